What follows belongs to an exercise in optimizing a design on an open flow for small area; a production flow would make more cautious choices.
RTL that was checked went through simulation tests only; none was proved equivalent to the original.
The runs stand in the order in which they began. Some may have run side by side, so a run need not build on the results above it, and the first need not be the original design.
Some runs may be left out. An edit can pass the tests and still lose a function that they never use.
No functional check of the RTL was part of run 3.

### design.v
module dna_quant_processor #(
    parameter DNA_WIDTH = 32,       
    parameter QUANTUM_DEPTH = 4,    
    parameter AGING_FACTOR_WIDTH = 8
) (
    input wire clk,
    input wire rst_n,
    input wire start,
    input wire [DNA_WIDTH-1:0] dna_sequence,
    input wire [AGING_FACTOR_WIDTH-1:0] aging_factor,
    input wire [1:0] gate_select,   
    output reg [DNA_WIDTH-1:0] processed_dna,
    output reg [15:0] entropy_measure,
    output reg processing_done,
    output reg [7:0] mutation_count
);
    localparam BASE_A = 2'b00;
    localparam BASE_T = 2'b01;
    localparam BASE_G = 2'b10;
    localparam BASE_C = 2'b11;
    localparam GATE_HADAMARD = 2'b00;
    localparam GATE_CNOT = 2'b01;
    localparam GATE_TOFFOLI = 2'b10;
    localparam GATE_CUSTOM = 2'b11;
    reg [DNA_WIDTH-1:0] quantum_state;
    reg [DNA_WIDTH-1:0] working_dna;
    reg [3:0] process_counter;
    reg [15:0] entropy_accumulator;
    reg [7:0] mutation_counter;
    reg [15:0] pseudo_random;
    reg [15:0] lfsr;
    always @(posedge clk or negedge rst_n) begin
        if (!rst_n)
            lfsr <= 16'hACE1;
        else
            lfsr <= {lfsr[14:0], lfsr[15] ^ lfsr[13] ^ lfsr[12] ^ lfsr[10]};
    end
    reg [2:0] state;
    localparam IDLE = 3'b000;
    localparam INIT_QUANTUM = 3'b001;
    localparam APPLY_GATES = 3'b010;
    localparam AGING_MUTATION = 3'b011;
    localparam ENTROPY_CALC = 3'b100;
    localparam COLLAPSE = 3'b101;
    localparam DONE = 3'b110;
    always @(posedge clk or negedge rst_n) begin
        if (!rst_n) begin
            state <= IDLE;
            processed_dna <= 0;
            entropy_measure <= 0;
            processing_done <= 0;
            mutation_count <= 0;
            process_counter <= 0;
            entropy_accumulator <= 0;
            mutation_counter <= 0;
        end else begin
            case (state)
                IDLE: begin
                    processing_done <= 0;
                    mutation_counter <= 0;
                    entropy_accumulator <= 0;
                    if (start) begin
                        working_dna <= dna_sequence;
                        quantum_state <= dna_sequence;
                        process_counter <= 0;
                        state <= INIT_QUANTUM;
                    end
                end
                INIT_QUANTUM: begin
                    quantum_state <= working_dna ^ {{(DNA_WIDTH-16){1'b0}}, lfsr};
                    state <= APPLY_GATES;
                end
                APPLY_GATES: begin
                    case (gate_select)
                        GATE_HADAMARD: begin
                            quantum_state <= quantum_hadamard(quantum_state, process_counter);
                        end
                        GATE_CNOT: begin
                            quantum_state <= quantum_cnot(quantum_state, process_counter);
                        end
                        GATE_TOFFOLI: begin
                            quantum_state <= quantum_toffoli(quantum_state, process_counter);
                        end
                        GATE_CUSTOM: begin
                            quantum_state <= quantum_aging_gate(quantum_state, aging_factor, process_counter);
                        end
                    endcase
                    process_counter <= process_counter + 1;
                    if (process_counter >= QUANTUM_DEPTH - 1)
                        state <= AGING_MUTATION;
                end
                AGING_MUTATION: begin
                    {working_dna, mutation_counter} <= apply_aging_mutations(quantum_state, aging_factor, lfsr);
                    state <= ENTROPY_CALC;
                end
                ENTROPY_CALC: begin
                    entropy_accumulator <= calculate_dna_entropy(working_dna);
                    state <= COLLAPSE;
                end
                COLLAPSE: begin
                    processed_dna <= collapse_quantum_state(working_dna, lfsr);
                    entropy_measure <= entropy_accumulator;
                    mutation_count <= mutation_counter;
                    state <= DONE;
                end
                DONE: begin
                    processing_done <= 1;
                    if (!start)
                        state <= IDLE;
                end
            endcase
        end
    end
    function [DNA_WIDTH-1:0] quantum_hadamard;
        input [DNA_WIDTH-1:0] dna_in;
        input [3:0] position;
        integer i;
        begin
            quantum_hadamard = dna_in;
            for (i = 0; i < DNA_WIDTH; i = i + 2) begin
                if ((i >> 1) % 4 == position % 4) begin
                    quantum_hadamard[i +: 2] = dna_in[i +: 2] ^ lfsr[1:0];
                end
            end
        end
    endfunction
    function [DNA_WIDTH-1:0] quantum_cnot;
        input [DNA_WIDTH-1:0] dna_in;
        input [3:0] position;
        integer i;
        begin
            quantum_cnot = dna_in;
            for (i = 0; i < DNA_WIDTH-2; i = i + 2) begin
                if ((i >> 1) % 4 == position % 4) begin
                    if (dna_in[i +: 2] == BASE_A || dna_in[i +: 2] == BASE_G)
                        quantum_cnot[i+2 +: 2] = dna_in[i+2 +: 2] ^ 2'b01;
                end
            end
        end
    endfunction
    function [DNA_WIDTH-1:0] quantum_toffoli;
        input [DNA_WIDTH-1:0] dna_in;
        input [3:0] position;
        integer i;
        begin
            quantum_toffoli = dna_in;
            for (i = 0; i < DNA_WIDTH-4; i = i + 2) begin
                if ((i >> 1) % 4 == position % 4) begin
                    if ((dna_in[i +: 2] == BASE_G) && (dna_in[i+2 +: 2] == BASE_C))
                        quantum_toffoli[i+4 +: 2] = dna_in[i+4 +: 2] ^ 2'b11;
                end
            end
        end
    endfunction
    function [DNA_WIDTH-1:0] quantum_aging_gate;
        input [DNA_WIDTH-1:0] dna_in;
        input [AGING_FACTOR_WIDTH-1:0] aging;
        input [3:0] position;
        integer i;
        begin
            quantum_aging_gate = dna_in;
            for (i = 0; i < DNA_WIDTH; i = i + 2) begin
                if ((lfsr[7:0] < aging) && ((i >> 1) % 8 == position % 8)) begin
                    quantum_aging_gate[i +: 2] = dna_in[i +: 2] ^ lfsr[9:8];
                end
            end
        end
    endfunction
    function [DNA_WIDTH:0] apply_aging_mutations;
        input [DNA_WIDTH-1:0] dna_in;
        input [AGING_FACTOR_WIDTH-1:0] aging;
        input [15:0] random;
        integer i;
        reg [7:0] mutations;
        reg [DNA_WIDTH-1:0] mutated_dna;
        begin
            mutated_dna = dna_in;
            mutations = 0;
            for (i = 0; i < DNA_WIDTH; i = i + 2) begin
                if (random[i%16] && (random[7:0] < aging)) begin
                    case (dna_in[i +: 2])
                        BASE_A: mutated_dna[i +: 2] = BASE_G;   
                        BASE_T: mutated_dna[i +: 2] = BASE_C;   
                        BASE_G: mutated_dna[i +: 2] = BASE_A;   
                        BASE_C: mutated_dna[i +: 2] = BASE_T;   
                    endcase
                    mutations = mutations + 1;
                end
            end
            apply_aging_mutations = {mutated_dna, mutations};
        end
    endfunction
    function [15:0] calculate_dna_entropy;
        input [DNA_WIDTH-1:0] dna_in;
        integer i;
        reg [7:0] base_count [0:3];
        reg [15:0] entropy;
        begin
            base_count[0] = 0; base_count[1] = 0; base_count[2] = 0; base_count[3] = 0;
            for (i = 0; i < DNA_WIDTH; i = i + 2) begin
                base_count[dna_in[i +: 2]] = base_count[dna_in[i +: 2]] + 1;
            end
            entropy = (base_count[0] * base_count[0]) + 
                     (base_count[1] * base_count[1]) + 
                     (base_count[2] * base_count[2]) + 
                     (base_count[3] * base_count[3]);
            calculate_dna_entropy = 16'hFFFF - entropy;   
        end
    endfunction
    function [DNA_WIDTH-1:0] collapse_quantum_state;
        input [DNA_WIDTH-1:0] quantum_dna;
        input [15:0] random;
        integer i;
        begin
            collapse_quantum_state = quantum_dna;
            for (i = 0; i < DNA_WIDTH; i = i + 2) begin
                if (random[i%16]) begin
                    case (quantum_dna[i +: 2])
                        2'b00: collapse_quantum_state[i +: 2] = BASE_A;
                        2'b01: collapse_quantum_state[i +: 2] = BASE_T;
                        2'b10: collapse_quantum_state[i +: 2] = BASE_G;
                        2'b11: collapse_quantum_state[i +: 2] = BASE_C;
                    endcase
                end
            end
        end
    endfunction
endmodule
module quant_interface #(
    parameter DNA_WIDTH = 32,
    parameter BATCH_SIZE = 16,
    parameter RESULT_BUFFER_DEPTH = 64,
    parameter AGING_FACTOR_WIDTH = 8
) (
    input wire clk,
    input wire rst_n,
    input wire host_req,
    input wire [7:0] host_cmd,
    input wire [DNA_WIDTH-1:0] host_dna_data,
    input wire [AGING_FACTOR_WIDTH-1:0] host_aging_factor,
    output reg host_ack,
    output reg [DNA_WIDTH-1:0] host_result_data,
    output reg [15:0] host_entropy_data,
    output reg [7:0] host_mutation_count,
    output reg host_data_valid,
    output reg proc_start,
    output reg [DNA_WIDTH-1:0] proc_dna_sequence,
    output reg [AGING_FACTOR_WIDTH-1:0] proc_aging_factor,
    output reg [1:0] proc_gate_select,
    input wire [DNA_WIDTH-1:0] proc_processed_dna,
    input wire [15:0] proc_entropy_measure,
    input wire proc_processing_done,
    input wire [7:0] proc_mutation_count,
    output reg [7:0] batch_progress,
    output reg batch_complete,
    output reg error_flag,
    output reg [15:0] total_sequences_processed
);
    localparam CMD_SINGLE_PROCESS = 8'h01;
    localparam CMD_BATCH_PROCESS = 8'h02;
    localparam CMD_SET_GATE = 8'h03;
    localparam CMD_GET_STATUS = 8'h04;
    localparam CMD_RESET_COUNTERS = 8'h05;
    localparam CMD_CONFIGURE_AGING = 8'h06;
    localparam CMD_GET_BATCH_RESULTS = 8'h07;
    localparam CMD_CONTINUOUS_MODE = 8'h08;
    reg [3:0] interface_state;
    localparam IF_IDLE = 4'h0;
    localparam IF_DECODE_CMD = 4'h1;
    localparam IF_SETUP_PROC = 4'h2;
    localparam IF_WAIT_PROC = 4'h3;
    localparam IF_COLLECT_RESULT = 4'h4;
    localparam IF_SEND_RESPONSE = 4'h5;
    localparam IF_BATCH_PROCESS = 4'h6;
    localparam IF_ERROR = 4'hF;
    reg [7:0] current_cmd;
    reg [1:0] current_gate_select;
    reg [AGING_FACTOR_WIDTH-1:0] configured_aging_factor;
    reg [DNA_WIDTH-1:0] batch_dna_buffer [0:BATCH_SIZE-1];
    reg [4:0] batch_counter;
    reg [4:0] batch_size_reg;
    reg continuous_mode;
    reg [15:0] sequence_counter;
    reg [DNA_WIDTH-1:0] result_buffer [0:RESULT_BUFFER_DEPTH-1];
    reg [15:0] entropy_buffer [0:RESULT_BUFFER_DEPTH-1];
    reg [7:0] mutation_buffer [0:RESULT_BUFFER_DEPTH-1];
    reg [5:0] result_write_ptr;
    reg [5:0] result_read_ptr;
    reg result_buffer_full;
    reg [15:0] timeout_counter;
    localparam TIMEOUT_LIMIT = 16'hFFFF;
    always @(posedge clk or negedge rst_n) begin
        if (!rst_n) begin
            interface_state <= IF_IDLE;
            host_ack <= 0;
            host_data_valid <= 0;
            host_result_data <= 0;
            host_entropy_data <= 0;
            host_mutation_count <= 0;
            proc_start <= 0;
            batch_progress <= 0;
            batch_complete <= 0;
            error_flag <= 0;
            current_gate_select <= 2'b00;
            configured_aging_factor <= 8'h10;
            batch_counter <= 0;
            sequence_counter <= 0;
            total_sequences_processed <= 0;
            result_write_ptr <= 0;
            result_read_ptr <= 0;
            result_buffer_full <= 0;
            continuous_mode <= 0;
            timeout_counter <= 0;
        end else begin
            if (proc_processing_done) begin
                sequence_counter <= sequence_counter + 1;
            end
            if (interface_state != IF_IDLE && interface_state != IF_SEND_RESPONSE) begin
                timeout_counter <= timeout_counter + 1;
                if (timeout_counter >= TIMEOUT_LIMIT) begin
                    interface_state <= IF_ERROR;
                    error_flag <= 1;
                end
            end else begin
                timeout_counter <= 0;
            end
            case (interface_state)
                IF_IDLE: begin
                    host_ack <= 0;
                    host_data_valid <= 0;
                    proc_start <= 0;
                    error_flag <= 0;
                    if (host_req) begin
                        current_cmd <= host_cmd;
                        interface_state <= IF_DECODE_CMD;
                    end
                end
                IF_DECODE_CMD: begin
                    case (current_cmd)
                        CMD_SINGLE_PROCESS: begin
                            proc_dna_sequence <= host_dna_data;
                            proc_aging_factor <= host_aging_factor;
                            proc_gate_select <= current_gate_select;
                            interface_state <= IF_SETUP_PROC;
                        end
                        CMD_BATCH_PROCESS: begin
                            batch_counter <= 0;
                            batch_size_reg <= host_dna_data[4:0];   
                            batch_complete <= 0;
                            interface_state <= IF_BATCH_PROCESS;
                        end
                        CMD_SET_GATE: begin
                            current_gate_select <= host_dna_data[1:0];
                            interface_state <= IF_SEND_RESPONSE;
                        end
                        CMD_CONFIGURE_AGING: begin
                            configured_aging_factor <= host_aging_factor;
                            interface_state <= IF_SEND_RESPONSE;
                        end
                        CMD_GET_STATUS: begin
                            host_result_data <= {16'h0, batch_progress, 8'h0};
                            host_entropy_data <= total_sequences_processed;
                            host_mutation_count <= {7'h0, batch_complete};
                            interface_state <= IF_SEND_RESPONSE;
                        end
                        CMD_RESET_COUNTERS: begin
                            total_sequences_processed <= 0;
                            sequence_counter <= 0;
                            result_write_ptr <= 0;
                            result_read_ptr <= 0;
                            result_buffer_full <= 0;
                            interface_state <= IF_SEND_RESPONSE;
                        end
                        CMD_GET_BATCH_RESULTS: begin
                            if (result_read_ptr != result_write_ptr || result_buffer_full) begin
                                host_result_data <= result_buffer[result_read_ptr];
                                host_entropy_data <= entropy_buffer[result_read_ptr];
                                host_mutation_count <= mutation_buffer[result_read_ptr];
                                result_read_ptr <= (result_read_ptr + 1) % RESULT_BUFFER_DEPTH;
                                result_buffer_full <= 0;
                            end
                            interface_state <= IF_SEND_RESPONSE;
                        end
                        CMD_CONTINUOUS_MODE: begin
                            continuous_mode <= host_dna_data[0];
                            interface_state <= IF_SEND_RESPONSE;
                        end
                        default: begin
                            interface_state <= IF_ERROR;
                        end
                    endcase
                end
                IF_SETUP_PROC: begin
                    proc_start <= 1;
                    interface_state <= IF_WAIT_PROC;
                end
                IF_WAIT_PROC: begin
                    if (proc_processing_done) begin
                        proc_start <= 0;
                        interface_state <= IF_COLLECT_RESULT;
                    end
                end
                IF_COLLECT_RESULT: begin
                    host_result_data <= proc_processed_dna;
                    host_entropy_data <= proc_entropy_measure;
                    host_mutation_count <= proc_mutation_count;
                    if (!result_buffer_full) begin
                        result_buffer[result_write_ptr] <= proc_processed_dna;
                        entropy_buffer[result_write_ptr] <= proc_entropy_measure;
                        mutation_buffer[result_write_ptr] <= proc_mutation_count;
                        result_write_ptr <= (result_write_ptr + 1) % RESULT_BUFFER_DEPTH;
                        if (((result_write_ptr + 1) % RESULT_BUFFER_DEPTH) == result_read_ptr)
                            result_buffer_full <= 1;
                    end
                    total_sequences_processed <= total_sequences_processed + 1;
                    if (current_cmd == CMD_BATCH_PROCESS)
                        interface_state <= IF_BATCH_PROCESS;
                    else
                        interface_state <= IF_SEND_RESPONSE;
                end
                IF_SEND_RESPONSE: begin
                    host_ack <= 1;
                    host_data_valid <= 1;
                    if (continuous_mode && current_cmd == CMD_SINGLE_PROCESS) begin
                        interface_state <= IF_IDLE;
                    end else if (!host_req) begin
                        interface_state <= IF_IDLE;
                    end
                end
                IF_BATCH_PROCESS: begin
                    if (batch_counter < batch_size_reg) begin
                        proc_dna_sequence <= generate_synthetic_dna(batch_counter, configured_aging_factor);
                        proc_aging_factor <= configured_aging_factor;
                        proc_gate_select <= current_gate_select;
                        proc_start <= 1;
                        batch_counter <= batch_counter + 1;
                        interface_state <= IF_WAIT_PROC;
                        batch_progress <= (batch_counter * 100) / batch_size_reg;
                    end else begin
                        batch_complete <= 1;
                        batch_progress <= 100;
                        interface_state <= IF_SEND_RESPONSE;
                    end
                end
                IF_ERROR: begin
                    error_flag <= 1;
                    host_ack <= 1;
                    host_result_data <= 32'hDEADBEEF;   
                    host_entropy_data <= 16'hFFFF;
                    host_mutation_count <= 8'hFF;
                    if (!host_req) begin
                        interface_state <= IF_IDLE;
                    end
                end
            endcase
        end
    end
    function [DNA_WIDTH-1:0] generate_synthetic_dna;
        input [4:0] sequence_id;
        input [AGING_FACTOR_WIDTH-1:0] aging;
        integer i;
        reg [DNA_WIDTH-1:0] synthetic_dna;
        reg [15:0] seed;
        begin
            seed = {sequence_id, aging, 3'b101};
            synthetic_dna = 0;
            for (i = 0; i < DNA_WIDTH; i = i + 2) begin
                seed = seed * 1664525 + 1013904223;   
                case (seed[1:0])
                    2'b00: synthetic_dna[i +: 2] = 2'b00;   
                    2'b01: synthetic_dna[i +: 2] = 2'b01;   
                    2'b10: synthetic_dna[i +: 2] = 2'b10;   
                    2'b11: synthetic_dna[i +: 2] = 2'b11;   
                endcase
                if ((seed[7:0] < aging) && (aging > 8'h20)) begin
                    synthetic_dna[i +: 2] = synthetic_dna[i +: 2] ^ 2'b01;
                end
            end
            generate_synthetic_dna = synthetic_dna;
        end
    endfunction
endmodule
module qga_top (
    input wire clk,
    input wire rst_n,
    input wire host_req,
    input wire [7:0] host_cmd,
    input wire [31:0] host_dna_data,
    input wire [7:0] host_aging_factor,
    output wire host_ack,
    output wire [31:0] host_result_data,
    output wire [15:0] host_entropy_data,
    output wire [7:0] host_mutation_count,
    output wire host_data_valid,
    output wire [7:0] batch_progress,
    output wire batch_complete,
    output wire error_flag,
    output wire [15:0] total_sequences_processed
);
    wire proc_start;
    wire [31:0] proc_dna_sequence;
    wire [7:0] proc_aging_factor;
    wire [1:0] proc_gate_select;
    wire [31:0] proc_processed_dna;
    wire [15:0] proc_entropy_measure;
    wire proc_processing_done;
    wire [7:0] proc_mutation_count;
    quant_interface #(
        .DNA_WIDTH(32),
        .BATCH_SIZE(16),
        .RESULT_BUFFER_DEPTH(64),
        .AGING_FACTOR_WIDTH(8)
    ) u_if (
        .clk(clk),
        .rst_n(rst_n),
        .host_req(host_req),
        .host_cmd(host_cmd),
        .host_dna_data(host_dna_data),
        .host_aging_factor(host_aging_factor),
        .host_ack(host_ack),
        .host_result_data(host_result_data),
        .host_entropy_data(host_entropy_data),
        .host_mutation_count(host_mutation_count),
        .host_data_valid(host_data_valid),
        .proc_start(proc_start),
        .proc_dna_sequence(proc_dna_sequence),
        .proc_aging_factor(proc_aging_factor),
        .proc_gate_select(proc_gate_select),
        .proc_processed_dna(proc_processed_dna),
        .proc_entropy_measure(proc_entropy_measure),
        .proc_processing_done(proc_processing_done),
        .proc_mutation_count(proc_mutation_count),
        .batch_progress(batch_progress),
        .batch_complete(batch_complete),
        .error_flag(error_flag),
        .total_sequences_processed(total_sequences_processed)
    );
    dna_quant_processor #(
        .DNA_WIDTH(32),
        .QUANTUM_DEPTH(4),
        .AGING_FACTOR_WIDTH(8)
    ) u_p (
        .clk(clk),
        .rst_n(rst_n),
        .start(proc_start),
        .dna_sequence(proc_dna_sequence),
        .aging_factor(proc_aging_factor),
        .gate_select(proc_gate_select),
        .processed_dna(proc_processed_dna),
        .entropy_measure(proc_entropy_measure),
        .processing_done(proc_processing_done),
        .mutation_count(proc_mutation_count)
    );
endmodule
### run.sh
#!/bin/bash
# synth_recipe.tcl (not shown) runs the flow's synth.tcl, then flattens the netlist and writes it again
# the make line also repeats each setting of config.mk as NAME=value (left out here)
make -C /OpenROAD-flow-scripts/flow DESIGN_CONFIG=/design/flow/config.mk WORK_HOME=/design/flow/orfs CLKGATE_MAP_FILE= SYNTH_SCRIPT=/design/flow/synth_recipe.tcl finish
### config.mk
export PLATFORM = sky130hd
export DESIGN_NAME = qga_top
export DESIGN_NICKNAME = qga_top
export VERILOG_FILES = /design/flow/design.v
export SDC_FILE = /design/flow/constraint.sdc
export NUM_CORES = 8
export LEC_CHECK = 0
export CAP_MARGIN = 20
export CORE_MARGIN = 2
export CORE_UTILIZATION = 40
export SLEW_MARGIN = 20
### constraint.sdc
create_clock -name core_clock -period 100.0 [get_ports {clk}]
set_input_delay 20.0000 -clock core_clock [delete_from_list [all_inputs] [get_ports {clk}]]
set_output_delay 20.0000 -clock core_clock [all_outputs]
set_load 0.01 [all_outputs]
==> results of run 1 <==
==> worst max-delay path, delay by kind of cell (launching register included) <==
kind,cells,cell delay [ns]
adder cells (fa/ha/maj),36,11.38
XOR/XNOR,4,0.95
buffers and inverters,20,2.92
multiplexers,8,2.45
flip-flops,1,0.75
AO/OA/AOI/OAI,152,35.14
AND/OR/NAND/NOR,127,34.40
==> per-stage QoR <==
stage / instance area, µm² / setup WS, ns / util (%)
floorplan: 196000 / 25.36 / -
global placement: 207000 / 14.49 / 42.4
detailed placement: 207000 / 12.73 / 42.4
CTS: 219000 / 12.33 / 44.8
global route: 219000 / 3.88 / 44.8
finish: 219000 / 11.54 / 44.8
==> area by class of cell <==
type	instances	area share (%)
clock buffers	507	4.62
repair buffers	616	2.46
diodes	37	0.0422
clock inverters	187	0.703
inverters	533	0.913
flip-flops and latches	3934	53.4
well taps	6475	3.70
multi-input cells	9719	34.2
==> cells in the final DEF (no fill, tap or decap), types with 119 or more instances in the layout <==
cell,count
sky130_fd_sc_hd__a221oi_1,397
sky130_fd_sc_hd__xnor2_1,612
sky130_fd_sc_hd__edfxtp_1,3696
sky130_fd_sc_hd__nand2b_1,122
sky130_fd_sc_hd__nand4_1,386
sky130_fd_sc_hd__clkbuf_16,381
sky130_fd_sc_hd__nand3_1,325
sky130_fd_sc_hd__ha_1,532
sky130_fd_sc_hd__fa_1,200
sky130_fd_sc_hd__inv_1,517
sky130_fd_sc_hd__clkdlybuf4s50_1,133
sky130_fd_sc_hd__nor2_1,838
sky130_fd_sc_hd__o21ai_0,366
sky130_fd_sc_hd__a22o_1,380
sky130_fd_sc_hd__nor2_4,136
sky130_fd_sc_hd__a211oi_1,129
sky130_fd_sc_hd__nand2_1,693
sky130_fd_sc_hd__nor3_1,260
sky130_fd_sc_hd__buf_4,447
sky130_fd_sc_hd__a21oi_1,503
sky130_fd_sc_hd__xor2_1,285
sky130_fd_sc_hd__mux2_2,119
sky130_fd_sc_hd__dfrtp_1,177
sky130_fd_sc_hd__a22oi_1,999
==> metal layers <==
| metal | share of wire [%] | routed length, µm |
|---|---|---|
| met5 | 0.068 | 559 |
| met4 | 6.6 | 53900 |
| met3 | 15 | 120000 |
| met2 | 43 | 348000 |
| met1 | 36 | 296000 |
==> kinds of logic after synthesis <==
| group | after synthesis |
|---|---|
| buffers and inverters | 1289 |
| adders and majority gates | 732 |
| other | 2 |
| muxes | 292 |
| xor gates and xnor gates | 938 |
| and+or+nand+nor | 3785 |
| AOI/OAI and AO/OA | 3946 |
| DFF | 3934 |
==> worst max-delay path by stage <==
stage,start,endpoint,cells after the start
final,u_if.batch_counter[2],u_if.batch_progress[0],347
after global routing,u_if.batch_counter[2],u_if.batch_progress[0],356
after CTS,u_if.batch_counter[2],u_if.batch_progress[0],345
after detailed placement,u_if.batch_counter[2],u_if.batch_progress[0],344
after global placement,u_if.batch_counter[2],u_if.batch_progress[0],354
after floorplan,u_if.batch_counter[0],u_if.batch_progress[0],389
==> results.sh, run 1 <==
export IMPL_drt_pass1_iterations=9
export IMPL_fp_row_count=257
export IMPL_ys_top_cells_by_area="sky130_fd_sc_hd__edfxtp_1 57%, sky130_fd_sc_hd__a22oi_1 3.8%, sky130_fd_sc_hd__ha_1 3.4%, sky130_fd_sc_hd__dfrtp_1 2.9%, sky130_fd_sc_hd__xnor2_1 2.7%"
export IMPL_synth_seq_cells=3934
export IMPL_clk_insertion_delay_late_ns=1.06
export IMPL_post_cts_setup_buffers=0
export IMPL_biggestRegsByFlops="u_if.result_buffer (2048), u_if.entropy_buffer (1024), u_if.mutation_buffer (512)"
export IMPL_drc=0
export IMPL_cts_root_buffer_cell="sky130_fd_sc_hd__clkbuf_16"
export IMPL_coreArea_um2=489000
export IMPL_whs_ns=0.396
export IMPL_starting_density_of_the_core_pct=40.1
export IMPL_post_synth_top_area_share_pct=56.6
export IMPL_synthesis_area_um2=196000
export IMPL_max_flop_register="u_if.result_buffer"
export IMPL_area_growth_pct=11.7
export IMPL_main_flop_type_after_synthesis="sky130_fd_sc_hd__edfxtp_1"
export IMPL_ff2ff_path_depth=347
export IMPL_synth_mux_area_share_pct=1.83
export IMPL_synth_area_leader_cell="sky130_fd_sc_hd__edfxtp_1"
export IMPL_maximum_number_of_pins_on_one_net_before_global_route_repair=96
export IMPL_die_width_um=704
export IMPL_setup_total_negative_slack_ns=0
export IMPL_synth_sequential_area_ratio_pct=59.6
export IMPL_ctsHoldBuffers=0
export IMPL_multi_input_area_um2=74900
export IMPL_drt_vias_per_instance=6.72
export IMPL_asyncSetResetFlopFracSynth_pct=6.05
export IMPL_synth_compound_area_share_pct=15.5
export IMPL_dp_hpwl_um=483000
export IMPL_synth_top_family_by_area="compound AO/OA/AOI/OAI gates"
export IMPL_place_inst=21271
export IMPL_numClockSinks=3934
export IMPL_detailroute_via_count=147833
export IMPL_die_y_um=704
export IMPL_clock_path_buffers=4
export IMPL_grt_first_pass_wirelength_um=1110000
export IMPL_post_route_period_util_pct=88.5
export IMPL_number_of_nets_in_the_layout=15966
export IMPL_synth_xor_area_share_pct=4.37
export IMPL_max_slew_margin_rel_pct=8.77
export IMPL_finalWeightedCongestion=0.890
export IMPL_post_synth_and_or_nand_nor_area_fraction_pct=10.4
export IMPL_post_synth_inst_count=14918
export IMPL_ys_top_cells_by_count="3,696 x sky130_fd_sc_hd__edfxtp_1, 999 x sky130_fd_sc_hd__a22oi_1, 966 x sky130_fd_sc_hd__nor2_1, 694 x sky130_fd_sc_hd__nand2_1, 612 x sky130_fd_sc_hd__xnor2_1"
export IMPL_postRouteWirelength_um=818000
export IMPL_min_path_type="reg2reg"
export IMPL_worst_setup_hold_path_clk_slew_ns=0.06
export IMPL_drt_first_iter_violations=28106
export IMPL_fmax_mhz=11.3
export IMPL_reg2reg_slack_ns=11.54
export IMPL_finalMaxSlewViolations=0
export IMPL_slowest_stage_delay_cp_ns=0.86
export IMPL_ant_nets=0
export IMPL_yosysWarningCount=6
export IMPL_crit_reg2reg_capture="u_if.batch_progress[0]"
export IMPL_cpMostUsedCell="sky130_fd_sc_hd__a21oi_1"
export IMPL_grt_antenna_before_repair=37
export IMPL_cpMaxStageDelayCell="sky130_fd_sc_hd__and3_1"
export IMPL_cts_tree="yes"
export IMPL_post_synth_top_count_cell="sky130_fd_sc_hd__edfxtp_1"
export IMPL_grt_usage_pct=31.6
export IMPL_worstHoldPathCells=0
export IMPL_run_status="no timing/DRC/antenna violations"
export IMPL_sequential_cell_area_um2=117000
export IMPL_max_ffs_per_register=2048
export IMPL_fin_crit_ns=88.46
export IMPL_drt_wirelength_per_cell_um=37.2
export IMPL_n_fill_cell=43647
export IMPL_timing_final_hold_violations=0
export IMPL_critPathCaptureType="flip-flop"
export IMPL_fin_skew_ns=0.146
export IMPL_yosys_area_share_adder_pct=5.43
export IMPL_busiest_layer="met2"
export IMPL_finalSetupViolations=0
export IMPL_worstMarginPinSlew_ns=1.37
export IMPL_syn_mean_instance_area_um2=13.2
export IMPL_number_of_synthesized_flops_with_an_enable_pin=3696
export IMPL_r2r_start="u_if.batch_counter[2]"
export IMPL_global_route_usage_met1_pct=41.5
export IMPL_cts_buffers=379
export IMPL_die_footprint_um2=496000
export IMPL_first_global_vias=135023
export IMPL_arrival_ns=89.25
export IMPL_io_buffers=134
export IMPL_met3_usage_pct=9.97
export IMPL_start_kind="flip-flop"
export IMPL_cp_max_fo=32
export IMPL_final_instance_count_excl_fill=22008
export IMPL_global_route_usage_met2_pct=46.7
export IMPL_hold_worst_path_end="u_p.lfsr[11]"
export IMPL_hold_start="u_p.lfsr[10]"
export IMPL_design_portCount=135
export IMPL_netlist_cell_type_count=211
export IMPL_critical_path_required_ns=100.80
export IMPL_rsz0062_at_grt="false"
export IMPL_timing_setup_critical_path_class="reg2reg"
export IMPL_ctsHtreeMaxLevel=5
export IMPL_postCtsResizedCells=0
export IMPL_cap_violations=0
export IMPL_gr_total_overflow=0
export IMPL_share_of_cells_above_drive_strength_1_pct=13.2
Power of run 1 is not shown: default switching activity piles up to over one toggle a cycle in this logic, so the estimate is an artifact.
==> run 2, diff against run 1 <==
==> design.v (replaced) <==
module qga_top (
    input wire clk,
    input wire rst_n,
    input wire host_req,
    input wire [7:0] host_cmd,
    input wire [31:0] host_dna_data,
    input wire [7:0] host_aging_factor,
    output wire host_ack,
    output wire [31:0] host_result_data,
    output wire [15:0] host_entropy_data,
    output wire [7:0] host_mutation_count,
    output wire host_data_valid,
    output reg [7:0] batch_progress,
    output reg batch_complete,
    output reg error_flag,
    output reg [15:0] total_sequences_processed
);
    localparam S_IDLE = 3'd0, S_DEC = 3'd1, S_SETUP = 3'd2, S_WAIT = 3'd3,
               S_COLL = 3'd4, S_SEND = 3'd5, S_BATCH = 3'd6, S_ERR = 3'd7;
    reg [2:0] st;
    reg [3:0] cnt;           
    reg [3:0] cc;            
    reg ack;
    reg [1:0] gate_sel;
    reg [7:0] cfg_aging;
    reg [7:0] aging;         
    reg [4:0] bcnt;
    reg [4:0] bsize;
    reg cont;
    reg [15:0] lfsr;
    reg [31:0] q;            
    reg [3:0] mp;            
    reg [31:0] r;            
    reg [4:0] m;             
    reg m_stat, m_err;       
    reg [5:0] wptr, rptr;
    reg full, pend;
    reg [2:0] phi;           
    wire lt = lfsr[7:0] < aging;
    function [31:0] synth;
        input [7:0] ag;
        integer k;
        reg [7:0] s;
        begin
            s = {ag[4:0], 3'b101};
            synth = 0;
            for (k = 0; k < 16; k = k + 1) begin
                s = s * 8'd13 + 8'd95;
                synth[2*k +: 2] = s[1:0] ^ {1'b0, (s < ag) && (ag > 8'h20)};
            end
        end
    endfunction
    function [31:0] gate_step;
        input [31:0] d;
        input [1:0] p;
        input [1:0] g;
        input [15:0] rnd;
        input ltc;
        integer b;
        begin
            gate_step = d;
            for (b = 0; b < 16; b = b + 1) begin
                case (g)
                    2'b00: if (b % 4 == p) gate_step[2*b +: 2] = d[2*b +: 2] ^ rnd[1:0];
                    2'b01: if (b < 15 && b % 4 == p && !d[2*b])
                               gate_step[2*b+2 +: 2] = d[2*b+2 +: 2] ^ 2'b01;
                    2'b10: if (b < 14 && b % 4 == p && d[2*b +: 2] == 2'b10 && d[2*b+2 +: 2] == 2'b11)
                               gate_step[2*b+4 +: 2] = d[2*b+4 +: 2] ^ 2'b11;
                    2'b11: if (ltc && b % 8 == {1'b0, p}) gate_step[2*b +: 2] = d[2*b +: 2] ^ rnd[9:8];
                endcase
            end
        end
    endfunction
    wire [31:0] mut_mask;
    genvar gb;
    generate
        for (gb = 0; gb < 16; gb = gb + 1) begin : g_mut
            assign mut_mask[2*gb] = 1'b0;
            assign mut_mask[2*gb+1] = lfsr[2*(gb%8)] & lt;
        end
    endgenerate
    wire [3:0] pc8 = lfsr[0] + lfsr[2] + lfsr[4] + lfsr[6] + lfsr[8] + lfsr[10] + lfsr[12] + lfsr[14];
    reg [29*64-1:0] ring;
    wire [28:0] wdata = {q[24:0], mp};
    wire wr = pend && (phi == ~wptr[2:0]);
    integer bi, pi;
    always @(posedge clk) begin
        for (bi = 0; bi < 8; bi = bi + 1) begin
            for (pi = 1; pi < 8; pi = pi + 1)
                ring[29*(bi*8+pi) +: 29] <= ring[29*(bi*8+pi-1) +: 29];
            ring[29*(bi*8) +: 29] <= (wr && wptr[5:3] == bi) ? wdata : ring[29*(bi*8+7) +: 29];
        end
    end
    wire [2:0] rpos = rptr[2:0] + phi;
    wire [5:0] raddr = {rptr[5:3], rpos};
    reg [28:0] rdata;
    integer ri;
    always @(*) begin
        rdata = 29'd0;
        for (ri = 0; ri < 64; ri = ri + 1)
            rdata = rdata | ({29{raddr == ri}} & ring[29*ri +: 29]);
    end
    reg [4:0] c0, c1, c2, c3;
    reg [8:0] sq;
    integer ei;
    always @(*) begin
        c0 = 0; c1 = 0; c2 = 0; c3 = 0;
        for (ei = 0; ei < 16; ei = ei + 1) begin
            c0 = c0 + (r[2*ei +: 2] == 2'd0);
            c1 = c1 + (r[2*ei +: 2] == 2'd1);
            c2 = c2 + (r[2*ei +: 2] == 2'd2);
            c3 = c3 + (r[2*ei +: 2] == 2'd3);
        end
        sq = c0 * c0 + c1 * c1 + c2 * c2 + c3 * c3;
    end
    assign host_ack = ack;
    assign host_data_valid = ack & ~error_flag;
    assign host_result_data = {r[31:16] & {16{~m_stat}}, r[15:0]};
    assign host_entropy_data = m_err ? 16'hFFFF : m_stat ? r[31:16] : {7'h7F, ~sq};
    assign host_mutation_count = {{3{m_err}}, m};
    wire pop_ok = (rptr != wptr) || full || pend;
    wire byp = pend && (rptr == wptr);
    wire [11:0] pnum = bcnt * 7'd100;
    wire [11:0] prog = pnum / bsize;
    always @(posedge clk or negedge rst_n) begin
        if (!rst_n)
            lfsr <= 16'hACE1;
        else
            lfsr <= {lfsr[14:0], lfsr[15] ^ lfsr[13] ^ lfsr[12] ^ lfsr[10]};
    end
    always @(posedge clk or negedge rst_n) begin
        if (!rst_n)
            phi <= 3'd0;
        else
            phi <= phi + 3'd1;
    end
    always @(posedge clk) begin
        if (st == S_IDLE && host_req)
            cc <= (host_cmd[7:4] == 4'd0 && host_cmd[3:0] >= 4'd1 && host_cmd[3:0] <= 4'd8) ? host_cmd[3:0] : 4'd0;
        if (st == S_DEC && cc == 4'd1) begin
            q <= host_dna_data;
            aging <= host_aging_factor;
        end
        if (st == S_DEC && cc == 4'd2)
            bsize <= host_dna_data[4:0];
        if (st == S_BATCH)
            aging <= cfg_aging;
        if (st == S_SETUP || st == S_BATCH)
            cnt <= 4'd0;
        else
            cnt <= cnt + 4'd1;
        if (st == S_WAIT) begin
            if (cnt == 4'd1)
                q <= (cc == 4'd2 ? synth(cfg_aging) : q) ^ {16'h0, lfsr};
            else if (cnt >= 4'd2 && cnt <= 4'd5)
                q <= gate_step(q, cnt[1:0] - 2'd2, gate_sel, lfsr, lt);
            else if (cnt == 4'd6) begin
                q <= q ^ mut_mask;
                mp <= lt ? pc8 : 4'd0;
            end
        end
    end
    always @(posedge clk or negedge rst_n) begin
        if (!rst_n) begin
            st <= S_IDLE;
            ack <= 1'b0;
            error_flag <= 1'b0;
            batch_progress <= 8'd0;
            batch_complete <= 1'b0;
            total_sequences_processed <= 16'd0;
            gate_sel <= 2'b00;
            cfg_aging <= 8'h10;
            bcnt <= 5'd0;
            cont <= 1'b0;
            r <= 32'd0;
            m <= 5'd0;
            m_stat <= 1'b1;
            m_err <= 1'b0;
            wptr <= 6'd0;
            rptr <= 6'd0;
            full <= 1'b0;
            pend <= 1'b0;
        end else begin
            if (st == S_WAIT && cnt == 4'd6 && !full)
                pend <= 1'b1;
            if (wr) begin
                pend <= 1'b0;
                wptr <= wptr + 6'd1;
                if (wptr + 6'd1 == rptr)
                    full <= 1'b1;
            end
            case (st)
                S_IDLE: begin
                    ack <= 1'b0;
                    error_flag <= 1'b0;
                    if (host_req)
                        st <= S_DEC;
                end
                S_DEC: begin
                    case (cc)
                        4'd1: st <= S_SETUP;
                        4'd2: begin
                            bcnt <= 5'd0;
                            batch_complete <= 1'b0;
                            st <= S_BATCH;
                        end
                        4'd3: begin
                            gate_sel <= host_dna_data[1:0];
                            st <= S_SEND;
                        end
                        4'd6: begin
                            cfg_aging <= host_aging_factor;
                            st <= S_SEND;
                        end
                        4'd4: begin
                            r <= {total_sequences_processed, batch_progress, 8'h0};
                            m <= {4'h0, batch_complete};
                            m_stat <= 1'b1;
                            m_err <= 1'b0;
                            st <= S_SEND;
                        end
                        4'd5: begin
                            total_sequences_processed <= 16'd0;
                            wptr <= 6'd0;
                            rptr <= 6'd0;
                            full <= 1'b0;
                            pend <= 1'b0;
                            st <= S_SEND;
                        end
                        4'd7: begin
                            if (pop_ok) begin
                                r <= {7'h0, byp ? q[24:0] : rdata[28:4]};
                                m <= {byp ? mp : rdata[3:0], 1'b0};
                                m_stat <= 1'b0;
                                m_err <= 1'b0;
                                rptr <= rptr + 6'd1;
                                full <= 1'b0;
                            end
                            st <= S_SEND;
                        end
                        4'd8: begin
                            cont <= host_dna_data[0];
                            st <= S_SEND;
                        end
                        default: st <= S_ERR;
                    endcase
                end
                S_SETUP: st <= S_WAIT;
                S_WAIT: if (cnt == 4'd10) st <= S_COLL;
                S_COLL: begin
                    r <= {7'h0, q[24:0]};
                    m <= {mp, 1'b0};
                    m_stat <= 1'b0;
                    m_err <= 1'b0;
                    total_sequences_processed <= total_sequences_processed + 16'd1;
                    st <= (cc == 4'd2) ? S_BATCH : S_SEND;
                end
                S_SEND: begin
                    ack <= 1'b1;
                    if ((cont && cc == 4'd1) || !host_req)
                        st <= S_IDLE;
                end
                S_BATCH: begin
                    if (bcnt < bsize) begin
                        bcnt <= bcnt + 5'd1;
                        batch_progress <= prog[7:0];
                        st <= S_WAIT;
                    end else begin
                        batch_complete <= 1'b1;
                        batch_progress <= 8'd100;
                        st <= S_SEND;
                    end
                end
                S_ERR: begin
                    error_flag <= 1'b1;
                    ack <= 1'b1;
                    r <= 32'hDEADBEEF;
                    m <= 5'h1F;
                    m_stat <= 1'b0;
                    m_err <= 1'b1;
                    if (!host_req)
                        st <= S_IDLE;
                end
            endcase
        end
    end
endmodule
==> run 2 against run 1 <==
Net effect:
- still clean on timing, DRC and antenna
- final area down 62%
- via count down 63%
- worst hold slack worse by 0.088 ns
- critical endpoint is now host_entropy_data[8]
==> results.sh, run 2 <==
export IMPL_finalSetupViolations=0
export IMPL_top_metal_layer_carrying_routed_signals="met5"
export IMPL_biggestRegsByFlops="ring (1856), r (32), q (25)"
export IMPL_layout_cell_area_non_filler_um2=83600
export IMPL_n_fill_cell=16313
export IMPL_die_footprint_um2=185000
export IMPL_worstMarginPinSlew_ns=1.32
export IMPL_drc=0
export IMPL_grt_first_pass_wirelength_um=389000
export IMPL_ys_top_cells_by_count="1,866 x sky130_fd_sc_hd__dfxtp_1, 392 x sky130_fd_sc_hd__a22oi_1, 314 x sky130_fd_sc_hd__nor2_1, 287 x sky130_fd_sc_hd__clkbuf_1, 272 x sky130_fd_sc_hd__a221oi_1"
export IMPL_most_common_layout_cells="1,866 x sky130_fd_sc_hd__dfxtp_1, 392 x sky130_fd_sc_hd__a22oi_1, 272 x sky130_fd_sc_hd__a221oi_1"
export IMPL_critical_path_required_ns=80.00
export IMPL_clk_insertion_delay_late_ns=0.87
export IMPL_die_width_um=430
export IMPL_slowest_stage_delay_cp_ns=0.60
export IMPL_number_of_nets_in_the_layout=6829
export IMPL_clock_path_buffers=3
export IMPL_grt_usage_pct=29.0
export IMPL_synth_sequential_area_ratio_pct=57.1
export IMPL_first_global_vias=53924
export IMPL_detailroute_via_count=55322
export IMPL_fp_row_count=156
export IMPL_route_layer_met1_wl_um=112000
export IMPL_synth_area_leader_cell="sky130_fd_sc_hd__dfxtp_1"
export IMPL_drt_vias_per_instance=6.18
export IMPL_post_synth_inst_count=6344
export IMPL_arrival_ns=10.58
export IMPL_cpMaxStageDelayCell="sky130_fd_sc_hd__fa_1"
export IMPL_main_flop_type_after_synthesis="sky130_fd_sc_hd__dfxtp_1"
export IMPL_ys_top_cells_by_area="sky130_fd_sc_hd__dfxtp_1 51%, sky130_fd_sc_hd__ha_1 4.4%, sky130_fd_sc_hd__a22oi_1 4.0%, sky130_fd_sc_hd__mux2_2 3.9%, sky130_fd_sc_hd__dfrtp_1 3.7%"
export IMPL_postCtsResizedCells=0
export IMPL_finalMaxSlewViolations=0
export IMPL_cp_max_fo=6
export IMPL_number_of_synthesized_flops_with_an_enable_pin=40
export IMPL_placed_area_um2=77000
export IMPL_fmax_mhz=32.7
export IMPL_max_flop_register="ring"
export IMPL_post_synth_top_count_cell="sky130_fd_sc_hd__dfxtp_1"
export IMPL_finalWeightedCongestion=0.929
export IMPL_io_buffers=127
export IMPL_dp_hpwl_um=175000
export IMPL_drt_first_iter_violations=8119
export IMPL_postRouteWirelength_um=277000
export IMPL_fin_skew_ns=0.0624
export IMPL_maximum_number_of_pins_on_one_net_before_global_route_repair=70
export IMPL_most_common_cell_after_layout_fill_and_taps_aside="sky130_fd_sc_hd__dfxtp_1"
export IMPL_routed_met2_length_um=119000
export IMPL_cpMostUsedCell="sky130_fd_sc_hd__fa_1"
export IMPL_max_ffs_per_register=1856
export IMPL_worst_setup_hold_path_clk_slew_ns=0.07
export IMPL_starting_density_of_the_core_pct=40.2
export IMPL_ant_nets=0
export IMPL_rsz0062_at_grt="false"
export IMPL_critPathCaptureType="output pin"
export IMPL_share_of_cells_above_drive_strength_1_pct=12.6
export IMPL_cts_tree="yes"
export IMPL_netlist_cell_type_count=106
export IMPL_whs_ns=0.308
export IMPL_cts_root_buffer_cell="sky130_fd_sc_hd__clkbuf_16"
export IMPL_setup_total_negative_slack_ns=0
export IMPL_run_status="no timing/DRC/antenna violations"
export IMPL_cts_buffers=190
export IMPL_area_growth_pct=15.0
export IMPL_synth_seq_cells=2024
export IMPL_synthesis_area_um2=72700
export IMPL_yosysWarningCount=26
export IMPL_min_path_type="reg2reg"
export IMPL_timing_final_hold_violations=0
export IMPL_design_portCount=135
export IMPL_post_route_period_util_pct=30.6
export IMPL_coreArea_um2=181000
export IMPL_grt_antenna_before_repair=11
export IMPL_asyncSetResetFlopFracSynth_pct=5.83
export IMPL_ctsHtreeMaxLevel=4
export IMPL_layout_core_utilization_pct=46.3
export IMPL_post_synth_top_area_share_pct=51.4
export IMPL_gr_total_overflow=0
export IMPL_max_slew_margin_rel_pct=11.3
export IMPL_timing_setup_critical_path_class="reg2out"
export IMPL_syn_mean_instance_area_um2=11.5
export IMPL_detailroute_wirelength_met3_um=30900
export IMPL_die_y_um=430
export IMPL_ctsHoldBuffers=0
export IMPL_fin_crit_ns=30.58
export IMPL_post_cts_setup_buffers=0
export IMPL_drt_wirelength_per_cell_um=30.9
export IMPL_cap_violations=0
export IMPL_drt_pass1_iterations=9
export IMPL_numClockSinks=2024
export IMPL_start_kind="flip-flop"
## run 2: cell types whose count changed after synthesis, moves of 298 or more
cell,delta
sky130_fd_sc_hd__a21oi_1,-298
sky130_fd_sc_hd__inv_1,-328
sky130_fd_sc_hd__nand2_1,-429
sky130_fd_sc_hd__a22oi_1,-607
sky130_fd_sc_hd__xnor2_1,-448
sky130_fd_sc_hd__dfxtp_1,+1866
sky130_fd_sc_hd__edfxtp_1,-3656
sky130_fd_sc_hd__nor2_1,-652
## run 2: path summary, 6_finish.rpt
| path | start | end | slack [ns] | cells past startpoint |
|---|---|---|---|---|
| min in group asynchronous | rst_n | cfg_aging[5] | 19.10 | 1 |
| worst max-delay path | r[2] | host_entropy_data[8] | 69.42 | 32 |
| worst max register to register | bcnt[2] | batch_progress[0] | 73.08 | 117 |
| worst min register to register | ring[1824] | ring[1853] | 0.31 | 0 |
| worst min-delay path | ring[1824] | ring[1853] | 0.31 | 0 |
| max in group asynchronous | rst_n | total_sequences_processed[7] | 79.55 | 2 |
## run 2: cell families (layout without fill, tap and decap cells)
family / after synthesis / count (layout) / share of synthesized area [%]
multiplexers: 294 / 294 / 4.52
other: 0 / 7 / 0
flip-flops: 2024 / 2024 / 57.1
buffers and inverters: 570 / 805 / 3.07
AND/OR/NAND/NOR: 1252 / 1252 / 8.67
XOR/XNOR: 240 / 240 / 2.94
AO/OA/AOI/OAI: 1606 / 1606 / 16.5
adder cells (fa/ha/maj): 358 / 358 / 7.21
## run 2: metrics by stage
step	instances	setup WS, ns
finish	8956	69.42
global route	8950	68.95
CTS	8949	69.30
detailed placement	8598	70.20
global placement	8598	70.17
floorplan	6344	71.29
## run 2: critical path: cells and delay by family (launching register included)
family          cells  cell delay [ns]
buf+inv             7             0.85
fa+ha+maj          14             6.68
compound gates      5             0.83
mux                 1             0.11
simple gates        4             0.62
xor+xnor            1             0.18
flops               1             0.49
## run 2: per-layer routing
metal	vias up	track usage (%)
met2	3610	43.7
met3	851	7.02
met5	-	0.0781
li1	23360	-
met4	6	14.0
met1	27495	38.9
## run 2: cell type report
| cell class | instances | area [µm²] | area share [%] |
|---|---|---|---|
| sequential | 2024 | 41500 | 49.7 |
| multi-input combinational | 3750 | 29500 | 35.3 |
| clock buffer | 277 | 5590 | 6.68 |
| tap | 2370 | 2970 | 3.55 |
| timing repair buffer | 258 | 2270 | 2.71 |
| clock inverter | 74 | 1020 | 1.22 |
| inverter | 196 | 736 | 0.880 |
| antenna | 7 | 17.5 | 0.0209 |
Power of run 2 is left out for the same reason.
==> run 3, diff against run 2 <==
--- a/design.v
+++ b/design.v
@@ -39,15 +39,18 @@
     wire lt = lfsr[7:0] < aging;
-    function [31:0] synth;
-        input [7:0] ag;
-        integer k;
-        reg [7:0] s;
-        begin
-            s = {ag[4:0], 3'b101};
-            synth = 0;
-            for (k = 0; k < 16; k = k + 1) begin
-                s = s * 8'd13 + 8'd95;
-                synth[2*k +: 2] = s[1:0] ^ {1'b0, (s < ag) && (ag > 8'h20)};
+    localparam [13*5-1:0] SMK = {5'd29, 5'd17, 5'd21, 5'd9, 5'd13, 5'd1, 5'd5, 5'd25, 5'd29, 5'd17, 5'd21, 5'd9, 5'd13};
+    localparam [13*5-1:0] SDK = {5'd31, 5'd26, 5'd23, 5'd0, 5'd9, 5'd9, 5'd4, 5'd4, 5'd26, 5'd1, 5'd26, 5'd15, 5'd20};
+    localparam [13*3-1:0] SEK = {3'd4, 3'd1, 3'd2, 3'd7, 3'd0, 3'd5, 3'd6, 3'd3, 3'd4, 3'd1, 3'd2, 3'd7, 3'd0};
+    wire [24:0] syn;
+    wire ag_big = cfg_aging > 8'h20;
+    genvar gk;
+    generate
+        for (gk = 0; gk < 13; gk = gk + 1) begin : g_syn
+            wire [4:0] uk = SMK[5*gk +: 5] * cfg_aging[4:0] + SDK[5*gk +: 5];
+            wire ltk = (uk < cfg_aging[7:3]) || (uk == cfg_aging[7:3] && SEK[3*gk +: 3] < cfg_aging[2:0]);
+            assign syn[2*gk] = SEK[3*gk] ^ (ag_big & ltk);
+            if (gk < 12) begin : g_hi
+                assign syn[2*gk+1] = SEK[3*gk+1];
             end
         end
-    endfunction
+    endgenerate
     function [31:0] gate_step;
@@ -93,10 +96,21 @@
     end
-    wire [2:0] rpos = rptr[2:0] + phi;
-    wire [5:0] raddr = {rptr[5:3], rpos};
-    reg [28:0] rdata;
+    reg [28:0] hd;
+    wire [5:0] rptr_n;
+    wire [2:0] tpos = rptr_n[2:0] + phi;
+    wire tap = (tpos == 3'd0) || (tpos == 3'd3) || (tpos == 3'd6);
+    reg [28:0] tdata;
     integer ri;
     always @(*) begin
-        rdata = 29'd0;
-        for (ri = 0; ri < 64; ri = ri + 1)
-            rdata = rdata | ({29{raddr == ri}} & ring[29*ri +: 29]);
+        tdata = 29'd0;
+        for (ri = 0; ri < 8; ri = ri + 1) begin
+            tdata = tdata | ({29{rptr_n[5:3] == ri && tpos == 3'd0}} & ring[29*(ri*8+0) +: 29])
+                          | ({29{rptr_n[5:3] == ri && tpos == 3'd3}} & ring[29*(ri*8+3) +: 29])
+                          | ({29{rptr_n[5:3] == ri && tpos == 3'd6}} & ring[29*(ri*8+6) +: 29]);
+        end
+    end
+    always @(posedge clk) begin
+        if (pend && rptr_n == wptr)
+            hd <= wdata;
+        else if (tap)
+            hd <= tdata;
     end
@@ -121,5 +135,16 @@
     wire pop_ok = (rptr != wptr) || full || pend;
-    wire byp = pend && (rptr == wptr);
+    wire do_pop = st == S_DEC && cc == 4'd7 && pop_ok;
+    wire do_clr = st == S_DEC && cc == 4'd5;
+    assign rptr_n = do_clr ? 6'd0 : do_pop ? rptr + 6'd1 : rptr;
+    reg [11:0] dv;
     wire [11:0] pnum = bcnt * 7'd100;
-    wire [11:0] prog = pnum / bsize;
+    wire [5:0] dvt = dv[11:6];
+    wire dvge = dvt >= {1'b0, bsize};
+    wire [5:0] dvs = dvt - {1'b0, bsize};
+    always @(posedge clk) begin
+        if (st == S_WAIT && cnt == 4'd4)
+            dv <= pnum;
+        else
+            dv <= {dvge ? dvs[4:0] : dvt[4:0], dv[5:0], dvge};
+    end
     always @(posedge clk or negedge rst_n) begin
@@ -153,3 +178,3 @@
             if (cnt == 4'd1)
-                q <= (cc == 4'd2 ? synth(cfg_aging) : q) ^ {16'h0, lfsr};
+                q <= (cc == 4'd2 ? {7'h0, syn} : q) ^ {16'h0, lfsr};
             else if (cnt >= 4'd2 && cnt <= 4'd5)
@@ -231,4 +256,4 @@
                             if (pop_ok) begin
-                                r <= {7'h0, byp ? q[24:0] : rdata[28:4]};
-                                m <= {byp ? mp : rdata[3:0], 1'b0};
+                                r <= {7'h0, hd[28:4]};
+                                m <= {hd[3:0], 1'b0};
                                 m_stat <= 1'b0;
@@ -265,3 +290,3 @@
                         bcnt <= bcnt + 5'd1;
-                        batch_progress <= prog[7:0];
+                        batch_progress <= (bcnt == 5'd0) ? 8'd0 : {1'b0, dv[6:0]};
                         st <= S_WAIT;
--- a/config.mk
+++ b/config.mk
@@ -9,3 +9,4 @@
 export CORE_MARGIN = 2
-export CORE_UTILIZATION = 40
+export CORE_UTILIZATION = 60
+export CTS_BUF_LIST = sky130_fd_sc_hd__clkbuf_4
 export SLEW_MARGIN = 20
==> run 3 against run 2 <==
Net effect:
- still clean on timing, DRC and antenna
- flip-flop and latch count increased by 40
- sequential share of layout area is 8.8 points higher
- count of clock-buffer cells in the layout grew 459
- worst hold slack lost 0.061 ns
- via count down 27%
- setup slack got worse by 0.63 ns
- final cell count is 20% lower
==> results.sh, run 3 <==
export IMPL_grt_first_pass_wirelength_um=257000
export IMPL_gr_total_overflow=0
export IMPL_cpMostUsedCell="sky130_fd_sc_hd__fa_1"
export IMPL_synthesis_area_um2=64200
export IMPL_ys_top_cells_by_count="1,878 x sky130_fd_sc_hd__dfxtp_1, 255 x sky130_fd_sc_hd__nand2_1, 252 x sky130_fd_sc_hd__mux2_2, 195 x sky130_fd_sc_hd__inv_1"
export IMPL_cpMaxStageDelayCell="sky130_fd_sc_hd__fa_1"
export IMPL_fp_row_count=119
export IMPL_drt_pass1_iterations=7
export IMPL_setup_total_negative_slack_ns=0
export IMPL_slowest_stage_delay_cp_ns=0.56
export IMPL_critPathCaptureType="output pin"
export IMPL_critical_path_required_ns=80.00
export IMPL_share_of_cells_above_drive_strength_1_pct=20.3
export IMPL_yosysWarningCount=26
export IMPL_max_slew_margin_rel_pct=20.6
export IMPL_fin_crit_ns=31.21
export IMPL_run_status="no timing/DRC/antenna violations"
export IMPL_ctsHtreeMaxLevel=5
export IMPL_finalWeightedCongestion=0.901
export IMPL_clock_path_buffers=4
export IMPL_worst_setup_hold_path_clk_slew_ns=0.07
export IMPL_cap_violations=0
export IMPL_cts_tree="yes"
export IMPL_post_route_period_util_pct=31.2
export IMPL_clk_insertion_delay_late_ns=1.30
export IMPL_cts_root_buffer_cell="sky130_fd_sc_hd__clkbuf_4"
export IMPL_maximum_number_of_pins_on_one_net_before_global_route_repair=75
export IMPL_grt_antenna_before_repair=8
export IMPL_drt_vias_per_instance=5.64
export IMPL_die_width_um=331
export IMPL_worstMarginPinSlew_ns=1.19
export IMPL_ant_nets=0
export IMPL_post_synth_top_count_cell="sky130_fd_sc_hd__dfxtp_1"
export IMPL_timing_setup_critical_path_class="reg2out"
export IMPL_max_ffs_per_register=1856
export IMPL_die_footprint_um2=110000
export IMPL_coreArea_um2=106000
export IMPL_min_path_type="reg2reg"
export IMPL_fmax_mhz=32.0
export IMPL_syn_mean_instance_area_um2=12.9
export IMPL_final_instance_count_excl_fill=7183
export IMPL_ctsHoldBuffers=0
export IMPL_rsz0062_at_grt="false"
export IMPL_finalSetupViolations=0
export IMPL_layout_core_utilization_pct=69.0
export IMPL_synth_seq_cells=2064
export IMPL_postCtsResizedCells=0
export IMPL_start_kind="flip-flop"
export IMPL_fin_skew_ns=0.167
export IMPL_cts_buffers=477
export IMPL_synth_area_leader_cell="sky130_fd_sc_hd__dfxtp_1"
export IMPL_postRouteWirelength_um=175000
export IMPL_detailroute_via_count=40496
export IMPL_arrival_ns=11.21
export IMPL_drt_wirelength_per_cell_um=24.3
export IMPL_main_flop_type_after_synthesis="sky130_fd_sc_hd__dfxtp_1"
export IMPL_asyncSetResetFlopFracSynth_pct=5.67
export IMPL_cp_max_fo=7
export IMPL_design_portCount=135
export IMPL_synth_sequential_area_ratio_pct=66.4
export IMPL_place_inst=6333
export IMPL_number_of_synthesized_flops_with_an_enable_pin=69
export IMPL_dp_hpwl_um=110000
export IMPL_finalMaxSlewViolations=0
export IMPL_numClockSinks=2064
export IMPL_biggestRegsByFlops="ring (1856), r (32), hd (29)"
export IMPL_n_fill_cell=7896
export IMPL_timing_final_hold_violations=0
export IMPL_grt_usage_pct=32.0
export IMPL_drt_first_iter_violations=3482
export IMPL_io_buffers=126
export IMPL_netlist_cell_type_count=97
export IMPL_ys_top_cells_by_area="sky130_fd_sc_hd__dfxtp_1 59%, sky130_fd_sc_hd__mux2_2 4.4%, sky130_fd_sc_hd__dfrtp_1 4.2%, sky130_fd_sc_hd__ha_1 3.5%, sky130_fd_sc_hd__edfxtp_1 3.2%"
export IMPL_starting_density_of_the_core_pct=60.7
export IMPL_most_common_cell_after_layout_fill_and_taps_aside="sky130_fd_sc_hd__dfxtp_1"
export IMPL_die_y_um=331
export IMPL_most_common_layout_cells="1,878 x sky130_fd_sc_hd__dfxtp_1, 736 x sky130_fd_sc_hd__clkbuf_4, 254 x sky130_fd_sc_hd__nand2_1"
export IMPL_post_synth_inst_count=4991
export IMPL_drc=0
export IMPL_area_growth_pct=13.7
export IMPL_number_of_nets_in_the_layout=5751
export IMPL_max_flop_register="ring"
export IMPL_post_synth_top_area_share_pct=58.6
export IMPL_first_global_vias=40311
export IMPL_post_cts_setup_buffers=0
## run 3: final timing paths
check                            from                    to  slack, ns  cells after the start
max                              r[2]  host_entropy_data[8]      68.79                     31
min                        ring[1761]            ring[1790]       0.25                      0
max reg2reg                     st[0]                hd[13]      92.25                     18
min reg2reg                ring[1761]            ring[1790]       0.25                      0
max in group asynchronous       rst_n                 r[15]      79.95                      2
min in group asynchronous       rst_n          cfg_aging[5]      18.82                      1
## run 3: cell families after synthesis
kind of cell | synth area share (%)
AO/OA/AOI/OAI | 9.70
XOR/XNOR | 2.21
adder cells (fa/ha/maj) | 6.57
buffers and inverters | 2.93
flip-flops | 66.4
multiplexers | 5.19
other | 0.00585
AND/OR/NAND/NOR | 6.98
## run 3: metal layers
metal  vias to the layer above  part of all wire (%)  global-route usage [%]
met3                       310                   7.5                    6.13
met2                      1618                    44                    48.6
met4                         2                   3.3                    13.1
met1                     20021                    45                    45.3
met5                         -                0.0052                       0
li1                      18545                     -                       -
## run 3: final cells by class
class / count / area, µm² / area share, %
Inverter: 195 / 732 / 1.00
Timing Repair Buffer: 218 / 1970 / 2.71
Clock inverter: 101 / 508 / 0.697
Tap cell: 1391 / 1740 / 2.39
Sequential cell: 2064 / 42600 / 58.4
Multi-Input combinational cell: 2466 / 19800 / 27.2
Antenna cell: 12 / 30.0 / 0.0412
Clock buffer: 736 / 5530 / 7.58
## run 3: critical path, delay by kind of cell, from the launching register on
| kind | cells | cell delay (ns) |
|---|---|---|
| xor+xnor | 2 | 0.71 |
| simple gates | 2 | 0.25 |
| buf+inv | 8 | 0.90 |
| flops | 1 | 0.47 |
| compound gates | 5 | 0.91 |
| fa+ha+maj | 14 | 6.74 |
## run 3: through the flow
step,cell area (µm²),hold slack (ns),setup WS (ns)
floorplan,64200,0.310,71.19
global placement,66800,0.310,69.99
detailed placement,66800,0.312,70.01
CTS,72900,0.238,68.63
global route,72900,0.230,68.31
finish,72900,0.247,68.79
Power of run 3 is left out for the same reason.
==> run 4, diff against run 3 <==
--- a/design.v
+++ b/design.v
@@ -30,3 +30,3 @@
     reg [15:0] lfsr;
-    reg [31:0] q;            
+    reg [24:0] q;            
     reg [3:0] mp;            
@@ -55,29 +55,31 @@
     endgenerate
-    function [31:0] gate_step;
-        input [31:0] d;
-        input [1:0] p;
-        input [1:0] g;
-        input [15:0] rnd;
-        input ltc;
-        integer b;
-        begin
-            gate_step = d;
-            for (b = 0; b < 16; b = b + 1) begin
-                case (g)
-                    2'b00: if (b % 4 == p) gate_step[2*b +: 2] = d[2*b +: 2] ^ rnd[1:0];
-                    2'b01: if (b < 15 && b % 4 == p && !d[2*b])
-                               gate_step[2*b+2 +: 2] = d[2*b+2 +: 2] ^ 2'b01;
-                    2'b10: if (b < 14 && b % 4 == p && d[2*b +: 2] == 2'b10 && d[2*b+2 +: 2] == 2'b11)
-                               gate_step[2*b+4 +: 2] = d[2*b+4 +: 2] ^ 2'b11;
-                    2'b11: if (ltc && b % 8 == {1'b0, p}) gate_step[2*b +: 2] = d[2*b +: 2] ^ rnd[9:8];
-                endcase
-            end
-        end
-    endfunction
-    wire [31:0] mut_mask;
+    wire w_init = st == S_WAIT && cnt == 4'd1;
+    wire w_gate = st == S_WAIT && cnt >= 4'd2 && cnt <= 4'd5;
+    wire w_mut = st == S_WAIT && cnt == 4'd6;
+    wire [1:0] gp = cnt[1:0] - 2'd2;
+    wire [3:0] ph = {gp == 2'd3, gp == 2'd2, gp == 2'd1, gp == 2'd0};
+    wire gh = w_gate && gate_sel == 2'd0;    
+    wire gn = w_gate && gate_sel == 2'd1;    
+    wire gt = w_gate && gate_sel == 2'd2;    
+    wire gc = w_gate && gate_sel == 2'd3 && lt;   
+    wire [24:0] dq;
     genvar gb;
     generate
-        for (gb = 0; gb < 16; gb = gb + 1) begin : g_mut
-            assign mut_mask[2*gb] = 1'b0;
-            assign mut_mask[2*gb+1] = lfsr[2*(gb%8)] & lt;
+        for (gb = 0; gb < 13; gb = gb + 1) begin : g_dq
+            wire r0 = ph[gb % 4];
+            wire rn = (gb >= 1) ? ph[(gb + 3) % 4] & ~q[2*gb-2 + (gb == 0 ? 2 : 0)] : 1'b0;
+            wire rt = (gb >= 2) ? ph[(gb + 2) % 4] & (q[2*gb-4 + (gb < 2 ? 4 : 0) +: 4] == 4'b1110) : 1'b0;
+            wire cu = (gb % 8) < 4;
+            wire d0 = (r0 & gh & lfsr[0]) | (r0 & cu & gc & lfsr[8]) | (gn & rn) | (gt & rt);
+            wire d1 = (r0 & gh & lfsr[1]) | (r0 & cu & gc & lfsr[9]) | (gt & rt)
+                      | (w_mut & lt & lfsr[2*(gb%8)]);
+            if (gb < 8) begin : g_lo
+                assign dq[2*gb] = d0 | (w_init & lfsr[2*gb]);
+                assign dq[2*gb+1] = d1 | (w_init & lfsr[2*gb+1]);
+            end else if (gb < 12) begin : g_hi
+                assign dq[2*gb] = d0;
+                assign dq[2*gb+1] = d1;
+            end else begin : g_top
+                assign dq[2*gb] = d0;
+            end
         end
@@ -86,3 +88,3 @@
     reg [29*64-1:0] ring;
-    wire [28:0] wdata = {q[24:0], mp};
+    wire [28:0] wdata = {q, mp};
     wire wr = pend && (phi == ~wptr[2:0]);
@@ -116,15 +118,47 @@
     end
-    reg [4:0] c0, c1, c2, c3;
-    reg [8:0] sq;
-    integer ei;
-    always @(*) begin
-        c0 = 0; c1 = 0; c2 = 0; c3 = 0;
-        for (ei = 0; ei < 16; ei = ei + 1) begin
-            c0 = c0 + (r[2*ei +: 2] == 2'd0);
-            c1 = c1 + (r[2*ei +: 2] == 2'd1);
-            c2 = c2 + (r[2*ei +: 2] == 2'd2);
-            c3 = c3 + (r[2*ei +: 2] == 2'd3);
+    wire [11:0] ba, bt, bg, bc;
+    genvar ge;
+    generate
+        for (ge = 0; ge < 12; ge = ge + 1) begin : g_ent
+            assign ba[ge] = ~r[2*ge+1] & ~r[2*ge];
+            assign bt[ge] = ~r[2*ge+1] &  r[2*ge];
+            assign bg[ge] =  r[2*ge+1] & ~r[2*ge];
+            assign bc[ge] =  r[2*ge+1] &  r[2*ge];
         end
-        sq = c0 * c0 + c1 * c1 + c2 * c2 + c3 * c3;
-    end
+    endgenerate
+    function [3:0] pop12;
+        input [11:0] v;
+        reg [1:0] p0, p1, p2, p3;
+        reg [2:0] h0, h1;
+        begin
+            p0 = v[0] + v[1] + v[2];
+            p1 = v[3] + v[4] + v[5];
+            p2 = v[6] + v[7] + v[8];
+            p3 = v[9] + v[10] + v[11];
+            h0 = p0 + p1;
+            h1 = p2 + p3;
+            pop12 = h0 + h1;
+        end
+    endfunction
+    function [8:0] sqa;
+        input [4:0] v;
+        case (v)
+            5'd3: sqa = 9'd9;     5'd4: sqa = 9'd16;    5'd5: sqa = 9'd25;    5'd6: sqa = 9'd36;
+            5'd7: sqa = 9'd49;    5'd8: sqa = 9'd64;    5'd9: sqa = 9'd81;    5'd10: sqa = 9'd100;
+            5'd11: sqa = 9'd121;  5'd12: sqa = 9'd144;  5'd13: sqa = 9'd169;  5'd14: sqa = 9'd196;
+            5'd15: sqa = 9'd225;  5'd16: sqa = 9'd256;  default: sqa = 9'bx;
+        endcase
+    endfunction
+    function [7:0] sqb;
+        input [3:0] v;
+        case (v)
+            4'd0: sqb = 8'd0;     4'd1: sqb = 8'd1;     4'd2: sqb = 8'd4;     4'd3: sqb = 8'd9;
+            4'd4: sqb = 8'd16;    4'd5: sqb = 8'd25;    4'd6: sqb = 8'd36;    4'd7: sqb = 8'd49;
+            4'd8: sqb = 8'd64;    4'd9: sqb = 8'd81;    4'd10: sqb = 8'd100;  4'd11: sqb = 8'd121;
+            4'd12: sqb = 8'd144;  4'd13: sqb = 8'd169;  default: sqb = 8'bx;
+        endcase
+    endfunction
+    wire [4:0] cnt_a = pop12(ba) + 5'd3 + {4'd0, ~r[24]};
+    wire [3:0] cnt_t = pop12(bt) + {3'd0, r[24]};
+    wire [8:0] sq = sqa(cnt_a) + sqb(cnt_t) + sqb(pop12(bg)) + sqb(pop12(bc));
     assign host_ack = ack;
@@ -165,3 +199,3 @@
         if (st == S_DEC && cc == 4'd1) begin
-            q <= host_dna_data;
+            q <= host_dna_data[24:0];
             aging <= host_aging_factor;
@@ -176,12 +210,6 @@
             cnt <= cnt + 4'd1;
-        if (st == S_WAIT) begin
-            if (cnt == 4'd1)
-                q <= (cc == 4'd2 ? {7'h0, syn} : q) ^ {16'h0, lfsr};
-            else if (cnt >= 4'd2 && cnt <= 4'd5)
-                q <= gate_step(q, cnt[1:0] - 2'd2, gate_sel, lfsr, lt);
-            else if (cnt == 4'd6) begin
-                q <= q ^ mut_mask;
-                mp <= lt ? pc8 : 4'd0;
-            end
-        end
+        if (w_init || w_gate || w_mut)
+            q <= ((w_init && cc == 4'd2) ? syn : q) ^ dq;
+        if (w_mut)
+            mp <= lt ? pc8 : 4'd0;
     end
@@ -275,3 +303,3 @@
                 S_COLL: begin
-                    r <= {7'h0, q[24:0]};
+                    r <= {7'h0, q};
                     m <= {mp, 1'b0};
--- a/config.mk
+++ b/config.mk
@@ -10,3 +10,5 @@
 export CORE_UTILIZATION = 60
-export CTS_BUF_LIST = sky130_fd_sc_hd__clkbuf_4
+export CTS_BUF_LIST = sky130_fd_sc_hd__clkbuf_16
+export CTS_CLUSTER_DIAMETER = 60
+export CTS_CLUSTER_SIZE = 40
 export SLEW_MARGIN = 20
==> run 4 against run 3 <==
Net effect:
- area after synthesis shrank 4.1%
- global-route usage barely moved
- flip-flop and latch count did not move
- core utilization decreased by 1.4 points
- setup slack improved by 2.9 ns
- final cell count shrank 13%
- highest routed layer unchanged
- critical path depth down 4
- worst hold slack gained 0.053 ns
==> results.sh, run 4 <==
export IMPL_grt_first_pass_wirelength_um=242000
export IMPL_first_global_vias=35341
export IMPL_io_buffers=126
export IMPL_start_kind="flip-flop"
export IMPL_number_of_synthesized_flops_with_an_enable_pin=75
export IMPL_run_status="no timing/DRC/antenna violations"
export IMPL_drc=0
export IMPL_arrival_ns=8.34
export IMPL_postRouteWirelength_um=169000
export IMPL_synthesis_area_um2=61500
export IMPL_setup_total_negative_slack_ns=0
export IMPL_critPathCaptureType="output pin"
export IMPL_max_flop_register="ring"
export IMPL_dp_hpwl_um=109000
export IMPL_cap_violations=0
export IMPL_clock_path_buffers=3
export IMPL_post_cts_setup_buffers=0
export IMPL_slowest_stage_delay_cp_ns=0.57
export IMPL_clk_insertion_delay_late_ns=0.75
export IMPL_most_common_cell_after_layout_fill_and_taps_aside="sky130_fd_sc_hd__dfxtp_1"
export IMPL_area_growth_pct=11.7
export IMPL_worst_setup_hold_path_clk_slew_ns=0.10
export IMPL_cpMostUsedCell="sky130_fd_sc_hd__fa_1"
export IMPL_maximum_number_of_pins_on_one_net_before_global_route_repair=72
export IMPL_coreArea_um2=102000
export IMPL_cts_root_buffer_cell="sky130_fd_sc_hd__clkbuf_16"
export IMPL_main_flop_type_after_synthesis="sky130_fd_sc_hd__dfxtp_1"
export IMPL_yosys_area_share_adder_pct=4.48
export IMPL_detailroute_via_count=36828
export IMPL_grt_antenna_before_repair=10
export IMPL_cts_buffers=115
export IMPL_fin_crit_ns=28.34
export IMPL_design_portCount=135
export IMPL_most_common_layout_cells="1,872 x sky130_fd_sc_hd__dfxtp_1, 275 x sky130_fd_sc_hd__nand2_1, 246 x sky130_fd_sc_hd__mux2_2"
export IMPL_ctsHoldBuffers=0
export IMPL_fin_skew_ns=0.0542
export IMPL_synth_compound_area_share_pct=10.1
export IMPL_die_y_um=324
export IMPL_yosysWarningCount=1
export IMPL_max_ffs_per_register=1856
export IMPL_ant_nets=0
export IMPL_finalMaxSlewViolations=0
export IMPL_timing_final_hold_violations=0
export IMPL_timing_setup_critical_path_class="reg2out"
export IMPL_synth_seq_cells=2064
export IMPL_worstMarginPinSlew_ns=1.19
export IMPL_synth_top_family_by_area="compound AO/OA/AOI/OAI gates"
export IMPL_cp_num_buf_inv=4
export IMPL_place_inst=6065
export IMPL_synth_sequential_area_ratio_pct=69.4
export IMPL_die_width_um=324
export IMPL_synth_mux_area_share_pct=4.89
export IMPL_grt_usage_pct=32.0
export IMPL_synth_xor_area_share_pct=1.77
export IMPL_max_slew_margin_rel_pct=20.5
export IMPL_ys_top_cells_by_count="1,872 x sky130_fd_sc_hd__dfxtp_1, 277 x sky130_fd_sc_hd__nand2_1, 246 x sky130_fd_sc_hd__mux2_2, 192 x sky130_fd_sc_hd__nor2_1, 174 x sky130_fd_sc_hd__a22oi_1"
export IMPL_share_of_cells_above_drive_strength_1_pct=12.8
export IMPL_busiest_layer="met2"
export IMPL_biggestRegsByFlops="ring (1856), r (32), hd (29)"
export IMPL_synth_area_leader_cell="sky130_fd_sc_hd__dfxtp_1"
export IMPL_met3_usage_pct=5.20
export IMPL_finalSetupViolations=0
export IMPL_fmax_mhz=35.3
export IMPL_final_instance_count_excl_fill=6284
export IMPL_cts_tree="yes"
export IMPL_rsz0062_at_grt="false"
export IMPL_drt_first_iter_violations=3477
export IMPL_post_synth_and_or_nand_nor_area_fraction_pct=7.00
export IMPL_cp_max_fo=6
export IMPL_postCtsResizedCells=0
export IMPL_drt_vias_per_instance=5.86
export IMPL_worstHoldPathCells=0
export IMPL_post_synth_top_area_share_pct=60.9
export IMPL_critPathTopFamily="adder cells"
export IMPL_min_path_type="reg2reg"
export IMPL_critical_path_required_ns=80.00
export IMPL_number_of_nets_in_the_layout=5057
export IMPL_ctsHtreeMaxLevel=3
export IMPL_syn_mean_instance_area_um2=13.0
export IMPL_global_route_usage_met1_pct=44.8
export IMPL_finalWeightedCongestion=0.929
export IMPL_asyncSetResetFlopFracSynth_pct=5.67
export IMPL_drt_wirelength_per_cell_um=26.8
export IMPL_die_footprint_um2=105000
export IMPL_ys_top_cells_by_area="sky130_fd_sc_hd__dfxtp_1 61%, sky130_fd_sc_hd__mux2_2 4.5%, sky130_fd_sc_hd__dfrtp_1 4.4%, sky130_fd_sc_hd__edfxtp_1 3.7%, sky130_fd_sc_hd__ha_1 2.9%"
export IMPL_numClockSinks=2064
export IMPL_global_route_usage_met2_pct=49.0
export IMPL_crit_cells=27
export IMPL_drt_pass1_iterations=8
export IMPL_post_synth_inst_count=4724
export IMPL_post_route_period_util_pct=28.3
export IMPL_gr_total_overflow=0
export IMPL_ff2ff_path_depth=17
export IMPL_starting_density_of_the_core_pct=60.5
export IMPL_fp_row_count=117
export IMPL_cpMaxStageDelayCell="sky130_fd_sc_hd__fa_1"
export IMPL_post_synth_top_count_cell="sky130_fd_sc_hd__dfxtp_1"
export IMPL_netlist_cell_type_count=96
-- run 4: cell types whose count changed after synthesis, sizes merged, moves of 17 or more --
cell | before | now
a211oi | 31 | 14
a22oi | 124 | 175
and2 | 53 | 21
clkbuf | 182 | 163
fa | 98 | 49
ha | 180 | 142
inv | 195 | 118
mux2i | 49 | 24
nand2 | 256 | 278
nand3 | 79 | 99
nor2b | 67 | 37
nor3 | 26 | 44
xor2 | 64 | 41
-- run 4: worst register-to-register path, delay by kind of cell, from the launching register on --
family	cells	cell delay (ns)
DFF	1	0.69
adders and majority gates	2	0.73
AOI/OAI and AO/OA	4	1.56
buffers and inverters	5	1.57
and+or+nand+nor	6	2.88
-- run 4: area by class of cell --
class | count | area (µm²)
Inverter | 120 | 450
Sequential cell | 2064 | 42700
Timing Repair Buffer | 216 | 1950
Antenna cell | 1 | 2.50
Clock inverter | 100 | 1400
Multi-Input combinational cell | 2298 | 17600
Fill cell | 7571 | 33000
Tap cell | 1368 | 1710
Clock buffer | 117 | 2930
-- run 4: logic make-up after synthesis --
logic type | Yosys count
AO/OA/AOI/OAI | 840
XOR/XNOR | 124
adder cells (fa/ha/maj) | 191
buffers and inverters | 362
flip-flops | 2064
multiplexers | 270
other | 1
AND/OR/NAND/NOR | 872
-- run 4: worst paths after layout --
| path | endpoint | start | slack [ns] |
|---|---|---|---|
| worst max-delay path | host_entropy_data[8] | r[13] | 71.66 |
| worst min-delay path | ring[319] | ring[290] | 0.30 |
| worst max register to register | hd[20] | st[0] | 92.22 |
| worst min register to register | ring[319] | ring[290] | 0.30 |
| max in group asynchronous | r[4] | rst_n | 79.22 |
| min in group asynchronous | cfg_aging[0] | rst_n | 19.30 |
-- run 4: layer usage --
| metal | part of all wire, % | up-vias |
|---|---|---|
| li1 | - | 16744 |
| met2 | 44 | 1432 |
| met5 | 0.018 | - |
| met4 | 4.9 | 4 |
| met3 | 7.4 | 357 |
| met1 | 44 | 18291 |
-- run 4: through the flow --
stage / instance area, µm² / setup WS (ns) / hold slack (ns) / utilization (%)
final: 68700 / 71.66 / 0.300 / 67.5
after global routing: 68700 / 71.23 / 0.312 / 67.5
after CTS: 68700 / 71.55 / 0.299 / 67.5
after detailed placement: 64400 / 72.38 / 0.312 / 63.3
after global placement: 64300 / 72.45 / 0.309 / 63.2
after floorplan: 61500 / 73.42 / 0.310 / -
Power of run 4 is not shown: the default activity estimate is doubtful for this run.
==> run 5, diff against run 4 <==
--- a/config.mk
+++ b/config.mk
@@ -10,5 +10,5 @@
 export CORE_UTILIZATION = 60
-export CTS_BUF_LIST = sky130_fd_sc_hd__clkbuf_16
-export CTS_CLUSTER_DIAMETER = 60
-export CTS_CLUSTER_SIZE = 40
+export CTS_BUF_LIST = sky130_fd_sc_hd__clkbuf_4
+export CTS_CLUSTER_DIAMETER = 40
+export CTS_CLUSTER_SIZE = 10
 export SLEW_MARGIN = 20
==> run 5 against run 4 <==
Net effect:
- first-iteration DRC count is 4.4% lower
- critical endpoint unchanged
- synthesized cell count unchanged
- worst hold slack got worse by 0.026 ns
- flip-flop and latch count is the same
- global-route usage increased by 0.37 points
- sequential share of layout area increased by 1.9 points
- via count rose by 1.3%
==> results.sh, run 5 <==
export IMPL_run_status="no timing/DRC/antenna violations"
export IMPL_dp_hpwl_um=109000
export IMPL_post_place_ws_ns=72.38
export IMPL_ys_top_cells_by_count="1,872 x sky130_fd_sc_hd__dfxtp_1, 277 x sky130_fd_sc_hd__nand2_1, 246 x sky130_fd_sc_hd__mux2_2, 192 x sky130_fd_sc_hd__nor2_1, 174 x sky130_fd_sc_hd__a22oi_1"
export IMPL_start_kind="flip-flop"
export IMPL_synth_sequential_area_ratio_pct=69.4
export IMPL_area_growth_pct=8.46
export IMPL_finalWeightedCongestion=0.929
export IMPL_asyncSetResetFlopFracSynth_pct=5.67
export IMPL_syn_mean_instance_area_um2=13.0
export IMPL_ctsHtreeMaxLevel=4
export IMPL_ys_top_cells_by_area="sky130_fd_sc_hd__dfxtp_1 61%, sky130_fd_sc_hd__mux2_2 4.5%, sky130_fd_sc_hd__dfrtp_1 4.4%, sky130_fd_sc_hd__edfxtp_1 3.7%, sky130_fd_sc_hd__ha_1 2.9%"
export IMPL_numClockSinks=2064
export IMPL_die_y_um=324
export IMPL_drt_first_iter_violations=3323
export IMPL_number_of_nets_in_the_layout=5177
export IMPL_share_of_cells_above_drive_strength_1_pct=14.4
export IMPL_synth_seq_cells=2064
export IMPL_grt_usage_pct=32.4
export IMPL_post_synth_top_count_cell="sky130_fd_sc_hd__dfxtp_1"
export IMPL_die_width_um=324
export IMPL_post_synth_inst_count=4724
export IMPL_fmax_mhz=34.7
export IMPL_die_footprint_um2=105000
export IMPL_worst_setup_hold_path_clk_slew_ns=0.12
export IMPL_starting_density_of_the_core_pct=60.5
export IMPL_most_common_layout_cells="1,872 x sky130_fd_sc_hd__dfxtp_1, 275 x sky130_fd_sc_hd__nand2_1, 267 x sky130_fd_sc_hd__clkbuf_4"
export IMPL_timing_final_hold_violations=0
export IMPL_post_route_period_util_pct=28.8
export IMPL_main_flop_type_after_synthesis="sky130_fd_sc_hd__dfxtp_1"
export IMPL_final_critical_path_setup_slack_ns=71.20
export IMPL_drt_pass1_iterations=7
export IMPL_synth_area_leader_cell="sky130_fd_sc_hd__dfxtp_1"
export IMPL_detailroute_via_count=37296
export IMPL_post_cts_setup_buffers=0
export IMPL_finalMaxSlewViolations=0
export IMPL_biggestRegsByFlops="ring (1856), r (32), hd (29)"
export IMPL_fp_row_count=117
export IMPL_postCtsResizedCells=0
export IMPL_drt_wirelength_per_cell_um=26.6
export IMPL_cts_buffers=236
export IMPL_critPathTopFamily="adder cells"
export IMPL_gr_total_overflow=0
export IMPL_finalSetupViolations=0
export IMPL_timing_setup_critical_path_class="reg2out"
export IMPL_clock_path_buffers=3
export IMPL_number_of_synthesized_flops_with_an_enable_pin=75
export IMPL_n_fill_cell=7911
export IMPL_cpMostUsedCell="sky130_fd_sc_hd__fa_1"
export IMPL_cts_root_buffer_cell="sky130_fd_sc_hd__clkbuf_4"
export IMPL_min_path_type="reg2reg"
export IMPL_clk_insertion_delay_late_ns=1.20
export IMPL_cp_max_fo=6
export IMPL_io_buffers=126
export IMPL_postRouteWirelength_um=170000
export IMPL_critical_path_required_ns=80.00
export IMPL_arrival_ns=8.80
export IMPL_setup_total_negative_slack_ns=0
export IMPL_cp_num_buf_inv=4
export IMPL_maximum_number_of_pins_on_one_net_before_global_route_repair=72
export IMPL_slowest_stage_delay_cp_ns=0.57
export IMPL_drc=0
export IMPL_ant_nets=0
export IMPL_rsz0062_at_grt="false"
export IMPL_drt_vias_per_instance=5.85
export IMPL_critPathCaptureType="output pin"
export IMPL_synthesis_area_um2=61500
export IMPL_first_global_vias=36235
export IMPL_cpMaxStageDelayCell="sky130_fd_sc_hd__fa_1"
export IMPL_grt_antenna_before_repair=13
export IMPL_design_portCount=135
export IMPL_fin_skew_ns=0.0996
export IMPL_cap_violations=0
export IMPL_cts_tree="yes"
export IMPL_fin_crit_ns=28.80
export IMPL_grt_first_pass_wirelength_um=244000
export IMPL_most_common_cell_after_layout_fill_and_taps_aside="sky130_fd_sc_hd__dfxtp_1"
export IMPL_max_ffs_per_register=1856
export IMPL_netlist_cell_type_count=96
export IMPL_max_flop_register="ring"
export IMPL_yosysWarningCount=1
export IMPL_max_slew_margin_rel_pct=25.2
export IMPL_ctsHoldBuffers=0
export IMPL_coreArea_um2=102000
export IMPL_post_synth_top_area_share_pct=60.9
export IMPL_worstMarginPinSlew_ns=1.12
-- run 5: cell counts after synthesis --
Identical to the previous run, type by type.
-- run 5: metrics by stage --
| step | cell area [µm²] | utilization (%) | std cells | hold WS (ns) |
|---|---|---|---|---|
| after detailed placement | 64400 | 63.3 | 6065 | 0.312 |
| after floorplan | 61500 | - | 4724 | 0.310 |
| after CTS | 66700 | 65.6 | 6367 | 0.265 |
| after global placement | 64300 | 63.2 | 6064 | 0.309 |
| after global routing | 66700 | 65.6 | 6374 | 0.275 |
| final | 66700 | 65.6 | 6374 | 0.274 |
-- run 5: worst paths after layout --
| kind | slack [ns] | cells past startpoint | startpoint | endpoint |
|---|---|---|---|---|
| worst min-delay path | 0.27 | 0 | ring[1685] | ring[1714] |
| worst max register to register | 92.38 | 17 | st[0] | hd[20] |
| worst min register to register | 0.27 | 0 | ring[1685] | ring[1714] |
| min in group asynchronous | 18.85 | 1 | rst_n | cfg_aging[6] |
| worst max-delay path | 71.20 | 27 | r[9] | host_entropy_data[8] |
| max in group asynchronous | 79.66 | 2 | rst_n | r[1] |
-- run 5: cells by family after synthesis --
family          count (synthesis)  synth area share, %
xor+xnor                      124                 1.77
flops                        2064                 69.4
other cells                     1              0.00610
compound gates                840                 10.1
fa+ha+maj                     191                 4.48
mux                           270                 4.89
simple gates                  872                 7.00
buf+inv                       362                 2.43
-- run 5: routing by layer --
layer  share of wire (%)  GRT usage, %  up-vias  wire length (µm)
met4                 4.6          14.9        4              7770
met5               0.016             0        -                27
met2                  44          49.5     1453             74600
li1                    -             -    17006                 -
met3                 7.4          6.57      384             12600
met1                  44          44.5    18449             74500
-- run 5: area by class of cell --
| type | instances | area [µm²] | share of cell area (%) |
|---|---|---|---|
| clock inverter | 35 | 337 | 0.504 |
| tap | 1368 | 1710 | 2.57 |
| antenna | 7 | 17.5 | 0.0263 |
| sequential | 2064 | 42700 | 63.9 |
| timing repair buffer | 215 | 1930 | 2.90 |
| multi-input combinational | 2298 | 17600 | 26.4 |
| clock buffer | 267 | 2000 | 3.00 |
| inverter | 120 | 450 | 0.675 |
Power of run 5 is not shown: the default activity estimate is doubtful for this run.
==> run 6, diff against run 5 <==
--- a/config.mk
+++ b/config.mk
@@ -10,5 +10,5 @@
 export CORE_UTILIZATION = 60
-export CTS_BUF_LIST = sky130_fd_sc_hd__clkbuf_4
-export CTS_CLUSTER_DIAMETER = 40
-export CTS_CLUSTER_SIZE = 10
+export CTS_BUF_LIST = sky130_fd_sc_hd__clkbuf_8
+export CTS_CLUSTER_DIAMETER = 50
+export CTS_CLUSTER_SIZE = 20
 export SLEW_MARGIN = 20
==> run 6 against run 5 <==
Net effect:
- clock skew decreased by 0.048 ns
- global-route usage down 0.29 points
- register-to-register slack got worse by 0.11 ns
- flip-flop and latch count stayed put
- final area is 0.71% higher
- die area did not move
- wire length decreased by 0.50%
- synthesized cell count did not move
- sequential share of layout area down 0.45 points
- via count decreased by 1.6%
==> results.sh, run 6 <==
export IMPL_drt_vias_per_instance=5.84
export IMPL_n_fill_cell=7789
export IMPL_gr_total_overflow=0
export IMPL_cp_max_fo=6
export IMPL_clock_path_buffers=3
export IMPL_area_growth_pct=9.24
export IMPL_max_slew_margin_rel_pct=21.5
export IMPL_crit_reg2reg_capture="hd[4]"
export IMPL_max_ffs_per_register=1856
export IMPL_cpMostUsedCell="sky130_fd_sc_hd__fa_1"
export IMPL_max_flop_register="ring"
export IMPL_biggestRegsByFlops="ring (1856), r (32), hd (29)"
export IMPL_ant_nets=0
export IMPL_cts_root_buffer_cell="sky130_fd_sc_hd__clkbuf_8"
export IMPL_worstHoldPathCells=0
export IMPL_ys_top_cells_by_area="sky130_fd_sc_hd__dfxtp_1 61%, sky130_fd_sc_hd__mux2_2 4.5%, sky130_fd_sc_hd__dfrtp_1 4.4%, sky130_fd_sc_hd__edfxtp_1 3.7%, sky130_fd_sc_hd__ha_1 2.9%"
export IMPL_slowest_stage_delay_cp_ns=0.57
export IMPL_placed_area_um2=64400
export IMPL_reg2reg_slack_ns=92.27
export IMPL_yosysWarningCount=1
export IMPL_drt_first_iter_violations=3497
export IMPL_critical_path_required_ns=80.00
export IMPL_timing_setup_critical_path_class="reg2out"
export IMPL_sequential_cell_area_um2=42700
export IMPL_crit_path_start="r[13]"
export IMPL_fin_skew_ns=0.0518
export IMPL_worst_setup_hold_path_clk_slew_ns=0.12
export IMPL_crit_cells=27
export IMPL_grt_first_pass_wirelength_um=241000
export IMPL_asyncSetResetFlopFracSynth_pct=5.67
export IMPL_cap_violations=0
export IMPL_drt_pass1_iterations=8
export IMPL_synth_area_leader_cell="sky130_fd_sc_hd__dfxtp_1"
export IMPL_maximum_number_of_pins_on_one_net_before_global_route_repair=72
export IMPL_netlist_cell_type_count=96
export IMPL_ff2ff_path_depth=18
export IMPL_r2r_start="rptr[5]"
export IMPL_finalSetupViolations=0
export IMPL_post_cts_setup_buffers=0
export IMPL_fp_row_count=117
export IMPL_finalWeightedCongestion=0.929
export IMPL_arrival_ns=8.48
export IMPL_synth_seq_cells=2064
export IMPL_start_kind="flip-flop"
export IMPL_detailroute_via_count=36710
export IMPL_coreArea_um2=102000
export IMPL_drc=0
export IMPL_share_of_cells_above_drive_strength_1_pct=12.7
export IMPL_post_synth_top_area_share_pct=60.9
export IMPL_critPathCaptureType="output pin"
export IMPL_ctsHtreeMaxLevel=4
export IMPL_die_y_um=324
export IMPL_number_of_nets_in_the_layout=5082
export IMPL_min_path_type="reg2reg"
export IMPL_drt_wirelength_per_cell_um=26.8
export IMPL_cpMaxStageDelayCell="sky130_fd_sc_hd__fa_1"
export IMPL_setup_total_negative_slack_ns=0
export IMPL_grt_usage_pct=32.1
export IMPL_die_width_um=324
export IMPL_io_buffers=126
export IMPL_dp_hpwl_um=109000
export IMPL_timing_final_hold_violations=0
export IMPL_worstMarginPinSlew_ns=1.18
export IMPL_post_route_period_util_pct=28.5
export IMPL_ys_top_cells_by_count="1,872 x sky130_fd_sc_hd__dfxtp_1, 277 x sky130_fd_sc_hd__nand2_1, 246 x sky130_fd_sc_hd__mux2_2, 192 x sky130_fd_sc_hd__nor2_1, 174 x sky130_fd_sc_hd__a22oi_1"
export IMPL_critPathTopFamily="adder cells"
export IMPL_ctsHoldBuffers=0
export IMPL_most_common_cell_after_layout_fill_and_taps_aside="sky130_fd_sc_hd__dfxtp_1"
export IMPL_most_common_layout_cells="1,872 x sky130_fd_sc_hd__dfxtp_1, 275 x sky130_fd_sc_hd__nand2_1, 246 x sky130_fd_sc_hd__mux2_2"
export IMPL_starting_density_of_the_core_pct=60.5
export IMPL_multi_input_area_um2=17600
export IMPL_die_footprint_um2=105000
export IMPL_clk_insertion_delay_late_ns=0.87
export IMPL_grt_antenna_before_repair=9
export IMPL_main_flop_type_after_synthesis="sky130_fd_sc_hd__dfxtp_1"
export IMPL_fin_crit_ns=28.48
export IMPL_postCtsResizedCells=0
export IMPL_timing_critical_path_to="host_entropy_data[8]"
export IMPL_postRouteWirelength_um=169000
export IMPL_syn_mean_instance_area_um2=13.0
export IMPL_synthesis_area_um2=61500
export IMPL_rsz0062_at_grt="false"
export IMPL_layout_cell_area_non_filler_um2=67200
export IMPL_run_status="no timing/DRC/antenna violations"
export IMPL_number_of_synthesized_flops_with_an_enable_pin=75
export IMPL_cts_tree="yes"
export IMPL_numClockSinks=2064
export IMPL_synth_sequential_area_ratio_pct=69.4
export IMPL_cp_num_buf_inv=4
export IMPL_fmax_mhz=35.1
export IMPL_cts_buffers=141
export IMPL_first_global_vias=35272
export IMPL_post_synth_top_count_cell="sky130_fd_sc_hd__dfxtp_1"
export IMPL_finalMaxSlewViolations=0
export IMPL_design_portCount=135
export IMPL_post_synth_inst_count=4724
[run 6: worst min-delay path by stage]
stage	startpoint	endpoint
after floorplan	ring[971]	ring[1000]
after global placement	ring[602]	ring[631]
after detailed placement	ring[293]	ring[322]
after CTS	ring[392]	ring[421]
after global routing	ring[392]	ring[421]
final	ring[1666]	ring[1695]
[run 6: routing by layer]
layer | GRT usage (%) | part of all wire, % | vias to the layer above
li1 | - | - | 16709
met1 | 44.5 | 44 | 18231
met2 | 49.1 | 44 | 1393
met3 | 5.86 | 7.3 | 375
met4 | 14.7 | 4.9 | 2
met5 | 0 | 0.0077 | -
[run 6: final cells by class]
type | instances | share of cell area, %
inverters | 120 | 0.670
diodes | 1 | 0.00372
repair buffers | 215 | 2.88
clock buffers | 160 | 3.28
flip-flops and latches | 2064 | 63.5
clock inverters | 59 | 0.929
multi-input cells | 2298 | 26.2
well taps | 1368 | 2.55
[run 6: kinds of logic (layout without fill, tap and decap cells)]
family / after synthesis / after routing / synth area share, %
multiplexers: 270 / 270 / 4.89
XOR/XNOR: 124 / 124 / 1.77
other: 1 / 2 / 0.00610
AO/OA/AOI/OAI: 840 / 840 / 10.1
flip-flops: 2064 / 2064 / 69.4
buffers and inverters: 362 / 554 / 2.43
adder cells (fa/ha/maj): 191 / 191 / 4.48
AND/OR/NAND/NOR: 872 / 872 / 7.00
[run 6: metrics by stage]
step / worst slack [ns] / instances / hold WS (ns) / utilization, %
5_1_grt: 71.06 / 6285 / 0.318 / 66.1
3_5_place_dp: 72.38 / 6065 / 0.312 / 63.3
4_1_cts: 71.39 / 6284 / 0.315 / 66.0
3_3_place_gp: 72.45 / 6064 / 0.309 / 63.2
6_report: 71.52 / 6285 / 0.317 / 66.1
2_1_floorplan: 73.42 / 4724 / 0.310 / -
Power of run 6 is not shown: the default activity estimate is doubtful for this run.

## afterwards: timing with drivers on the ports
The flow's constraints put no driver on any port. The routed layouts listed below were extracted and timed again, unchanged, in two steps.
Step 1 (the two cells are an assumption about what drives the block):
set clk [get_ports {clk}]
set_driving_cell -lib_cell sky130_fd_sc_hd__clkbuf_16 $clk
set_driving_cell -lib_cell sky130_fd_sc_hd__buf_2 [delete_from_list [all_inputs] $clk]
Step 2 moves the port delays by t, midway between the first and last clock arrival at a register: inputs arrive t later, outputs are due t later. That takes back most of the time a late clock gives input paths.
Three values: ideal, step 1, step 2; two values: the first two.
run	shift t [ns]	setup slack, ns	worst data-port slew with drivers (ns)	cell pins on the clock port's net
run 1	1.107	11.543 / 11.543 / 11.543	0.13	1
run 2	0.927	69.420 / 69.326 / 70.253	0.04	1
run 3	1.280	68.792 / 68.724 / 70.003	0.04	1
run 4	0.798	71.660 / 71.581 / 72.380	0.05	1
run 5	1.219	71.198 / 71.126 / 72.345	0.05	1
run 6	0.913	71.516 / 71.452 / 72.365	0.05	1
After both steps setup and hold are still met in every run listed.
